This is an optimization exercise on Yosys and OpenROAD, whose aim is small area, not a production implementation.
At most, simulation tests tie the RTL to the original design; equivalence was not proved.
The runs stand in the order in which they began. Some may have run side by side, so a run need not build on the results above it, and the first need not be the original design.
Not every run is shown, and edits may drop behaviour that the tests do not exercise.
The RTL of runs 16 and 17 was laid out without a check of its function.
No activity file was given, so power comes from the tool's default toggle rates.

==> design.v <==
module axis_rotate
#(
    parameter   DATA_WIDTH          = 128,
    parameter   USER_WIDTH          = 64
)
(
    input   logic                       aclk,
    input   logic                       aresetn,
    input   logic   [DATA_WIDTH-1:0]    s_axis_tdata,
    input   logic   [USER_WIDTH-1:0]    s_axis_tuser,
    input   logic                       s_axis_tvalid,
    output  logic                       s_axis_tready,
    input   logic                       s_axis_tlast,
    input   logic   [DATA_WIDTH/8-1:0]  s_axis_tkeep,
    output   logic  [DATA_WIDTH-1:0]    m_axis_tdata,
    output   logic  [USER_WIDTH-1:0]    m_axis_tuser,
    output   logic                      m_axis_tvalid,
    input    logic                      m_axis_tready,
    output   logic                      m_axis_tlast,
    output   logic  [DATA_WIDTH/8-1:0]  m_axis_tkeep
);
logic s_axis_tready_int;
logic m_axis_tvalid_int;
integer i;
always @(posedge aclk or negedge aresetn)
begin
    if(!aresetn) begin
        m_axis_tdata        <= {DATA_WIDTH{1'b0}};
        m_axis_tuser        <= {USER_WIDTH{1'b0}};
        m_axis_tvalid_int   <= 1'b0;
        m_axis_tlast        <= 1'b0;
        m_axis_tkeep        <= {DATA_WIDTH/8{1'b0}};
    end
    else begin
        if (s_axis_tready_int==1'b1) begin
            m_axis_tvalid_int   <= s_axis_tvalid;
            m_axis_tlast        <= s_axis_tlast;
            m_axis_tuser        <= s_axis_tuser;
            i = s_axis_tuser[$clog2(DATA_WIDTH/8)-1:0];
            if (s_axis_tuser[$clog2(DATA_WIDTH/8)-1:0]==0) begin
                m_axis_tdata <= s_axis_tdata;
                m_axis_tkeep <= s_axis_tkeep;
            end
            if (s_axis_tuser[$clog2(DATA_WIDTH/8)]==1'b0) begin
                m_axis_tdata <= (s_axis_tdata << i*8) | (s_axis_tdata >> DATA_WIDTH-i*8);
                m_axis_tkeep <= (s_axis_tkeep << i) | (s_axis_tkeep >> DATA_WIDTH/8-i);
            end
            if (s_axis_tuser[$clog2(DATA_WIDTH/8)]==1'b1) begin
                m_axis_tdata <= (s_axis_tdata >> i*8) | (s_axis_tdata << DATA_WIDTH-i*8);
                m_axis_tkeep <= (s_axis_tkeep >> i) | (s_axis_tkeep << DATA_WIDTH/8-i);
            end
        end
    end
end
assign s_axis_tready_int = m_axis_tready | ~m_axis_tvalid_int;
assign s_axis_tready = s_axis_tready_int;
assign m_axis_tvalid = m_axis_tvalid_int;
endmodule
==> run.sh <==
#!/bin/bash
# synth_recipe.tcl (not shown) runs the flow's synth.tcl, then flattens the netlist and writes it again
# the make line also repeats each setting of config.mk as NAME=value (left out here)
make -C /OpenROAD-flow-scripts/flow DESIGN_CONFIG=/design/flow/config.mk WORK_HOME=/design/flow/orfs CLKGATE_MAP_FILE= SYNTH_SCRIPT=/design/flow/synth_recipe.tcl finish
==> config.mk <==
export PLATFORM = sky130hd
export DESIGN_NAME = axis_rotate
export DESIGN_NICKNAME = axis_rotate
export VERILOG_FILES = /design/flow/design.v
export SDC_FILE = /design/flow/constraint.sdc
export NUM_CORES = 4
export LEC_CHECK = 0
export CAP_MARGIN = 20
export CORE_MARGIN = 2
export CORE_UTILIZATION = 40
export SLEW_MARGIN = 20
==> constraint.sdc <==
create_clock -name core_clock -period 5.0 [get_ports {aclk}]
set_input_delay 1.0000 -clock core_clock [delete_from_list [all_inputs] [get_ports {aclk}]]
set_output_delay 1.0000 -clock core_clock [all_outputs]
set_load 0.01 [all_outputs]
==> impl_results.md, run 1 <==
* Status: finished clean
* Worst path most repeated cell: clkdlybuf4s50_1
* Post-Syn Nets at 3772
* Clock skew at 15.7 ps
* PD cells at 256 nW/um^2
* Yosys cell types at 84
* Largest net degree at the start of global routing at 138
* Core area at 80500 sq um
* Longest Clk Path Bufs at 3
* Crit-path max FO at 65
* Fin util at 47.1%
* Critical path type: in2out
* Final nets at 3829
* Final period utilization at 75.7%
* CP Launch Point: m_axis_tready
* GPL Wtd Cong at 1.00
* Vias/cell at 7.53
* Hold Buf Count CTS at 0
* Port Buffers at 423
* Sequential-to-total area share from yosys stat at 16.2%
* DRC Markers at 0
* CTS Root Cell: clkbuf_16
* Die Area at 83600 sq um
* Post-CTS Setup Inserts at 0
* Worst path depth at 4
* YS warnings at 1
* Leak Pwr at 14.1 nW
* CTS resizes at 0
* # H-tree levels at 1
* RSZ-0062 raised after global routing: no
* HPWL after DPL at 113000 um
* R2R cell count at 6
* Chip Width at 289 um
* Post-route ant nets at 0
* Worst r2r dst: m_axis_tkeep[5]$_DFFE_PN0P_
* Total power at 9.72 mW
* Gr usage total at 39.9%
* Worst-path cell chain: clkdlybuf4s50_1, nor2b_4, inv_6, clkdlybuf4s50_1
* Async set-reset flop share out of synthesis at 100%
* Initial antenna violation count at 29
* DIE HEIGHT at 289 um
* Slew margin rel. at 21.7%
* Final Routed Wirelength at 172000 um
* Grt total ovfl at 0
* Final Hold Viols at 0
* Tmin final at 3790 ps
* Maxcap violations at 0
* Global-route wire length before repair at 246000 um
* 1st-pass router iterations at 8
* Worst slew pin tran at 1170 ps
* Slowest-stage cell, CP: clkdlybuf4s50_1
* Final Instance Area at 38000 sq um
* Max IR drop VDD at 0.000314 V
* Critical Path Source Type: input pin
* WP data required at 4000 ps
* Final setup violation count at 0
* Cell count after synthesis at 3558
* CTS tree: yes
* Synthesized flop and latch total at 210
* Synth top area share at 26.0%
* Synth area leader: mux4_2
* Top post-synthesis cells by area: mux4_2, dfrtp_1, mux2i_1
* Reg2Reg Setup Slack at 1830 ps
* Slew Viols, Final at 0
* Nature of the critical path endpoint: output pin
* Syn avg cell area at 9.14 sq um
* Crit path to: s_axis_tready
* Post-placement cell area at 36800 sq um
* CTS buffer count at 30
* Most common cell in the netlist: nor2_1
* EDFF count, synth at 0
* CP arrival at 2790 ps
* Area grow syn2layout at 16.7%
* Fin Setup TNS at 0 ps
* Worst min-delay path class: reg2reg
* Top post-synthesis cells by count: nor2_1, nand2_1, mux4_2
* Row cnt at 104
* Starting density of the core at 40.4%
* Ratio of cells with drive above 1 in the final layout at 21.1%
* Top_reg_cell synth: dfrtp_1
* Vias at 35.5k
* Clock transition at path regs at 60 ps
* Worst skew pair latency at 630 ps
* Worst stage delay on the critical path at 680 ps
* Post-Syn Area at 32500 sq um
* CP delay by family, top: buffers and inverters
* DRT iter0 DRCs at 6358
* Worst r2r src: m_axis_tvalid_int$_DFFE_PN0P_
* Max Fclk at 264 MHz
* Clock Sinks at 210
* HP Start: m_axis_tuser[31]$_DFFE_PN0P_
* Wire per inst at 36.6 um
* Vias in the first global route at 32.7k
* Top Ports at 424
* Bufs and invs on worst path at 3
-- layout make-up --
class                           count  area, sq um
Antenna cell                       17         42.5
Multi-Input combinational cell   2812        24600
Tap cell                         1060         1330
Clock inverter                     19          288
Inverter                            9         48.8
Clock buffer                       35          831
Sequential cell                   210         5260
Timing Repair Buffer              552         5520
Fill cell                        7668        42600
-- how the worst min path moves through the flow --
stage / to / slack [ps] / cells after the start
6_report: m_axis_tuser[31]$_DFFE_PN0P_ / 460 / 2
5_1_grt: m_axis_tuser[45]$_DFFE_PN0P_ / 480 / 2
4_1_cts: m_axis_tuser[34]$_DFFE_PN0P_ / 470 / 2
3_5_place_dp: m_axis_tuser[34]$_DFFE_PN0P_ / 450 / 2
3_3_place_gp: m_axis_tuser[11]$_DFFE_PN0P_ / 450 / 2
2_1_floorplan: m_axis_tlast$_DFFE_PN0P_ / 510 / 2
-- power breakdown --
group / switching (mW) / internal [mW] / total [mW]
logic: 2.72 / 2.07 / 4.79
registers: 0.430 / 1.97 / 2.40
clock network: 0.992 / 1.54 / 2.53
total: 4.14 / 5.59 / 9.72
-- logic make-up (layout without fill, tap and decap cells) --
logic type      after synthesis  in the layout  synth area share [%]
flops                       210            210                  16.2
compound gates              810            810                  18.2
other cells                   0             17                     0
xor+xnor                      2              2                 0.112
buf+inv                     536            615                  8.39
mux                         866            866                  42.2
simple gates               1133           1133                  14.9
fa+ha+maj                     1              1                0.0385
-- registers in the layout, indices dropped and copies added (netlist names) --
signal / cells
m_axis_tlast: 1
m_axis_tkeep: 16
m_axis_tdata: 128
m_axis_tvalid_int: 1
m_axis_tuser: 64
-- metal layers --
layer / vias to the layer above / share of wire [%] / track usage (%)
met5: - / 0.066 / 0
met4: 16 / 5.6 / 17.9
met3: 716 / 18 / 20.0
met2: 3551 / 39 / 53.3
met1: 17220 / 37 / 53.4
li1: 14003 / - / -
-- cells in the final DEF (no fill, tap or decap), types with 10 or more instances in the layout --
cell / instances
o31ai_1: 18
diode_2: 17
mux4_2: 376
nor4_1: 17
buf_4: 105
a221oi_1: 34
a311oi_1: 22
and2_1: 11
nor2b_1: 11
nor2_1: 426
a22oi_1: 31
o311ai_0: 14
o211ai_1: 29
a21oi_1: 122
nand2b_1: 37
buf_12: 24
nor3_1: 121
o21ai_0: 97
clkbuf_16: 31
a211oi_1: 100
o221ai_1: 44
a2bb2oi_1: 15
mux2_2: 154
a32oi_1: 13
mux2i_1: 326
a222oi_1: 11
dfrtp_1: 210
nand2_1: 408
a2111oi_0: 48
a221o_1: 13
o22ai_1: 41
or3_1: 10
nand3_1: 48
clkdlybuf4s50_1: 417
o32ai_1: 48
a31oi_1: 26
-- metrics by stage --
| step | instances | worst slack, ps | hold WS (ps) |
|---|---|---|---|
| 2_1_floorplan | 3558 | 813 | 507 |
| 3_3_place_gp | 4643 | 809 | 448 |
| 3_5_place_dp | 4643 | 728 | 454 |
| 4_1_cts | 4697 | 1220 | 468 |
| 5_1_grt | 4700 | 1170 | 481 |
| 6_report | 4714 | 1210 | 462 |
-- tightest hold or removal path, stage by stage, from the launching register on --
cell and delay, ps:
dfrtp_1 330, nand2_1 50, nand2_1 50
==> run 2: changes to the inputs <==
==> design.v (replaced) <==
module axr_oai22 (input logic a1, a2, b1, b2, output logic y);
    assign y = ~((a1 | a2) & (b1 | b2));
endmodule
module axr_aoi222 (input logic a1, a2, b1, b2, c1, c2, output logic y);
    assign y = ~((a1 & a2) | (b1 & b2) | (c1 & c2));
endmodule
module axr_inv (input logic a, output logic y);
    assign y = ~a;
endmodule
module axis_rotate
#(
    parameter   DATA_WIDTH          = 128,
    parameter   USER_WIDTH          = 64
)
(
    input   logic                       aclk,
    input   logic                       aresetn,
    input   logic   [DATA_WIDTH-1:0]    s_axis_tdata,
    input   logic   [USER_WIDTH-1:0]    s_axis_tuser,
    input   logic                       s_axis_tvalid,
    output  logic                       s_axis_tready,
    input   logic                       s_axis_tlast,
    input   logic   [DATA_WIDTH/8-1:0]  s_axis_tkeep,
    output   logic  [DATA_WIDTH-1:0]    m_axis_tdata,
    output   logic  [USER_WIDTH-1:0]    m_axis_tuser,
    output   logic                      m_axis_tvalid,
    input    logic                      m_axis_tready,
    output   logic                      m_axis_tlast,
    output   logic  [DATA_WIDTH/8-1:0]  m_axis_tkeep
);
localparam NB = DATA_WIDTH/8;        
localparam SW = $clog2(NB);          
localparam LW = 9*NB;                
logic m_valid;
wire  load = m_axis_tready | ~m_valid;
assign s_axis_tready = load;
assign m_axis_tvalid = m_valid;
always_ff @(posedge aclk or negedge aresetn) begin
    if (!aresetn)
        m_valid <= 1'b0;
    else if (load)
        m_valid <= s_axis_tvalid;
end
wire [SW-1:0] n   = s_axis_tuser[SW-1:0];
wire [SW-1:0] amt = s_axis_tuser[SW] ? (~n + 1'b1) : n;
wire [SW-1:0] amt_n = ~amt;
wire sel_keep = load & ~amt[SW-1];
wire sel_rot  = load &  amt[SW-1];
wire sel_hold = ~load;
logic [LW-1:0] lanes;
always_comb begin
    for (int k = 0; k < NB; k++)
        lanes[9*k +: 9] = {s_axis_tkeep[k], s_axis_tdata[8*k +: 8]};
end
wire [LW-1:0] st [0:SW-1];
assign st[0] = lanes;
genvar s, i;
generate
    for (s = 0; s < SW-1; s = s + 1) begin : g_stage
        for (i = 0; i < LW; i = i + 1) begin : g_bit
            axr_oai22 u_mux (
                .a1(amt[s]),   .a2(st[s][i]),
                .b1(amt_n[s]), .b2(st[s][(i + LW - 9*(1<<s)) % LW]),
                .y (st[s+1][i]));
        end
    end
endgenerate
logic [LW-1:0] r;         
wire  [LW-1:0] r_n;       
wire  [LW-1:0] r_d;
generate
    for (i = 0; i < LW; i = i + 1) begin : g_out
        axr_inv u_inv (.a(r[i]), .y(r_n[i]));
        axr_aoi222 u_last (
            .a1(sel_keep), .a2(st[SW-1][i]),
            .b1(sel_rot),  .b2(st[SW-1][(i + LW - 9*(NB/2)) % LW]),
            .c1(sel_hold), .c2(r_n[i]),
            .y (r_d[i]));
    end
endgenerate
always_ff @(posedge aclk)
    r <= r_d;
always_ff @(posedge aclk) begin
    if (load) begin
        m_axis_tuser <= s_axis_tuser;
        m_axis_tlast <= s_axis_tlast;
    end
end
always_comb begin
    for (int k = 0; k < NB; k++) begin
        m_axis_tdata[8*k +: 8] = r[9*k +: 8];
        m_axis_tkeep[k]        = r[9*k + 8];
    end
end
endmodule
--- a/config.mk
+++ b/config.mk
@@ -11 +11,3 @@
 export SLEW_MARGIN = 20
+export SYNTH_HIERARCHICAL = 1
+export SYNTH_MINIMUM_KEEP_SIZE = 0
==> run 2 against run 1 <==
Still clean on timing, DRC and antenna. Clock skew rose by 4.3 ps. Clock power fell by 35%. Count of clock-buffer cells in the layout fell by 2. Sequential share of layout area rose by 18 points. Via count fell by 69%. Design area fell by 60%. Worst hold slack improved by 6.8 ps. Sequential power fell by 4%. Largest cell class is now registers.
==> impl_results.md, run 2 <==
* Status: finished clean
* Crit-path max FO at 75
* Tmin final at 3420 ps
* Vias in the first global route at 10.1k
* Starting density of the core at 41.0%
* YS warnings at 7
* Max reg flops at 144
* Core area at 23500 sq um
* Largest registers: r x144, m_axis_tuser x64
* Critical Path Source Type: input pin
* CP Launch Point: s_axis_tuser[1]
* Die Area at 25400 sq um
* Grt total ovfl at 0
* HP Start: r[96]$_DFF_P_
* Most common cell after layout, fill and taps aside: o22ai_1
* CTS Root Cell: clkbuf_16
* Wire per inst at 22.3 um
* Leak Pwr at 5.92 nW
* Nature of the critical path endpoint: flop
* Clock Sinks at 210
* Top post-synthesis cells by count: o22ai_1, inv_1, a222oi_1, dfxtp_1, edfxtp_1
* HPWL after DPL at 28200 um
* Fin util at 64.8%
* DIE HEIGHT at 159 um
* Global-route wire length before repair at 57900 um
* CP arrival at 3760 ps
* Worst slew pin tran at 953 ps
* Maxcap violations at 0
* EDFF count, synth at 65
* Row cnt at 56
* WP data required at 5340 ps
* Async set-reset flop share out of synthesis at 0.476%
* Chip Width at 159 um
* RSZ-0062 raised after global routing: no
* Longest Clk Path Bufs at 3
* DRC Markers at 0
* Vias/cell at 6.34
* Initial antenna violation count at 7
* Final nets at 1626
* Worst r2r src: m_valid$_DFFE_PN0N_
* Final setup violation count at 0
* Worst min-delay path class: reg2reg
* Area grow syn2layout at 58.2%
* Final Instance Area at 15300 sq um
* CTS tree: yes
* Largest net degree at the start of global routing at 145
* Slew margin rel. at 36.5%
* GPL Wtd Cong at 0.903
* DRT iter0 DRCs at 1517
* Post-route ant nets at 0
* Final Routed Wirelength at 38900 um
* Synthesized flop and latch total at 210
* Post-placement cell area at 14500 sq um
* Final Hold Viols at 0
* Post-Syn Nets at 1160
* CTS buffer count at 23
* Top_reg_cell synth: dfxtp_1
* Ratio of cells with drive above 1 in the final layout at 4.55%
* Vias at 11.1k
* Yosys cell types at 16
* PD cells at 405 nW/um^2
* Sequential-to-total area share from yosys stat at 50.4%
* Gr usage total at 28.6%
* Final period utilization at 68.5%
* Top Ports at 424
* Worst skew pair latency at 520 ps
* 1st-pass router iterations at 13
* Max Fclk at 292 MHz
* Syn avg cell area at 10.2 sq um
* Post-Syn Area at 9640 sq um
* Synth top area share at 29.9%
* Port Buffers at 423
* Slew Viols, Final at 0
* # H-tree levels at 1
* Max IR drop VDD at 0.000240 V
* Top post-synthesis cells by area: dfxtp_1, o22ai_1, edfxtp_1
* CTS resizes at 0
* Synth area leader: dfxtp_1
* Clock skew at 20.0 ps
* Most frequent cells in the layout: o22ai_1, clkdlybuf4s50_1, inv_1, a222oi_1, dfxtp_1
* Top reg by flops: r
* Cell count after synthesis at 946
* Most common cell in the netlist: o22ai_1
* Clock transition at path regs at 60 ps
* Post-CTS Setup Inserts at 0
* Critical path type: in2reg
* Hold Buf Count CTS at 0
## run 2: cell count changes after synthesis, sizes merged, moves of 122 or more
cell    before  now
a21oi      122    0
a222oi      11  144
buf        248    0
clkbuf     279    0
dfrtp      210    1
dfxtp        0  144
inv          6  149
mux2       155    0
mux2i      326    0
mux4       385    0
nand2      410    1
nor2       432    1
nor3       123    0
o22ai       42  432
## run 2: report_power, final
part	total, mW	internal [mW]	leakage, nW	switching [mW]
Sequential	2.30	2.10	1.88	0.199
Combinational	2.24	1.13	3.68	1.11
Clock	1.64	0.960	0.361	0.676
## run 2: worst paths after layout
kind,end,slack [ps],cells after the start
max in group asynchronous,m_valid$_DFFE_PN0N_,4280,1
max,r[12]$_DFF_P_,1580,10
min reg2reg,r[96]$_DFF_P_,470,2
max reg2reg,r[12]$_DFF_P_,2460,6
min in group asynchronous,m_valid$_DFFE_PN0N_,620,1
min,r[96]$_DFF_P_,470,2
## run 2: area by class of cell
class                           count  area [sq um]
Fill cell                        2014          8290
Sequential cell                   210          4860
Timing Repair Buffer              441          4420
Multi-Input combinational cell    587          4280
Clock buffer                       33           657
Inverter                          149           568
Tap cell                          319           399
Clock inverter                      8          63.8
Antenna cell                        3          7.51
## run 2: kinds of logic (layout without fill, tap and decap cells)
logic type,after synthesis,in the layout,synth area share (%)
compound gates,578,578,43.2
simple gates,6,6,0.337
buf+inv,149,631,5.80
xor+xnor,2,2,0.182
flops,210,210,50.4
fa+ha+maj,1,1,0.130
other cells,0,3,0
## run 2: metal layers
layer	global-route usage (%)	vias up	wire length (um)
met4	10.7	6	1320
met5	0	-	46
li1	-	5202	-
met1	33.2	5170	14500
met3	9.12	81	4220
met2	49.5	641	18800
## run 2: critical path, stage by stage
cell             delay (ps)
clkdlybuf4s50_1         590
inv_1                   120
ha_1                    310
nand2_1                 110
o21ai_4                  90
inv_4                   550
buf_4                   410
o22ai_1                 150
o22ai_1                 260
a222oi_1                150
## run 2: metrics by stage
step	power (mW)	cells	TNS, ps	setup slack, ps	hold slack [ps]
after global routing	6.47	1750	0	1420	482
after floorplan	3.36	946	-458710	-3180	495
final	6.18	1750	0	1580	469
after CTS	6.19	1747	0	1640	471
after global placement	4.53	1706	0	1170	459
after detailed placement	4.55	1706	0	1100	462
## run 2: per-module statistics from Yosys, one instance, submodules excluded
module,area [sq um],copies in the design,flops+latches
axr_aoi222,10.0,144,0
axr_oai22,6.26,432,0
axr_inv,3.75,144,0
axis_rotate,4960,1,210
==> run 3: changes to the inputs <==
==> flow/run.sh (new file) <==
#!/bin/bash
# Standard layout, with the smallest buffer on the ports.
set -euo pipefail
export BUFFER_PORTS_ARGS="-buffer_cell sky130_fd_sc_hd__buf_1"
bash standard.sh finish > flow_make.log 2>&1
==> standard.sh (new file) <==
#!/bin/bash
# synth_recipe.tcl (not shown) runs the flow's synth.tcl, then flattens the netlist and writes it again
# the make line also repeats each setting of config.mk as NAME=value (left out here)
make -C /OpenROAD-flow-scripts/flow DESIGN_CONFIG=/design/flow/config.mk WORK_HOME=/design/flow/orfs CLKGATE_MAP_FILE= SYNTH_SCRIPT=/design/flow/synth_recipe.tcl "${@:-finish}"
--- a/config.mk
+++ b/config.mk
@@ -9,3 +9,4 @@
 export CORE_MARGIN = 2
-export CORE_UTILIZATION = 40
+export CORE_UTILIZATION = 60
+export CTS_BUF_LIST = sky130_fd_sc_hd__clkbuf_4 sky130_fd_sc_hd__clkbuf_8
 export SLEW_MARGIN = 20
removed: run.sh
==> run 3 against run 2 <==
Design area fell by 19%. First-iteration DRC count increased by 38%. Die area decreased by 33%. Sequential share of layout area grew 7.4 points. Clock skew up 3.1 ps. Clock power decreased by 13%. Setup slack better by 140 ps. Sequential cell count unchanged. Non-clock buffer count down 2. Synthesized area stayed put. Critical endpoint is now r[25]$_DFF_P_.
==> impl_results.md, run 3 <==
* Post-Syn Nets at 1160
* Final nets at 1635
* Largest net degree at the start of global routing at 101
* Final Routed Wirelength at 35900 um
* WP data required at 5330 ps
* Slew Viols, Final at 0
* Longest Clk Path Bufs at 3
* Final setup violation count at 0
* EDFF count, synth at 65
* Yosys cell types at 16
* Met2 Usage GRT at 64.6%
* Synth top area share at 29.9%
* Worst r2r src: m_valid$_DFFE_PN0N_
* Final Hold Viols at 0
* Ratio of cells with drive above 1 in the final layout at 5.82%
* Cell count after synthesis at 946
* CTS buffer count at 34
* Worst stage delay on the critical path at 820 ps
* R2R cell count at 4
* # H-tree levels at 2
* CTS resizes at 0
* Synthesized flop and latch total at 210
* Starting density of the core at 61.1%
* Worst path depth at 7
* GPL Wtd Cong at 0.937
* Post-Syn Area at 9640 sq um
* Reg2Reg Setup Slack at 2540 ps
* CP arrival at 3610 ps
* Worst r2r dst: r[25]$_DFF_P_
* Global-route wire length before repair at 52800 um
* HPWL after DPL at 24300 um
* Clock Sinks at 210
* Max reg flops at 144
* Hold Buf Count CTS at 0
* Most common cell after layout, fill and taps aside: o22ai_1
* PD cells at 440 nW/um^2
* DRC Markers at 0
* Maxcap violations at 0
* Crit path to: r[25]$_DFF_P_
* Most frequent cells in the layout: o22ai_1, buf_1, inv_1, a222oi_1, dfxtp_1
* Grt total ovfl at 0
* Post-Layout Cell Count at 1662
* Final period utilization at 65.6%
* Status: finished clean
* Fin Setup TNS at 0 ps
* CP delay by family, top: buffers and inverters
* Vias in the first global route at 10.2k
* Top post-synthesis cells by count: o22ai_1, inv_1, a222oi_1, dfxtp_1, edfxtp_1
* Vias at 11.8k
* Tmin final at 3280 ps
* Post-route ant nets at 0
* Clock skew at 23.1 ps
* CTS tree: yes
* Slew margin rel. at 29.0%
* Critical Path Source Type: input pin
* Top Ports at 424
* Leak Pwr at 4.71 nW
* Met3 Use GR at 10.5%
* Synth area leader: dfxtp_1
* CTS Root Cell: clkbuf_8
* Die Area at 17100 sq um
* Slowest-stage cell, CP: and2_4
* Max Fclk at 305 MHz
* WHS at 222 ps
* Gr usage total at 39.2%
* Top post-synthesis cells by area: dfxtp_1, o22ai_1, edfxtp_1
* Most common cell in the netlist: o22ai_1
* Nature of the critical path endpoint: flop
* YS warnings at 7
* Sequential-to-total area share from yosys stat at 50.4%
* Core area at 15800 sq um
* Post-CTS Setup Inserts at 0
* CP Launch Point: s_axis_tuser[0]
* Worst min-delay path class: in2async
* Critical path type: in2reg
* Row cnt at 46
* Initial antenna violation count at 2
* Bufs and invs on worst path at 3
* Area grow syn2layout at 28.2%
* Met1 Usage GRT at 46.7%
* Worst skew pair latency at 520 ps
* Top reg by flops: r
* Port Buffers at 423
* Crit-path max FO at 81
* Top_reg_cell synth: dfxtp_1
* GRT busiest layer: met2
* Async set-reset flop share out of synthesis at 0.476%
* Chip Width at 131 um
* Fillers at 1107
* Max IR drop VDD at 0.000260 V
* 1st-pass router iterations at 13
* Worst-path cell chain: clkbuf_4, buf_4, o31ai_2, xnor2_1, and2_4, buf_12, a222oi_1
* Syn avg cell area at 10.2 sq um
* Vias/cell at 7.08
* DIE HEIGHT at 131 um
* Placed cells at 1601
* Worst slew pin tran at 1070 ps
* Wire per inst at 21.6 um
* Largest registers: r x144, m_axis_tuser x64
* Clock transition at path regs at 60 ps
* RSZ-0062 raised after global routing: no
* DRT iter0 DRCs at 2100
run 3: cell counts after synthesis:
No cell type changed its count.
run 3: Yosys stat by module (local to each module, per instance):
module / cells inside / flops+latches / area, sq um / times used
axr_aoi222: 1 / 0 / 10.0 / 144
axr_oai22: 1 / 0 / 6.26 / 432
axr_inv: 1 / 0 / 3.75 / 144
axis_rotate: 226 / 210 / 4960 / 1
run 3: metal layers:
layer  vias up  part of all wire [%]
met5         -                     0
met3       180                    12
met2      1046                    48
li1       5208                     -
met4         0                   5.9
met1      5331                    34
run 3: through the flow:
stage | area, sq um | util, % | total power, mW | setup slack (ps)
final | 12400 | 78.4 | 5.44 | 1720
after global routing | 12400 | 78.4 | 5.68 | 1620
after CTS | 12400 | 78.4 | 5.39 | 1830
after detailed placement | 11700 | 74.4 | 3.98 | 1380
after global placement | 11700 | 74.4 | 3.94 | 1420
after floorplan | 9690 | - | 3.36 | -3180
run 3: kinds of logic after synthesis:
kind of cell | synth area share, %
buffers and inverters | 5.80
adders and majority gates | 0.130
and+or+nand+nor | 0.337
AOI/OAI and AO/OA | 43.2
DFF | 50.4
xor gates and xnor gates | 0.182
run 3: final cells by class:
cell class	instances	area (sq um)	area share (%)
Sequential cell	210	4860	39.3
Multi-Input combinational cell	587	4280	34.6
Timing Repair Buffer	439	1750	14.1
Clock buffer	47	578	4.67
Inverter	149	568	4.59
Tap cell	216	270	2.19
Clock inverter	11	53.8	0.435
Antenna cell	3	7.51	0.0607
run 3: where the power goes:
group,internal [mW],leakage (nW),total [mW],switching (mW)
sequential,2.10,1.88,2.29,0.181
combinational,0.617,2.49,1.73,1.12
clock,0.748,0.342,1.42,0.669
total,3.47,4.71,5.44,1.97
run 3: how the worst min path moves through the flow:
| stage | startpoint | endpoint | slack (ps) | depth (start not counted) |
|---|---|---|---|---|
| finish | aresetn | m_valid$_DFFE_PN0N_ | 220 | 1 |
| global placement | r[22]$_DFF_P_ | r[22]$_DFF_P_ | 460 | 2 |
| CTS | aresetn | m_valid$_DFFE_PN0N_ | 220 | 1 |
| global route | aresetn | m_valid$_DFFE_PN0N_ | 230 | 1 |
| detailed placement | r[17]$_DFF_P_ | r[17]$_DFF_P_ | 460 | 2 |
| floorplan | r[0]$_DFF_P_ | r[0]$_DFF_P_ | 500 | 2 |
==> run 4: changes to the inputs <==
--- a/design.v
+++ b/design.v
@@ -6,4 +6,4 @@
 endmodule
-module axr_inv (input logic a, output logic y);
-    assign y = ~a;
+module axr_ao22 (input logic a1, a2, b1, b2, output logic y);
+    assign y = (a1 & a2) | (b1 & b2);
 endmodule
@@ -35,2 +35,3 @@
 wire  load = m_axis_tready | ~m_valid;
+wire  hold = ~load;
 assign s_axis_tready = load;
@@ -43,8 +44,7 @@
 end
-wire [SW-1:0] n   = s_axis_tuser[SW-1:0];
-wire [SW-1:0] amt = s_axis_tuser[SW] ? (~n + 1'b1) : n;
+wire [SW-1:0] n     = s_axis_tuser[SW-1:0];
+wire [SW-1:0] amt   = {SW{load}} & (s_axis_tuser[SW] ? (~n + 1'b1) : n);
 wire [SW-1:0] amt_n = ~amt;
-wire sel_keep = load & ~amt[SW-1];
-wire sel_rot  = load &  amt[SW-1];
-wire sel_hold = ~load;
+wire sel_str = load & ~amt[0];
+wire sel_rot = load &  amt[0];
 logic [LW-1:0] lanes;
@@ -54,7 +54,14 @@
 end
-wire [LW-1:0] st [0:SW-1];
-assign st[0] = lanes;
+logic [LW-1:0] r;                    
+wire  [LW-1:0] st [0:SW];            
 genvar s, i;
 generate
-    for (s = 0; s < SW-1; s = s + 1) begin : g_stage
+    for (i = 0; i < LW; i = i + 1) begin : g_first
+        axr_aoi222 u_mux (
+            .a1(sel_str), .a2(lanes[i]),
+            .b1(sel_rot), .b2(lanes[(i + LW - 9) % LW]),
+            .c1(hold),    .c2(r[i]),
+            .y (st[1][i]));
+    end
+    for (s = 1; s < SW; s = s + 1) begin : g_stage
         for (i = 0; i < LW; i = i + 1) begin : g_bit
@@ -67,23 +74,4 @@
 endgenerate
-logic [LW-1:0] r;         
-wire  [LW-1:0] r_n;       
-wire  [LW-1:0] r_d;
-generate
-    for (i = 0; i < LW; i = i + 1) begin : g_out
-        axr_inv u_inv (.a(r[i]), .y(r_n[i]));
-        axr_aoi222 u_last (
-            .a1(sel_keep), .a2(st[SW-1][i]),
-            .b1(sel_rot),  .b2(st[SW-1][(i + LW - 9*(NB/2)) % LW]),
-            .c1(sel_hold), .c2(r_n[i]),
-            .y (r_d[i]));
-    end
-endgenerate
 always_ff @(posedge aclk)
-    r <= r_d;
-always_ff @(posedge aclk) begin
-    if (load) begin
-        m_axis_tuser <= s_axis_tuser;
-        m_axis_tlast <= s_axis_tlast;
-    end
-end
+    r <= st[SW];
 always_comb begin
@@ -94,2 +82,15 @@
 end
+logic [USER_WIDTH:0] u_q, u_d;
+generate
+    for (i = 0; i <= USER_WIDTH; i = i + 1) begin : g_user
+        axr_ao22 u_hold (
+            .a1(load), .a2(i < USER_WIDTH ? s_axis_tuser[i] : s_axis_tlast),
+            .b1(hold), .b2(u_q[i]),
+            .y (u_d[i]));
+    end
+endgenerate
+always_ff @(posedge aclk)
+    u_q <= u_d;
+assign m_axis_tuser = u_q[USER_WIDTH-1:0];
+assign m_axis_tlast = u_q[USER_WIDTH];
 endmodule
==> run 4 against run 3 <==
Setup slack lost 270 ps. Sequential cell count unchanged. Sequential share of layout area shrank 3.9 points. Die area down 6.0%. Non-clock buffer count up 4. Wire length increased by 4.2%. Clock skew down 0.59 ps. Worst hold slack improved by 41 ps. Critical endpoint is now r[47]$_DFF_P_. Largest power group unchanged. Highest routed layer unchanged.
==> impl_results.md, run 4 <==
* Initial antenna violation count at 0
* Yosys cell types at 17
* Final Hold Viols at 0
* Total power at 5.98 mW
* Vias/cell at 7.69
* Fillers at 1033
* Port Buffers at 423
* Tmin final at 3550 ps
* CTS buffer count at 35
* Top Ports at 424
* Area grow syn2layout at 31.5%
* Synthesized flop and latch total at 210
* Top_reg_cell synth: dfxtp_1
* Top post-synthesis cells by count: o22ai_1, dfxtp_1, a222oi_1
* Worst-path cell chain: buf_1, inv_1, ha_1, mux2i_1, or2_4, buf_4, buf_4, o22ai_1, o22ai_1, o22ai_1
* Gr usage total at 42.8%
* Die Area at 16100 sq um
* Post-route ant nets at 0
* Async set-reset flop share out of synthesis at 0.476%
* Most common cell after layout, fill and taps aside: o22ai_1
* # H-tree levels at 2
* Chip Width at 127 um
* CP arrival at 3900 ps
* Slew margin rel. at 29.3%
* Setup slack after layout at 1450 ps
* Sequential-to-total area share from yosys stat at 46.5%
* DIE HEIGHT at 127 um
* Fin util at 81.3%
* Worst path most repeated cell: o22ai_1
* DRT iter0 DRCs at 2928
* Critical Path Source Type: input pin
* EDFF count, synth at 0
* Post-CTS Setup Inserts at 0
* Synth top area share at 46.2%
* Longest Clk Path Bufs at 3
* Max IR drop VDD at 0.000313 V
* Final period utilization at 71.1%
* Worst skew pair latency at 530 ps
* HPWL after DPL at 25400 um
* Vias at 12.0k
* Max reg flops at 144
* Most common cell in the netlist: o22ai_1
* Slowest-stage cell, CP: buf_4
* Pre-CTS setup slack at 1090 ps
* PD cells at 502 nW/um^2
* Post-Syn Nets at 1085
* Final setup violation count at 0
* Maxcap violations at 0
* Final nets at 1564
* Vias in the first global route at 10.3k
* GPL Wtd Cong at 0.969
* Final Instance Area at 11900 sq um
* Clock transition at path regs at 60 ps
* Worst min-delay path class: in2async
* Crit-path max FO at 91
* Critical path type: in2reg
* Ratio of cells with drive above 1 in the final layout at 6.56%
* 1st-pass router iterations at 15
* Slew Viols, Final at 0
* Hold Buf Count CTS at 0
* Largest registers: r x144, u_q x65, m_valid x1
* WP data required at 5350 ps
* Top reg by flops: r
* Starting density of the core at 61.8%
* WHS at 263 ps
* Most frequent cells in the layout: o22ai_1, buf_1, dfxtp_1, a222oi_1, a22o_1
* Status: finished clean
* Global-route wire length before repair at 55700 um
* CTS tree: yes
* Syn avg cell area at 10.4 sq um
* Max Fclk at 281 MHz
* CTS Root Cell: clkbuf_8
* Row cnt at 44
* Cell count after synthesis at 871
* Clock Sinks at 210
* Worst slew pin tran at 1060 ps
* Post-Syn Area at 9050 sq um
* Synth area leader: dfxtp_1
* Clock skew at 22.5 ps
* Top post-synthesis cells by area: dfxtp_1, o22ai_1, a222oi_1
* DRC Markers at 0
* Final Routed Wirelength at 37400 um
* Grt total ovfl at 0
* Post-placement cell area at 11100 sq um
* Worst stage delay on the critical path at 680 ps
* Largest net degree at the start of global routing at 173
* Leak Pwr at 3.99 nW
* RSZ-0062 raised after global routing: no
* Wire per inst at 24.0 um
* Nature of the critical path endpoint: flop
* YS warnings at 7
* CTS resizes at 0
* Core area at 14600 sq um
## run 4: cell count changes after synthesis, moves of 3 or more
| cell | previous run | this run |
|---|---|---|
| inv_1 | 149 | 4 |
| a22o_1 | 0 | 65 |
| nor2_1 | 1 | 4 |
| dfxtp_1 | 144 | 209 |
| or2_1 | 0 | 3 |
| edfxtp_1 | 65 | 0 |
## run 4: modules after synthesis, one instance, submodules excluded
module | times used | flip-flops and latches | cells inside | area (sq um)
axis_rotate | 1 | 210 | 230 | 4340
axr_ao22 | 65 | 0 | 1 | 8.76
axr_aoi222 | 144 | 0 | 1 | 10.0
axr_oai22 | 432 | 0 | 1 | 6.26
## run 4: kinds of logic after synthesis
| kind of cell | count (synthesis) | synth area share [%] |
|---|---|---|
| and+or+nand+nor | 10 | 0.595 |
| AOI/OAI and AO/OA | 642 | 52.2 |
| xor gates and xnor gates | 2 | 0.194 |
| buffers and inverters | 5 | 0.221 |
| muxes | 1 | 0.111 |
| DFF | 210 | 46.5 |
| adders and majority gates | 1 | 0.138 |
## run 4: worst max-delay path: cells and delay by family
| family | cells | cell delay [ps] |
|---|---|---|
| buffers and inverters | 4 | 1630 |
| and+or+nand+nor | 1 | 160 |
| adders and majority gates | 1 | 310 |
| muxes | 1 | 150 |
| AOI/OAI and AO/OA | 3 | 620 |
## run 4: final timing paths
path | startpoint | endpoint | slack (ps) | depth (start not counted)
max | s_axis_tuser[0] | r[47]$_DFF_P_ | 1450 | 10
min | aresetn | m_valid$_DFFE_PN0N_ | 260 | 1
max reg2reg | m_valid$_DFFE_PN0N_ | r[108]$_DFF_P_ | 1970 | 8
min reg2reg | u_q[27]$_DFF_P_ | u_q[27]$_DFF_P_ | 470 | 1
max in group asynchronous | aresetn | m_valid$_DFFE_PN0N_ | 4610 | 1
min in group core_clock | u_q[27]$_DFF_P_ | u_q[27]$_DFF_P_ | 470 | 1
## run 4: power breakdown
part           total (mW)  leakage [nW]  internal [mW]  switching, mW
Sequential           2.34          1.77           2.06          0.286
Clock                1.65         0.399          0.952          0.693
Combinational        1.99          1.82          0.766           1.23
Total                5.98          3.99           3.78           2.20
## run 4: cell type report
cell class,count,area [sq um],share of cell area (%)
tap,184,230,1.93
clock buffer,51,664,5.58
antenna,2,5.00,0.0420
sequential,210,4210,35.4
multi-input combinational,656,4860,40.9
timing repair buffer,443,1830,15.3
clock inverter,7,85.1,0.715
inverter,4,18.8,0.158
## run 4: per-layer routing
metal | track usage, % | vias to the layer above | part of all wire [%]
li1 | - | 5209 | -
met1 | 52.2 | 5402 | 35
met2 | 67.9 | 1154 | 45
met3 | 13.7 | 204 | 14
met4 | 22.3 | 0 | 6.1
met5 | 0 | - | 0
## run 4: stage by stage
stage,setup TNS [ps],cells
after global routing,0,1555
final,0,1557
after CTS,0,1554
after floorplan,-60280,871
after detailed placement,0,1496
after global placement,0,1496
==> run 5: changes to the inputs <==
==> flow/run.sh (replaced) <==
#!/bin/bash
# Standard layout, with the smallest buffer on the ports and a leaner clock tree
# (larger sink clusters, no dummy loads).
set -euo pipefail
export BUFFER_PORTS_ARGS="-buffer_cell sky130_fd_sc_hd__buf_1"
export CTS_ARGS="-sink_clustering_enable -repair_clock_nets -sink_clustering_size 24 -sink_clustering_max_diameter 60 -buf_list {sky130_fd_sc_hd__clkbuf_8} -dont_use_dummy_load"
bash standard.sh finish > flow_make.log 2>&1
--- a/config.mk
+++ b/config.mk
@@ -9,4 +9,3 @@
 export CORE_MARGIN = 2
-export CORE_UTILIZATION = 60
-export CTS_BUF_LIST = sky130_fd_sc_hd__clkbuf_4 sky130_fd_sc_hd__clkbuf_8
+export CORE_UTILIZATION = 70
 export SLEW_MARGIN = 20
==> run 5 against run 4 <==
The run now fails in I/O pin placement. Synthesized cell count is the same. Synthesized area is the same.
==> impl_results.md, run 5 <==
* Syn avg cell area at 10.4 sq um
* Top post-synthesis cells by area: dfxtp_1, o22ai_1, a222oi_1
* Top_reg_cell synth: dfxtp_1
* Starting density of the core at 71.7%
* DIE HEIGHT at 118 um
* Post-Syn Area at 9050 sq um
* Status: stopped before the end
* Yosys cell types at 17
* First error: [ERROR PPL-0024] Number of IO pins (424) exceeds maximum number of available positions (418). Increase the die perimeter from 470.78um to 576.64um.
* Synth top area share at 46.2%
* Post-Syn Nets at 1085
* Cell count after synthesis at 871
* Stop stage: I/O pin placement
* Top post-synthesis cells by count: o22ai_1, dfxtp_1, a222oi_1
* Synthesized flop and latch total at 210
* Row cnt at 41
* YS warnings at 7
* EDFF count, synth at 0
* Sequential-to-total area share from yosys stat at 46.5%
* Synth area leader: dfxtp_1
* Async set-reset flop share out of synthesis at 0.476%
* Chip Width at 118 um
* Most common cell in the netlist: o22ai_1
[run 5: cell counts after synthesis]
Identical to the previous run, type by type.
[run 5: kinds of logic after synthesis]
| kind of cell | synth area share (%) |
|---|---|
| AOI/OAI and AO/OA | 52.2 |
| DFF | 46.5 |
| and+or+nand+nor | 0.595 |
| buffers and inverters | 0.221 |
| xor gates and xnor gates | 0.194 |
| muxes | 0.111 |
| adders and majority gates | 0.138 |
[run 5: Yosys stat by module, one instance, submodules excluded]
module / flip-flops and latches / cell area (sq um) / cells / times used
axr_oai22: 0 / 6.26 / 1 / 432
axis_rotate: 210 / 4340 / 230 / 1
axr_aoi222: 0 / 10.0 / 1 / 144
axr_ao22: 0 / 8.76 / 1 / 65
==> run 6: changes to the inputs <==
==> flow/run.sh (replaced) <==
#!/bin/bash
# Standard layout, with the smallest buffer on the ports and a leaner clock tree
# (larger sink clusters, no dummy loads).
set -euo pipefail
export BUFFER_PORTS_ARGS="-buffer_cell sky130_fd_sc_hd__buf_1"
export CTS_ARGS="-sink_clustering_enable -repair_clock_nets -sink_clustering_size 28 -sink_clustering_max_diameter 60 -buf_list {sky130_fd_sc_hd__clkbuf_16} -dont_use_dummy_load"
bash standard.sh finish > flow_make.log 2>&1
--- a/config.mk
+++ b/config.mk
@@ -7,6 +7,6 @@
 export LEC_CHECK = 0
-export CAP_MARGIN = 20
+export CAP_MARGIN = 0
 export CORE_MARGIN = 2
-export CORE_UTILIZATION = 70
-export SLEW_MARGIN = 20
+export CORE_UTILIZATION = 45
+export SLEW_MARGIN = 0
 export SYNTH_HIERARCHICAL = 1
==> run 6 against run 5 <==
The run now finishes clean. Synthesized cell count is the same. Synthesized area is the same.
==> impl_results.md, run 6 <==
* Most common cell after layout, fill and taps aside: o22ai_1
* Synth area leader: dfxtp_1
* Worst min-delay path class: in2async
* Crit-path max FO at 66
* Starting density of the core at 46.2%
* Critical path type: in2out
* Hold Buf Count CTS at 0
* Yosys cell types at 17
* Clock skew at 44.5 ps
* Final setup violation count at 0
* Top reg by flops: r
* Tmin final at 3390 ps
* Port Buffers at 423
* Grt total ovfl at 0
* EDFF count, synth at 0
* Worst skew pair latency at 510 ps
* Async set-reset flop share out of synthesis at 0.476%
* Status: finished clean
* WP data required at 4000 ps
* Max IR drop VDD at 0.000219 V
* Total power at 5.49 mW
* Core area at 19600 sq um
* Wire per inst at 22.8 um
* Synth top area share at 46.2%
* Post-Syn Area at 9050 sq um
* Cell count after synthesis at 871
* DIE HEIGHT at 146 um
* Worst-path cell chain: buf_1, nor2b_4, buf_4, inv_2, buf_4, buf_1
* Final Routed Wirelength at 36400 um
* CP delay by family, top: buffers and inverters
* Ratio of cells with drive above 1 in the final layout at 3.54%
* Vias in the first global route at 9723
* Final nets at 1544
* PD cells at 471 nW/um^2
* Chip Width at 146 um
* Most frequent cells in the layout: o22ai_1, buf_1, dfxtp_1, a222oi_1, a22o_1
* HPWL after DPL at 25500 um
* # H-tree levels at 1
* CTS Root Cell: clkbuf_16
* Bufs and invs on worst path at 5
* Final period utilization at 67.9%
* Fillers at 1864
* 1st-pass router iterations at 13
* Sequential-to-total area share from yosys stat at 46.5%
* Top post-synthesis cells by area: dfxtp_1, o22ai_1, a222oi_1
* Slowest-stage cell, CP: buf_4
* Maxcap violations at 0
* Worst stage delay on the critical path at 500 ps
* Clock Sinks at 210
* Max reg flops at 144
* Die Area at 21300 sq um
* CTS resizes at 0
* DRC Markers at 0
* Post-Layout Cell Count at 1600
* Placed cells at 1575
* Reg2Reg Setup Slack at 2090 ps
* Most common cell in the netlist: o22ai_1
* Worst slew pin tran at 1260 ps
* Largest registers: r x144, u_q x65, m_valid x1
* Top_reg_cell synth: dfxtp_1
* Slew margin rel. at 15.9%
* Post-route ant nets at 0
* Syn avg cell area at 10.4 sq um
* Row cnt at 51
* Global-route wire length before repair at 54200 um
* Max Fclk at 295 MHz
* Critical Path Source Type: input pin
* Synthesized flop and latch total at 210
* Gr usage total at 31.1%
* Top Ports at 424
* GPL Wtd Cong at 0.856
* Clock transition at path regs at 60 ps
* Leak Pwr at 3.79 nW
* YS warnings at 7
* Longest Clk Path Bufs at 3
* Initial antenna violation count at 6
* Area grow syn2layout at 28.8%
* CTS tree: yes
* Final Hold Viols at 0
* RSZ-0062 raised after global routing: no
* CP arrival at 2390 ps
* Slew Viols, Final at 0
* Nature of the critical path endpoint: output pin
* Post-CTS Setup Inserts at 0
* Largest net degree at the start of global routing at 145
* Top post-synthesis cells by count: o22ai_1, dfxtp_1, a222oi_1
* DRT iter0 DRCs at 1806
* Vias/cell at 7.04
* Vias at 11.3k
* Post-Syn Nets at 1085
* CTS buffer count at 18
## run 6: cell counts after synthesis
Identical to the previous run, type by type.
## run 6: modules after synthesis, one instance, submodules excluded
module,times used,flip-flops and latches,cells inside
axis_rotate,1,210,230
axr_aoi222,144,0,1
axr_oai22,432,0,1
axr_ao22,65,0,1
## run 6: per-layer routing
metal	vias to the layer above	part of all wire (%)	global-route usage, %
met5	-	0	0
met4	0	3.8	12.1
met3	83	10	7.18
met2	720	47	50.9
met1	5287	39	39.7
li1	5175	-	-
## run 6: logic make-up after synthesis
logic type | synth area share, %
XOR/XNOR | 0.194
AO/OA/AOI/OAI | 52.2
buffers and inverters | 0.221
flip-flops | 46.5
adder cells (fa/ha/maj) | 0.138
AND/OR/NAND/NOR | 0.595
multiplexers | 0.111
## run 6: final cells by class
type                    instances  area [sq um]  area share [%]
inverters                       4          18.8           0.161
multi-input cells             656          4860            41.7
repair buffers                440          1770            15.1
well taps                     265           332            2.84
clock buffers                  18           450            3.86
diodes                          7          17.5           0.150
flip-flops and latches        210          4210            36.1
## run 6: path summary, 6_finish.rpt
check	depth (start not counted)	to	startpoint
max in group asynchronous	1	m_valid$_DFFE_PN0N_	aresetn
min in group core_clock	1	u_q[41]$_DFF_P_	u_q[41]$_DFF_P_
hold / removal	1	m_valid$_DFFE_PN0N_	aresetn
hold reg to reg	1	u_q[41]$_DFF_P_	u_q[41]$_DFF_P_
setup reg to reg	7	r[3]$_DFF_P_	m_valid$_DFFE_PN0N_
setup / recovery	6	s_axis_tready	m_axis_tready
## run 6: where the power goes
group	internal (mW)	switching [mW]	leakage, nW	total (mW)
Clock	0.635	0.582	0.222	1.22
Combinational	0.757	1.20	1.79	1.96
Sequential	2.06	0.260	1.77	2.32
## run 6: per-stage QoR
stage	hold WS, ps	area (sq um)	worst slack, ps	util [%]	TNS (ps)
finish	267	11700	1610	59.5	0
global route	253	11700	1500	59.5	0
CTS	255	11600	1590	59.4	0
detailed placement	451	11200	1320	57.1	0
global placement	450	11200	1340	57.1	0
floorplan	511	9100	-419	-	-60280
==> run 7: changes to the inputs <==
==> flow/run.sh (replaced) <==
#!/bin/bash
# Standard layout, with the smallest buffer on the ports and a leaner clock tree
# (larger sink clusters, no dummy loads).
set -euo pipefail
export BUFFER_PORTS_ARGS="-buffer_cell sky130_fd_sc_hd__buf_1"
export CTS_ARGS="-sink_clustering_enable -repair_clock_nets -sink_clustering_size 16 -sink_clustering_max_diameter 50 -buf_list {sky130_fd_sc_hd__clkbuf_8} -dont_use_dummy_load"
bash standard.sh finish > flow_make.log 2>&1
==> run 7 against run 6 <==
Worst hold slack worse by 52 ps. Sequential power about the same. Maximum frequency down 0.40%. Total power decreased by 4.3%. Wire length decreased by 0.23%. Die area is the same. Global-route usage down 0.16 points. Synthesized area unchanged. Synthesized cell count is the same. Clock skew shrank 8.1 ps. Critical endpoint unchanged. Largest cell class unchanged.
==> impl_results.md, run 7 <==
* WHS at 215 ps
* Gr usage total at 30.9%
* Slew margin rel. at 15.3%
* Total power at 5.25 mW
* Grt total ovfl at 0
* Max Fclk at 293 MHz
* Leak Pwr at 3.74 nW
* YS warnings at 7
* Post-Syn Nets at 1085
* Post-placement cell area at 11200 sq um
* Critical path type: in2out
* Final Routed Wirelength at 36300 um
* Worst r2r src: m_valid$_DFFE_PN0N_
* WP data required at 4000 ps
* Final setup violation count at 0
* Final period utilization at 68.2%
* Clock transition at path regs at 80 ps
* EDFF count, synth at 0
* Chip Width at 146 um
* Synth area leader: dfxtp_1
* # H-tree levels at 1
* Die Area at 21300 sq um
* Most frequent cells in the layout: o22ai_1, buf_1, dfxtp_1, a222oi_1, a22o_1
* Syn avg cell area at 10.4 sq um
* Cell count after synthesis at 871
* Critical Path Source Type: input pin
* Crit-path max FO at 66
* Vias at 11.3k
* Tmin final at 3410 ps
* Synth top area share at 46.2%
* CTS tree: yes
* Post-route ant nets at 0
* CP arrival at 2410 ps
* DRC Markers at 0
* CTS resizes at 0
* Post-Layout Cell Count at 1605
* Final nets at 1550
* Wire per inst at 22.6 um
* Sequential-to-total area share from yosys stat at 46.5%
* Top reg by flops: r
* Hold Buf Count CTS at 0
* Largest net degree at the start of global routing at 145
* Longest Clk Path Bufs at 3
* Area taken by multi-input logic gates at 4860 sq um
* Top post-synthesis cells by area: dfxtp_1, o22ai_1, a222oi_1
* Fin util at 58.9%
* Max reg flops at 144
* CTS Root Cell: clkbuf_8
* PD cells at 456 nW/um^2
* Clock skew at 36.4 ps
* Clock Sinks at 210
* Ratio of cells with drive above 1 in the final layout at 3.97%
* Placed cells at 1575
* HPWL after DPL at 25500 um
* Top post-synthesis cells by count: o22ai_1, dfxtp_1, a222oi_1
* Async set-reset flop share out of synthesis at 0.476%
* Nature of the critical path endpoint: output pin
* Initial antenna violation count at 6
* Yosys cell types at 17
* Top Ports at 424
* Setup slack after layout at 1590 ps
* GPL Wtd Cong at 0.856
* Area grow syn2layout at 27.5%
* Vias in the first global route at 9863
* Top_reg_cell synth: dfxtp_1
* Core area at 19600 sq um
* Most common cell in the netlist: o22ai_1
* Largest registers: r x144, u_q x65, m_valid x1
* Post-CTS Setup Inserts at 0
* FF/Latch Area at 4210 sq um
* Worst skew pair latency at 530 ps
* 1st-pass router iterations at 10
* Fillers at 1871
* Status: finished clean
* Maxcap violations at 0
* DIE HEIGHT at 146 um
* Pre-CTS setup slack at 1320 ps
* Final Hold Viols at 0
* Post-Syn Area at 9050 sq um
* Global-route wire length before repair at 54000 um
* Worst min-delay path class: in2async
* Port Buffers at 423
* RSZ-0062 raised after global routing: no
* DRT iter0 DRCs at 1817
* Worst slew pin tran at 1270 ps
* Synthesized flop and latch total at 210
* Row cnt at 51
* Fin Setup TNS at 0 ps
* Starting density of the core at 46.2%
* Final Instance Area at 11500 sq um
* CP Launch Point: m_axis_tready
* Most common cell after layout, fill and taps aside: o22ai_1
* Max IR drop VDD at 0.000238 V
* Slew Viols, Final at 0
* CTS buffer count at 24
* Vias/cell at 7.02
-- run 7: path summary, 6_finish.rpt --
check	slack (ps)	end	cells past startpoint
worst min register to register	470	u_q[2]$_DFF_P_	1
worst max-delay path	1590	s_axis_tready	6
worst max register to register	2100	r[3]$_DFF_P_	7
worst min-delay path	220	m_valid$_DFFE_PN0N_	1
max in group asynchronous	4690	m_valid$_DFFE_PN0N_	1
min in group core_clock	470	u_q[2]$_DFF_P_	1
-- run 7: kinds of logic after synthesis --
kind of cell / after synthesis / share of synthesized area, %
flops: 210 / 46.5
fa+ha+maj: 1 / 0.138
simple gates: 10 / 0.595
mux: 1 / 0.111
buf+inv: 5 / 0.221
xor+xnor: 2 / 0.194
compound gates: 642 / 52.2
-- run 7: worst max-delay path, stage by stage --
cell and delay (ps):
buf_1 100, nor2b_4 190, buf_4 500, inv_2 40
buf_4 340, buf_1 210
-- run 7: cell type report --
class	count	area share (%)
antenna	6	0.130
clock buffer	24	2.86
inverter	4	0.163
multi-input combinational	656	42.2
sequential	210	36.5
tap	265	2.87
timing repair buffer	440	15.3
-- run 7: modules after synthesis, one instance, submodules excluded --
module       cells inside  flip-flops and latches
axis_rotate           230                     210
axr_ao22                1                       0
axr_aoi222              1                       0
axr_oai22               1                       0
-- run 7: per-layer routing --
metal / up-vias / part of all wire (%) / GRT usage [%]
met5: - / 0 / 0
met2: 745 / 47 / 50.6
met3: 88 / 11 / 7.08
met1: 5235 / 38 / 39.0
met4: 0 / 3.7 / 13.6
li1: 5192 / - / -
-- run 7: where the power goes --
part	internal (mW)	switching (mW)	total, mW
registers	2.06	0.257	2.31
clock network	0.425	0.557	0.982
logic	0.757	1.20	1.96
total	3.24	2.02	5.25
==> run 8: changes to the inputs <==
==> flow/run.sh (replaced) <==
#!/bin/bash
# Standard layout, with the smallest buffer on the ports and a leaner clock tree
# (larger sink clusters, no dummy loads).
set -euo pipefail
export BUFFER_PORTS_ARGS="-buffer_cell sky130_fd_sc_hd__buf_1"
export CTS_ARGS="-sink_clustering_enable -repair_clock_nets -sink_clustering_size 18 -sink_clustering_max_diameter 100 -buf_list {sky130_fd_sc_hd__clkbuf_8} -dont_use_dummy_load"
bash standard.sh finish > flow_make.log 2>&1
==> run 8 against run 7 <==
Maximum frequency up 0.61%. Total power down 3.7%. Count of clock-buffer cells in the layout fell by 9.
==> impl_results.md, run 8 <==
* Worst skew pair latency at 510 ps
* Total length of routed met3 wires at 3880 um
* Slew margin rel. at 16.4%
* Clock power frac at 15.8%
* Wire per inst at 22.5 um
* Post-placement cell area at 11200 sq um
* DRC Markers at 0
* Max IR drop VDD at 0.000216 V
* Chip Width at 146 um
* Core area at 19600 sq um
* R2R cell count at 7
* HPWL after DPL at 25500 um
* CTS resizes at 0
* Clock skew at 39.6 ps
* Largest registers: r x144, u_q x65, m_valid x1
* Synth top area share at 46.2%
* Starting density of the core at 46.2%
* Vias in the first global route at 9716
* DRT iter0 DRCs at 1791
* Final setup violation count at 0
* PD cells at 443 nW/um^2
* Tmin final at 3390 ps
* Final nets at 1541
* CTS Root Cell: clkbuf_8
* Synthesized flop and latch total at 210
* Post-Syn Nets at 1085
* Top post-synthesis cells by area: dfxtp_1, o22ai_1, a222oi_1
* Worst r2r src: m_valid$_DFFE_PN0N_
* Maxcap violations at 0
* Sequential-to-total area share from yosys stat at 46.5%
* Switch Pwr at 1.98 mW
* Critical path type: in2out
* 1st-pass router iterations at 12
* WP data required at 4000 ps
* Clock Sinks at 210
* Post-Syn Area at 9050 sq um
* Most common cell in the netlist: o22ai_1
* P_int at 3.08 mW
* Gr usage total at 30.9%
* Port Buffers at 423
* Area grow syn2layout at 26.1%
* EDFF count, synth at 0
* Synth area leader: dfxtp_1
* Setup slack after layout at 1610 ps
* CP arrival at 2390 ps
* Vias at 11.2k
* Seq pwr share at 45.6%
* Critical Path Source Type: input pin
* Top Ports at 424
* Grt total ovfl at 0
* Die Area at 21300 sq um
* Final Hold Viols at 0
* Sw frac at 39.1%
* Vias/cell at 7.02
* Syn avg cell area at 10.4 sq um
* Crit-path max FO at 66
* Ratio of cells with drive above 1 in the final layout at 3.32%
* Max reg flops at 144
* CTS buffer count at 15
* GPL Wtd Cong at 0.856
* Metal-1 WL at 13700 um
* Async set-reset flop share out of synthesis at 0.476%
* Largest net degree at the start of global routing at 145
* DIE HEIGHT at 146 um
* # H-tree levels at 1
* Fillers at 1897
* Yosys cell types at 17
* Cell count after synthesis at 871
* Slew Viols, Final at 0
* CTS tree: yes
* Row cnt at 51
* Top post-synthesis cells by count: o22ai_1, dfxtp_1, a222oi_1
* Status: finished clean
* Worst r2r dst: r[49]$_DFF_P_
* Met2 routed WL at 17100 um
* Clock transition at path regs at 120 ps
* Fin Setup TNS at 0 ps
* Initial antenna violation count at 5
* Top_reg_cell synth: dfxtp_1
* Most common cell after layout, fill and taps aside: o22ai_1
* YS warnings at 7
* RSZ-0062 raised after global routing: no
* Final period utilization at 67.8%
* Most frequent cells in the layout: o22ai_1, buf_1, dfxtp_1, a222oi_1, a22o_1
* Max Fclk at 295 MHz
* Nature of the critical path endpoint: output pin
* Worst min-delay path class: in2async
* Gate power share at 38.6%
* Post-CTS Setup Inserts at 0
* Crit path to: s_axis_tready
* Worst slew pin tran at 1250 ps
* Pre-CTS setup slack at 1320 ps
* Longest Clk Path Bufs at 3
* Post-Layout Cell Count at 1596
* Final Instance Area at 11400 sq um
* Placed cells at 1575
* CP Launch Point: m_axis_tready
* Final Routed Wirelength at 36000 um
* Top reg by flops: r
* Leak Pwr at 3.67 nW
* Global-route wire length before repair at 53800 um
* Post-route ant nets at 0
* Reg2Reg Setup Slack at 2120 ps
* Highest Signal Layer: met4
* Hold Buf Count CTS at 0
-- run 8: worst min path at each step --
stage / slack [ps] / cells after the start / start / endpoint
global placement: 450 / 1 / u_q[48]$_DFF_P_ / u_q[48]$_DFF_P_
CTS: 200 / 1 / aresetn / m_valid$_DFFE_PN0N_
finish: 220 / 1 / aresetn / m_valid$_DFFE_PN0N_
floorplan: 510 / 1 / u_q[0]$_DFF_P_ / u_q[0]$_DFF_P_
detailed placement: 450 / 1 / u_q[10]$_DFF_P_ / u_q[10]$_DFF_P_
global route: 200 / 1 / aresetn / m_valid$_DFFE_PN0N_
-- run 8: kinds of logic after synthesis --
kind of cell    count (synthesis)  share of synthesized area, %
fa+ha+maj                       1                         0.138
flops                         210                          46.5
xor+xnor                        2                         0.194
mux                             1                         0.111
simple gates                   10                         0.595
buf+inv                         5                         0.221
compound gates                642                          52.2
-- run 8: critical path, stage by stage --
cell and delay (ps):
buf_1 100, nor2b_4 190, buf_4 490, inv_2 40
buf_4 340, buf_1 210
-- run 8: metal layers --
metal  global-route usage [%]  vias up
met5                        0        -
met4                     11.5        0
met3                     7.34       79
met2                     51.1      766
met1                     39.2     5202
li1                         -     5161
-- run 8: through the flow --
stage / hold WS, ps / power [mW] / utilization [%]
CTS: 204 / 5.05 / 58.2
global route: 199 / 5.33 / 58.2
floorplan: 511 / 3.54 / -
detailed placement: 451 / 4.26 / 57.1
finish: 220 / 5.06 / 58.2
global placement: 450 / 4.26 / 57.1
-- run 8: power groups by stage --
stage | Clock [mW] | Sequential, mW | Combinational [mW]
floorplan | 0 | 2.45 | 1.10
global placement | 0 | 2.34 | 1.92
detailed placement | 0 | 2.34 | 1.92
CTS | 0.823 | 2.30 | 1.93
global route | 0.877 | 2.34 | 2.11
finish | 0.797 | 2.31 | 1.95
-- run 8: per-module statistics from Yosys, one instance, submodules excluded --
module / flip-flops and latches / copies in the design / cell area [sq um]
axr_aoi222: 0 / 144 / 10.0
axr_ao22: 0 / 65 / 8.76
axr_oai22: 0 / 432 / 6.26
axis_rotate: 210 / 1 / 4340
-- run 8: cell type report --
cell class                      instances  area [sq um]  area share [%]
Timing Repair Buffer                  440          1770            15.5
Sequential cell                       210          4210            36.9
Clock buffer                           15           206            1.81
Tap cell                              265           332            2.91
Multi-Input combinational cell        656          4860            42.6
Antenna cell                            6          15.0           0.132
Inverter                                4          18.8           0.164
==> run 9: changes to the inputs <==
==> flow/run.sh (replaced) <==
#!/bin/bash
# Standard layout, with the smallest buffer on the ports and a leaner clock tree
# (larger sink clusters, no dummy loads).
set -euo pipefail
export BUFFER_PORTS_ARGS="-buffer_cell sky130_fd_sc_hd__buf_1"
export CTS_ARGS="-sink_clustering_enable -repair_clock_nets -sink_clustering_size 16 -sink_clustering_max_diameter 100 -buf_list {sky130_fd_sc_hd__clkbuf_8} -dont_use_dummy_load"
bash standard.sh finish > flow_make.log 2>&1
==> run 9 against run 8 <==
Worst hold slack worse by 11 ps. Register-to-register slack about the same. Total power up 1.1%. Final cell count is 0.19% higher. Clock power is 6.9% higher. Count of clock-buffer cells in the layout is 2 higher. Still clean on timing, DRC and antenna. First-iteration DRC count shrank 3.2%. Critical path type unchanged. Largest power group unchanged. Combinational power about the same. Sequential share of layout area fell by 0.097 points.
==> impl_results.md, run 9 <==
* Status: finished clean
* Clock skew at 82.7 ps
* Met2 Usage GRT at 50.9%
* Hold Buf Count CTS at 0
* Total power at 5.12 mW
* Post-route ant nets at 0
* Vias at 11.2k
* DRT iter0 DRCs at 1733
* Row cnt at 51
* Met3 Use GR at 6.99%
* Slew Viols, Final at 0
* Async set-reset flop share out of synthesis at 0.476%
* Top Ports at 424
* Starting density of the core at 46.2%
* Crit-path max FO at 66
* Top post-synthesis cells by count: o22ai_1, dfxtp_1, a222oi_1
* Gr usage total at 31.0%
* Synth area leader: dfxtp_1
* 1st-pass router iterations at 12
* Most common cell after layout, fill and taps aside: o22ai_1
* Final setup violation count at 0
* RSZ-0062 raised after global routing: no
* YS warnings at 7
* CTS tree: yes
* Grt total ovfl at 0
* Worst skew pair latency at 520 ps
* Max Fclk at 295 MHz
* Global-route wire length before repair at 54000 um
* Final nets at 1543
* Top post-synthesis cells by area: dfxtp_1, o22ai_1, a222oi_1
* Cell count after synthesis at 871
* Wire per inst at 22.6 um
* GRT busiest layer: met2
* DRC Markers at 0
* Longest Clk Path Bufs at 3
* Max IR drop VDD at 0.000229 V
* Core area at 19600 sq um
* Largest registers: r x144, u_q x65, m_valid x1
* Vias in the first global route at 9713
* Clock Sinks at 210
* # H-tree levels at 1
* Post-Syn Area at 9050 sq um
* Post-Syn Nets at 1085
* Most frequent cells in the layout: o22ai_1, buf_1, dfxtp_1, a222oi_1, a22o_1
* Slew margin rel. at 15.0%
* EDFF count, synth at 0
* Most common cell in the netlist: o22ai_1
* CTS buffer count at 17
* Reg2Reg Setup Slack at 2120 ps
* GPL Wtd Cong at 0.856
* Largest net degree at the start of global routing at 145
* Post-CTS Setup Inserts at 0
* WP data required at 4000 ps
* Sequential-to-total area share from yosys stat at 46.5%
* Final Routed Wirelength at 36200 um
* Worst slew pin tran at 1280 ps
* Area grow syn2layout at 26.4%
* Top_reg_cell synth: dfxtp_1
* Initial antenna violation count at 6
* HPWL after DPL at 25500 um
* Met1 Usage GRT at 39.6%
* CTS resizes at 0
* Port Buffers at 423
* Critical Path Source Type: input pin
* Critical path type: in2out
* Clock transition at path regs at 110 ps
* Worst min-delay path class: in2async
* Leak Pwr at 3.69 nW
* CP arrival at 2390 ps
* DIE HEIGHT at 146 um
* Die Area at 21300 sq um
* Chip Width at 146 um
* Max reg flops at 144
* Fin util at 58.4%
* Ratio of cells with drive above 1 in the final layout at 3.47%
* Synthesized flop and latch total at 210
* Final period utilization at 67.9%
* Synth top area share at 46.2%
* Vias/cell at 7.01
* Yosys cell types at 17
* Maxcap violations at 0
* Final Hold Viols at 0
* Nature of the critical path endpoint: output pin
* Syn avg cell area at 10.4 sq um
* PD cells at 447 nW/um^2
* Top reg by flops: r
* Tmin final at 3390 ps
* CTS Root Cell: clkbuf_8
-- run 9: cell counts after synthesis --
Identical to the previous run, type by type.
-- run 9: worst max-delay path, stage by stage --
cell,delay [ps]
buf_1,100
nor2b_4,190
buf_4,490
inv_2,40
buf_4,340
buf_1,210
-- run 9: power breakdown --
| group | total (mW) | internal (mW) | switching [mW] | leakage (nW) |
|---|---|---|---|---|
| Combinational | 1.96 | 0.757 | 1.20 | 1.79 |
| Sequential | 2.31 | 2.05 | 0.257 | 1.77 |
| Clock | 0.852 | 0.307 | 0.545 | 0.122 |
| Total | 5.12 | 3.12 | 2.00 | 3.69 |
-- run 9: per-layer routing --
layer  up-vias  wire [um]
li1       5181          -
met2       739      17000
met5         -          0
met1      5209      14000
met3        78       3800
met4         0       1290
-- run 9: final timing paths --
check | from | cells after the start | to
max in group asynchronous | aresetn | 1 | m_valid$_DFFE_PN0N_
min in group core_clock | u_q[41]$_DFF_P_ | 1 | u_q[41]$_DFF_P_
hold / removal | aresetn | 1 | m_valid$_DFFE_PN0N_
setup / recovery | m_axis_tready | 6 | s_axis_tready
hold reg to reg | u_q[41]$_DFF_P_ | 1 | u_q[41]$_DFF_P_
setup reg to reg | m_valid$_DFFE_PN0N_ | 5 | r[121]$_DFF_P_
-- run 9: kinds of logic after synthesis --
family                     share of synthesized area [%]
buffers and inverters                              0.221
muxes                                              0.111
xor gates and xnor gates                           0.194
and+or+nand+nor                                    0.595
DFF                                                 46.5
adders and majority gates                          0.138
AOI/OAI and AO/OA                                   52.2
-- run 9: per-module statistics from Yosys, one instance, submodules excluded --
module	cell area, sq um	cells inside	flip-flops and latches	copies in the design
axis_rotate	4340	230	210	1
axr_ao22	8.76	1	0	65
axr_aoi222	10.0	1	0	144
axr_oai22	6.26	1	0	432
-- run 9: per-stage QoR --
step	cell area (sq um)	setup slack (ps)	std cells	hold slack, ps	TNS [ps]
after detailed placement	11200	1320	1575	451	0
after floorplan	9100	-419	871	511	-60280
after CTS	11400	1600	1592	194	0
final	11400	1610	1599	210	0
after global placement	11200	1340	1575	450	0
after global routing	11400	1500	1597	191	0
-- run 9: cell type report --
| type | count | area (sq um) |
|---|---|---|
| Fill cell | 1900 | 8150 |
| Multi-Input combinational cell | 656 | 4860 |
| Sequential cell | 210 | 4210 |
| Timing Repair Buffer | 440 | 1770 |
| Tap cell | 265 | 332 |
| Clock buffer | 17 | 234 |
| Inverter | 4 | 18.8 |
| Antenna cell | 7 | 17.5 |
==> run 10: changes to the inputs <==
==> flow/run.sh (replaced) <==
#!/bin/bash
# Standard layout, with the smallest buffer on the ports and a leaner clock tree
# (larger sink clusters, no dummy loads).
set -euo pipefail
export BUFFER_PORTS_ARGS="-buffer_cell sky130_fd_sc_hd__buf_1"
export CTS_ARGS="-sink_clustering_enable -repair_clock_nets -sink_clustering_size 17 -sink_clustering_max_diameter 80 -buf_list {sky130_fd_sc_hd__clkbuf_8} -dont_use_dummy_load"
bash standard.sh finish > flow_make.log 2>&1
==> run 10 against run 9 <==
Design area down 0.12%. Maximum frequency hardly changed. Sequential power about the same. Critical endpoint unchanged. Largest power group unchanged.
==> impl_results.md, run 10 <==
* Most common cell in the netlist: o22ai_1
* Status: finished clean
* DRT iter0 DRCs at 1810
* Top reg by flops: r
* Worst min-delay path class: in2async
* Async set-reset flop share out of synthesis at 0.476%
* Largest registers: r x144, u_q x65, m_valid x1
* Port Buffers at 423
* CTS tree: yes
* Starting density of the core at 46.2%
* YS warnings at 7
* Most common cell after layout, fill and taps aside: o22ai_1
* Gr usage total at 30.9%
* Largest family of logic cells by synthesized area: compound AO/OA/AOI/OAI gates
* Clock transition at path regs at 110 ps
* Row cnt at 51
* Post-Layout Cell Count at 1598
* Yosys cell types at 17
* Final setup violation count at 0
* Most frequent cells in the layout: o22ai_1, buf_1, dfxtp_1, a222oi_1, a22o_1
* CTS buffer count at 16
* WHS at 235 ps
* Critical Path Source Type: input pin
* Vias in the first global route at 9740
* R2R cell count at 7
* Wire per inst at 22.6 um
* Grt total ovfl at 0
* Core area at 19600 sq um
* Synthesized flop and latch total at 210
* CTS resizes at 0
* Post-Syn Nets at 1085
* Initial antenna violation count at 6
* Nature of the critical path endpoint: output pin
* Global-route wire length before repair at 53900 um
* Top_reg_cell synth: dfxtp_1
* Worst-path cell chain: buf_1, nor2b_4, buf_4, inv_2, buf_4, buf_1
* Clock skew at 22.5 ps
* Final nets at 1542
* Max reg flops at 144
* Synth Area in Simple Gates at 0.595%
* WP data required at 4000 ps
* Critical path type: in2out
* Post-route ant nets at 0
* Synth area leader: dfxtp_1
* Worst stage delay on the critical path at 500 ps
* Final period utilization at 67.9%
* Max IR drop VDD at 0.000198 V
* Crit-path max FO at 66
* Adder-Cell Fraction of Synth Area at 0.138%
* Final Routed Wirelength at 36200 um
* Top post-synthesis cells by area: dfxtp_1, o22ai_1, a222oi_1
* HPWL after DPL at 25500 um
* Die Area at 21300 sq um
* Synth Area in XOR/XNOR at 0.194%
* Mux share of post-synthesis cell area at 0.111%
* Area grow syn2layout at 26.3%
* GPL Wtd Cong at 0.856
* Reg2Reg Setup Slack at 2080 ps
* 1st-pass router iterations at 10
* Syn avg cell area at 10.4 sq um
* Hold Buf Count CTS at 0
* Worst skew pair latency at 500 ps
* Slowest-stage cell, CP: buf_4
* Clock Sinks at 210
* Synth Area in Compound Gates at 52.2%
* Vias/cell at 6.97
* Sequential-to-total area share from yosys stat at 46.5%
* DIE HEIGHT at 146 um
* Maxcap violations at 0
* Final Hold Viols at 0
* Top post-synthesis cells by count: o22ai_1, dfxtp_1, a222oi_1
* EDFF count, synth at 0
* Post-Syn Area at 9050 sq um
* Worst slew pin tran at 1270 ps
* Top Ports at 424
* Synth top area share at 46.2%
* Leak Pwr at 3.68 nW
* Vias at 11.1k
* Placed cells at 1575
* Ratio of cells with drive above 1 in the final layout at 3.39%
* RSZ-0062 raised after global routing: no
* Tmin final at 3400 ps
* Slew Viols, Final at 0
* Chip Width at 146 um
* DRC Markers at 0
* # H-tree levels at 1
* Slew margin rel. at 15.6%
* Largest net degree at the start of global routing at 145
* Max Fclk at 295 MHz
* CP arrival at 2400 ps
* Worst r2r dst: r[3]$_DFF_P_
* Post-CTS Setup Inserts at 0
* PD cells at 445 nW/um^2
* Longest Clk Path Bufs at 3
* Cell count after synthesis at 871
* CTS Root Cell: clkbuf_8
* Worst r2r src: m_valid$_DFFE_PN0N_
-- run 10: cell counts after synthesis --
Identical to the previous run, type by type.
-- run 10: layer usage --
layer | vias to the layer above | GRT usage [%] | share of wire [%]
li1 | 5171 | - | -
met1 | 5156 | 39.4 | 39
met2 | 720 | 50.8 | 47
met3 | 85 | 6.80 | 11
met4 | 0 | 12.4 | 3.7
met5 | - | 0 | 0
-- run 10: area by class of cell --
| class | instances | area [sq um] |
|---|---|---|
| Inverter | 4 | 18.8 |
| Multi-Input combinational cell | 656 | 4860 |
| Timing Repair Buffer | 440 | 1770 |
| Clock buffer | 16 | 220 |
| Fill cell | 1886 | 8160 |
| Antenna cell | 7 | 17.5 |
| Tap cell | 265 | 332 |
| Sequential cell | 210 | 4210 |
-- run 10: worst max path at each step --
stage,startpoint,endpoint,cells past startpoint
3_5_place_dp,s_axis_tuser[0],r[49]$_DFF_P_,10
4_1_cts,m_axis_tready,s_axis_tready,6
6_report,m_axis_tready,s_axis_tready,6
5_1_grt,m_axis_tready,s_axis_tready,6
2_1_floorplan,m_axis_tready,r[0]$_DFF_P_,7
3_3_place_gp,s_axis_tuser[0],r[49]$_DFF_P_,10
-- run 10: critical path, delay by kind of cell --
kind / cells / cell delay [ps]
buf+inv: 5 / 1190
simple gates: 1 / 190
-- run 10: logic make-up after synthesis --
logic type	count (synthesis)
flops	210
simple gates	10
compound gates	642
xor+xnor	2
buf+inv	5
mux	1
fa+ha+maj	1
-- run 10: per-module statistics from Yosys (local to each module, per instance) --
| module | flip-flops and latches | copies in the design | cells | cell area, sq um |
|---|---|---|---|---|
| axr_aoi222 | 0 | 144 | 1 | 10.0 |
| axr_ao22 | 0 | 65 | 1 | 8.76 |
| axr_oai22 | 0 | 432 | 1 | 6.26 |
| axis_rotate | 210 | 1 | 230 | 4340 |
-- run 10: report_power, final --
group,total [mW],internal [mW],switching (mW)
combinational,1.96,0.757,1.20
sequential,2.31,2.05,0.258
clock,0.820,0.291,0.529
total,5.09,3.10,1.99
-- run 10: through the flow --
stage	power (mW)	util [%]	setup WS [ps]	TNS, ps	instance area [sq um]
6_report	5.09	58.3	1600	0	11400
5_1_grt	5.35	58.3	1500	0	11400
4_1_cts	5.07	58.2	1600	0	11400
3_5_place_dp	4.26	57.1	1320	0	11200
3_3_place_gp	4.26	57.1	1340	0	11200
2_1_floorplan	3.54	-	-419	-60280	9100
==> run 11: changes to the inputs <==
--- a/config.mk
+++ b/config.mk
@@ -10,2 +10,3 @@
 export CORE_UTILIZATION = 45
+export PLACE_DENSITY = 0.8
 export SLEW_MARGIN = 0
==> run 11 against run 10 <==
Count of clock-buffer cells in the layout stayed put. Final cell count hardly changed. Critical endpoint unchanged. Utilization is 0.077 points higher. Critical path type unchanged. Sequential power hardly changed. Synthesized cell count stayed put. Sequential cell count stayed put. Clock power hardly changed.
==> impl_results.md, run 11 <==
* Top reg by flops: r
* Top post-synthesis cells by count: o22ai_1, dfxtp_1, a222oi_1
* Vias/cell at 7.27
* Bufs and invs on worst path at 4
* Final period utilization at 65.6%
* Switch Pwr at 1.99 mW
* Post-Syn Area at 9050 sq um
* Largest registers: r x144, u_q x65, m_valid x1
* Worst stage delay on the critical path at 520 ps
* Final setup violation count at 0
* Crit path to: s_axis_tready
* EDFF count, synth at 0
* Gr usage total at 30.5%
* Max IR drop VDD at 0.000231 V
* Yosys cell types at 17
* Most common cell after layout, fill and taps aside: o22ai_1
* Leak Pwr at 3.69 nW
* Crit-path max FO at 33
* Area grow syn2layout at 26.5%
* Worst min-delay path class: in2async
* Top post-synthesis cells by area: dfxtp_1, o22ai_1, a222oi_1
* PD cells at 445 nW/um^2
* Initial antenna violation count at 3
* Clock transition at path regs at 100 ps
* Wire per inst at 22.5 um
* Post-route ant nets at 0
* Largest net degree at the start of global routing at 145
* Global-route wire length before repair at 53700 um
* HPWL after DPL at 25400 um
* Worst skew pair latency at 510 ps
* Grt total ovfl at 0
* WHS at 265 ps
* Max reg flops at 144
* Slew Viols, Final at 0
* Critical path type: in2out
* Fillers at 1814
* Core area at 19600 sq um
* Top_reg_cell synth: dfxtp_1
* Status: finished clean
* Async set-reset flop share out of synthesis at 0.476%
* Row cnt at 51
* Critical Path Source Type: input pin
* CTS tree: yes
* Max Fclk at 305 MHz
* CTS buffer count at 16
* Clock skew at 40.1 ps
* Worst slew pin tran at 997 ps
* Seq pwr share at 45.5%
* CP Launch Point: m_axis_tready
* GPL Wtd Cong at 0.959
* Synth area leader: dfxtp_1
* CP arrival at 2280 ps
* Most frequent cells in the layout: o22ai_1, buf_1, dfxtp_1, a222oi_1, a22o_1
* Slew margin rel. at 33.4%
* Final Hold Viols at 0
* DRC Markers at 0
* Chip Width at 146 um
* Gate power share at 38.4%
* Clock Sinks at 210
* Clock power frac at 16.1%
* Vias at 11.6k
* Longest Clk Path Bufs at 3
* Worst r2r dst: r[34]$_DFF_P_
* 1st-pass router iterations at 13
* Tmin final at 3280 ps
* Worst path depth at 5
* CTS Root Cell: clkbuf_8
* YS warnings at 7
* Worst-path cell chain: buf_1, nor2b_4, buf_4, inv_2, buf_1
* Reg2Reg Setup Slack at 2130 ps
* Top Ports at 424
* Hold Buf Count CTS at 0
* Most common cell in the netlist: o22ai_1
* R2R cell count at 7
* Sw frac at 39.1%
* Die Area at 21300 sq um
* Worst r2r src: m_valid$_DFFE_PN0N_
* Final Routed Wirelength at 35900 um
* P_int at 3.10 mW
* # H-tree levels at 1
* CTS resizes at 0
* Ratio of cells with drive above 1 in the final layout at 3.47%
* Cell count after synthesis at 871
* Worst path most repeated cell: buf_1
* CP delay by family, top: buffers and inverters
* Starting density of the core at 46.2%
* DRT iter0 DRCs at 2213
* Vias in the first global route at 9991
* RSZ-0062 raised after global routing: no
* WP data required at 4000 ps
* Total power at 5.10 mW
* Maxcap violations at 0
* Synthesized flop and latch total at 210
* Synth top area share at 46.2%
* Syn avg cell area at 10.4 sq um
* Post-CTS Setup Inserts at 0
* Slowest-stage cell, CP: nor2b_4
* DIE HEIGHT at 146 um
* Sequential-to-total area share from yosys stat at 46.5%
* Final nets at 1543
* Nature of the critical path endpoint: output pin
* Post-Syn Nets at 1085
* Port Buffers at 423
==> run 11: cell counts after synthesis <==
Identical to the previous run, type by type.
==> run 11: worst reg2reg max path, stage by stage, from the launching register on <==
cell,delay (ps)
dfrtp_1,380
nor2b_4,560
nor2_4,180
buf_4,360
a222oi_1,590
o22ai_1,220
o22ai_1,280
o22ai_1,130
==> run 11: cells by family after synthesis <==
family / count (synthesis) / share of synthesized area, %
xor+xnor: 2 / 0.194
fa+ha+maj: 1 / 0.138
simple gates: 10 / 0.595
mux: 1 / 0.111
flops: 210 / 46.5
buf+inv: 5 / 0.221
compound gates: 642 / 52.2
==> run 11: through the flow <==
stage	utilization [%]	std cells	instance area (sq um)	TNS (ps)	setup slack (ps)
CTS	58.3	1592	11400	0	1740
global placement	57.2	1576	11200	0	1530
global route	58.4	1595	11400	0	1650
floorplan	-	871	9100	-60280	-419
finish	58.4	1597	11400	0	1720
detailed placement	57.2	1576	11200	0	1520
==> run 11: layout make-up <==
class | count | area [sq um] | share of cell area [%]
multi-input combinational | 656 | 4860 | 42.5
sequential | 210 | 4210 | 36.8
timing repair buffer | 441 | 1790 | 15.6
tap | 265 | 332 | 2.90
clock buffer | 16 | 220 | 1.92
inverter | 4 | 18.8 | 0.164
antenna | 5 | 12.5 | 0.109
==> run 11: Yosys stat by module, one instance, submodules excluded <==
| module | flip-flops and latches | cells inside | times used |
|---|---|---|---|
| axis_rotate | 210 | 230 | 1 |
| axr_ao22 | 0 | 1 | 65 |
| axr_aoi222 | 0 | 1 | 144 |
| axr_oai22 | 0 | 1 | 432 |
==> run 11: how the worst min path moves through the flow <==
stage	startpoint	to	slack [ps]	depth (start not counted)
after global routing	aresetn	m_valid$_DFFE_PN0N_	220	1
after detailed placement	u_q[41]$_DFF_P_	u_q[41]$_DFF_P_	450	1
final	aresetn	m_valid$_DFFE_PN0N_	260	1
after floorplan	u_q[0]$_DFF_P_	u_q[0]$_DFF_P_	510	1
after CTS	aresetn	m_valid$_DFFE_PN0N_	230	1
after global placement	u_q[13]$_DFF_P_	u_q[13]$_DFF_P_	450	1
==> run 11: metal layers <==
metal	vias up	part of all wire, %	GRT usage [%]
met5	-	0	0
met4	0	3.9	13.5
met3	109	12	5.86
met2	957	48	50.2
met1	5375	36	38.9
li1	5162	-	-
==> run 11: power groups by stage <==
stage	sequential [mW]	combinational (mW)	clock (mW)
floorplan	2.45	1.10	0
global placement	2.34	1.88	0
detailed placement	2.33	1.91	0
CTS	2.30	1.92	0.835
global route	2.34	2.11	0.902
finish	2.32	1.96	0.819
==> run 12: changes to the inputs <==
==> flow/run.sh (replaced) <==
#!/bin/bash
# Standard layout, with the smallest buffer on the ports and a leaner clock tree
# (larger sink clusters, no dummy loads).
set -euo pipefail
export BUFFER_PORTS_ARGS="-buffer_cell sky130_fd_sc_hd__buf_1"
export CTS_ARGS="-sink_clustering_enable -repair_clock_nets -sink_clustering_size 17 -sink_clustering_max_diameter 80 -buf_list {sky130_fd_sc_hd__clkbuf_4 sky130_fd_sc_hd__clkbuf_8} -dont_use_dummy_load"
bash standard.sh finish > flow_make.log 2>&1
--- a/config.mk
+++ b/config.mk
@@ -10,3 +10,2 @@
 export CORE_UTILIZATION = 45
-export PLACE_DENSITY = 0.8
 export SLEW_MARGIN = 0
==> run 12 against run 11 <==
Final cell count is essentially flat. Die area unchanged. Global-route usage up 0.42 points. Maximum frequency decreased by 3.3%. Still clean. Worst hold slack worse by 30 ps. Critical path depth rose by 1. Clock power hardly changed. First-iteration DRC count fell by 18%. Register-to-register slack worse by 50 ps. Synthesized area did not move.
==> impl_results.md, run 12 <==
* Starting density of the core at 46.2%
* Final period utilization at 67.9%
* Synthesized flop and latch total at 210
* YS warnings at 7
* Top reg by flops: r
* Synth area leader: dfxtp_1
* Status: finished clean
* Initial antenna violation count at 6
* Crit-path max FO at 66
* EDFF count, synth at 0
* CTS tree: yes
* Leak Pwr at 3.68 nW
* Most common cell in the netlist: o22ai_1
* GPL Wtd Cong at 0.856
* Largest net degree at the start of global routing at 145
* PD cells at 445 nW/um^2
* Critical path type: in2out
* Vias in the first global route at 9740
* Chip Width at 146 um
* Final Instance Area at 11400 sq um
* Area taken by multi-input logic gates at 4860 sq um
* Ratio of cells with drive above 1 in the final layout at 3.39%
* Final Hold Viols at 0
* Max IR drop VDD at 0.000198 V
* CTS buffer count at 16
* GRT busiest layer: met2
* Post-Syn Nets at 1085
* Top Ports at 424
* Clock Sinks at 210
* Worst skew pair latency at 500 ps
* Final nets at 1542
* Gr usage total at 30.9%
* Row cnt at 51
* DRC Markers at 0
* # H-tree levels at 1
* Most common cell after layout, fill and taps aside: o22ai_1
* Max Fclk at 295 MHz
* Clock skew at 22.5 ps
* 1st-pass router iterations at 10
* RSZ-0062 raised after global routing: no
* Critical Path Source Type: input pin
* CTS resizes at 0
* Worst slew pin tran at 1270 ps
* Cell count after synthesis at 871
* DRT iter0 DRCs at 1810
* Vias/cell at 6.97
* Met3 Use GR at 6.80%
* Met1 Usage GRT at 39.4%
* Post-route ant nets at 0
* CP arrival at 2400 ps
* Slew margin rel. at 15.6%
* Tmin final at 3400 ps
* HPWL after DPL at 25500 um
* Most frequent cells in the layout: o22ai_1, buf_1, dfxtp_1, a222oi_1, a22o_1
* Fin util at 58.3%
* Post-placement cell area at 11200 sq um
* Hold Buf Count CTS at 0
* Async set-reset flop share out of synthesis at 0.476%
* Clock transition at path regs at 110 ps
* Sequential-to-total area share from yosys stat at 46.5%
* Area grow syn2layout at 26.3%
* Largest registers: r x144, u_q x65, m_valid x1
* Core area at 19600 sq um
* Met2 Usage GRT at 50.8%
* Yosys cell types at 17
* Vias at 11.1k
* Top_reg_cell synth: dfxtp_1
* Maxcap violations at 0
* Port Buffers at 423
* Top post-synthesis cells by area: dfxtp_1, o22ai_1, a222oi_1
* WP data required at 4000 ps
* Fillers at 1886
* Post-Syn Area at 9050 sq um
* Post-CTS Setup Inserts at 0
* Longest Clk Path Bufs at 3
* Nature of the critical path endpoint: output pin
* Worst min-delay path class: in2async
* Syn avg cell area at 10.4 sq um
* DIE HEIGHT at 146 um
* CTS Root Cell: clkbuf_8
* Final setup violation count at 0
* Final Routed Wirelength at 36200 um
* Synth top area share at 46.2%
* FF/Latch Area at 4210 sq um
* Top post-synthesis cells by count: o22ai_1, dfxtp_1, a222oi_1
* Wire per inst at 22.6 um
* Die Area at 21300 sq um
* Slew Viols, Final at 0
* Max reg flops at 144
* Global-route wire length before repair at 53900 um
* R2R cell count at 7
* Grt total ovfl at 0
[run 12: cell count changes in the layout (fill, tap and decap cells not counted)]
cell / previous run / this run
diode_2: 5 / 7
buf_12: 5 / 4
[run 12: Yosys stat by module (local to each module, per instance)]
module / flip-flops and latches / area [sq um]
axr_aoi222: 0 / 10.0
axr_ao22: 0 / 8.76
axis_rotate: 210 / 4340
axr_oai22: 0 / 6.26
[run 12: layer usage]
layer  wire length (um)  share of wire, %
met3               3870                11
met4               1330               3.7
met5                  0                 0
met2              17000                47
met1              14000                39
[run 12: logic make-up (layout without fill, tap and decap cells)]
kind of cell | after synthesis | after routing | share of synthesized area [%]
AOI/OAI and AO/OA | 642 | 642 | 52.2
DFF | 210 | 210 | 46.5
and+or+nand+nor | 10 | 10 | 0.595
buffers and inverters | 5 | 460 | 0.221
xor gates and xnor gates | 2 | 2 | 0.194
adders and majority gates | 1 | 1 | 0.138
muxes | 1 | 1 | 0.111
other | 0 | 7 | 0
[run 12: final cells by class]
cell class	instances	area share, %
inverters	4	0.164
clock buffers	16	1.93
flip-flops and latches	210	36.8
multi-input cells	656	42.6
well taps	265	2.90
repair buffers	440	15.4
diodes	7	0.153
[run 12: final timing paths]
check / start / slack, ps / to
max in group asynchronous: aresetn / 4670 / m_valid$_DFFE_PN0N_
min in group core_clock: u_q[41]$_DFF_P_ / 480 / u_q[41]$_DFF_P_
min reg2reg: u_q[41]$_DFF_P_ / 480 / u_q[41]$_DFF_P_
max: m_axis_tready / 1600 / s_axis_tready
min: aresetn / 240 / m_valid$_DFFE_PN0N_
max reg2reg: m_valid$_DFFE_PN0N_ / 2080 / r[3]$_DFF_P_
[run 12: report_power, final]
group / switching (mW) / internal (mW) / total (mW) / leakage, nW
combinational: 1.20 / 0.757 / 1.96 / 1.79
clock: 0.529 / 0.291 / 0.820 / 0.115
sequential: 0.258 / 2.05 / 2.31 / 1.77
[run 12: worst max-delay path, stage by stage]
cell and delay (ps):
buf_1 100, nor2b_4 190, buf_4 500, inv_2 40, buf_4 340, buf_1 210
[run 12: stage by stage]
stage          cells  hold slack [ps]  setup slack, ps  setup TNS, ps  total power, mW
6_report        1598              235             1600              0             5.09
2_1_floorplan    871              511             -419         -60280             3.54
5_1_grt         1596              214             1500              0             5.35
3_5_place_dp    1575              451             1320              0             4.26
4_1_cts         1591              217             1600              0             5.07
3_3_place_gp    1575              450             1340              0             4.26
==> run 13: changes to the inputs <==
==> flow/run.sh (replaced) <==
#!/bin/bash
# Standard layout, with the smallest buffer on the ports and a leaner clock tree
# (larger sink clusters, no dummy loads).
set -euo pipefail
export BUFFER_PORTS_ARGS="-buffer_cell sky130_fd_sc_hd__buf_1"
export CTS_ARGS="-sink_clustering_enable -repair_clock_nets -sink_clustering_size 30 -sink_clustering_max_diameter 80 -buf_list {sky130_fd_sc_hd__clkbuf_16} -dont_use_dummy_load"
bash standard.sh finish > flow_make.log 2>&1
==> run 13 against run 12 <==
Non-clock buffer count did not move. Critical path depth did not move. Global-route usage shrank 0.12 points. Worst hold slack improved by 30 ps. Count of clock-buffer cells in the layout decreased by 5. Maximum frequency increased by 0.11%. Die area stayed put. Design area rose by 0.48%. Clock skew about the same. Final cell count down 0.31%. Synthesized area stayed put. Combinational power is essentially flat. Critical endpoint unchanged.
==> impl_results.md, run 13 <==
* Vias/cell at 6.99
* Fillers at 1890
* PD cells at 452 nW/um^2
* Post-route ant nets at 0
* CTS Root Cell: clkbuf_16
* Wire per inst at 22.6 um
* Status: finished clean
* WHS at 265 ps
* Yosys cell types at 17
* Max IR drop VDD at 0.000208 V
* Final Hold Viols at 0
* Leak Pwr at 3.70 nW
* Nature of the critical path endpoint: output pin
* Hold Buf Count CTS at 0
* Crit path to: s_axis_tready
* Final period utilization at 67.8%
* 1st-pass router iterations at 9
* Grt total ovfl at 0
* Top post-synthesis cells by count: o22ai_1, dfxtp_1, a222oi_1
* Largest registers: r x144, u_q x65, m_valid x1
* YS warnings at 7
* Most frequent cells in the layout: o22ai_1, buf_1, dfxtp_1, a222oi_1, a22o_1
* Synthesized flop and latch total at 210
* Most common cell after layout, fill and taps aside: o22ai_1
* EDFF count, synth at 0
* CP Launch Point: m_axis_tready
* Synth Area in XOR/XNOR at 0.194%
* Max Fclk at 295 MHz
* Max reg flops at 144
* GPL Wtd Cong at 0.856
* Starting density of the core at 46.2%
* HPWL after DPL at 25500 um
* Final Instance Area at 11500 sq um
* DRC Markers at 0
* Vias at 11.1k
* Vias in the first global route at 9664
* Mux share of post-synthesis cell area at 0.111%
* WP data required at 4000 ps
* R2R cell count at 7
* Top_reg_cell synth: dfxtp_1
* Top post-synthesis cells by area: dfxtp_1, o22ai_1, a222oi_1
* Worst skew pair latency at 470 ps
* Reg2Reg Setup Slack at 2110 ps
* Port Buffers at 423
* Post-Syn Nets at 1085
* Slew margin rel. at 15.2%
* Critical Path Source Type: input pin
* Post-CTS Setup Inserts at 0
* Clock transition at path regs at 110 ps
* Total power at 5.19 mW
* CTS tree: yes
* DRT iter0 DRCs at 1928
* Synth area leader: dfxtp_1
* Most common cell in the netlist: o22ai_1
* Initial antenna violation count at 6
* Worst slew pin tran at 1270 ps
* DIE HEIGHT at 146 um
* Final nets at 1537
* Chip Width at 146 um
* CTS buffer count at 11
* Row cnt at 51
* Final setup violation count at 0
* Largest family of logic cells by synthesized area: compound AO/OA/AOI/OAI gates
* Largest net degree at the start of global routing at 145
* Tmin final at 3390 ps
* CP arrival at 2390 ps
* Clock Sinks at 210
* Slew Viols, Final at 0
* # H-tree levels at 1
* Post-placement cell area at 11200 sq um
* Global-route wire length before repair at 53700 um
* Longest Clk Path Bufs at 3
* Critical path type: in2out
* Worst r2r dst: r[3]$_DFF_P_
* Clock skew at 22.6 ps
* Crit-path max FO at 66
* Top Ports at 424
* Die Area at 21300 sq um
* Adder-Cell Fraction of Synth Area at 0.138%
* Synth top area share at 46.2%
* Fin util at 58.6%
* Worst r2r src: m_valid$_DFFE_PN0N_
* Gr usage total at 30.8%
* Core area at 19600 sq um
* Sequential-to-total area share from yosys stat at 46.5%
* Cell count after synthesis at 871
* Synth Area in Compound Gates at 52.2%
* Synth Area in Simple Gates at 0.595%
* Area grow syn2layout at 26.9%
* CTS resizes at 0
* Ratio of cells with drive above 1 in the final layout at 3.03%
* Maxcap violations at 0
* Async set-reset flop share out of synthesis at 0.476%
* Top reg by flops: r
* Final Routed Wirelength at 35900 um
* Worst min-delay path class: in2async
* RSZ-0062 raised after global routing: no
* Post-Syn Area at 9050 sq um
* Syn avg cell area at 10.4 sq um
==> run 13: cell count changes in the layout (fill, tap and decap cells not counted) <==
cell	before	now
clkbuf_16	0	11
clkbuf_8	16	0
==> run 13: through the flow <==
stage	TNS, ps	worst slack [ps]	std cells
4_1_cts	0	1600	1586
3_5_place_dp	0	1320	1575
2_1_floorplan	-60280	-419	871
5_1_grt	0	1500	1591
3_3_place_gp	0	1340	1575
6_report	0	1610	1593
==> run 13: modules after synthesis, one instance, submodules excluded <==
module,flip-flops and latches,area [sq um],cells
axis_rotate,210,4340,230
axr_oai22,0,6.26,1
axr_aoi222,0,10.0,1
axr_ao22,0,8.76,1
==> run 13: worst min-delay path by stage <==
stage / from / to / slack (ps) / cells after the start
CTS: aresetn / m_valid$_DFFE_PN0N_ / 260 / 1
detailed placement: u_q[10]$_DFF_P_ / u_q[10]$_DFF_P_ / 450 / 1
global route: aresetn / m_valid$_DFFE_PN0N_ / 240 / 1
global placement: u_q[48]$_DFF_P_ / u_q[48]$_DFF_P_ / 450 / 1
floorplan: u_q[0]$_DFF_P_ / u_q[0]$_DFF_P_ / 510 / 1
finish: aresetn / m_valid$_DFFE_PN0N_ / 270 / 1
==> run 13: metal layers <==
| metal | vias up | track usage [%] | wire length, um | part of all wire (%) |
|---|---|---|---|---|
| li1 | 5159 | - | - | - |
| met1 | 5201 | 39.5 | 14000 | 39 |
| met2 | 696 | 50.2 | 16900 | 47 |
| met3 | 77 | 6.96 | 3720 | 10 |
| met4 | 0 | 12.5 | 1310 | 3.6 |
| met5 | - | 0 | 0 | 0 |
==> run 13: final cells by class <==
| type | instances | area (sq um) | area share, % |
|---|---|---|---|
| clock buffers | 11 | 275 | 2.40 |
| multi-input cells | 656 | 4860 | 42.4 |
| flip-flops and latches | 210 | 4210 | 36.7 |
| inverters | 4 | 18.8 | 0.163 |
| well taps | 265 | 332 | 2.89 |
| diodes | 7 | 17.5 | 0.153 |
| repair buffers | 440 | 1770 | 15.4 |
==> run 13: logic make-up after synthesis <==
group                      after synthesis
buffers and inverters                    5
muxes                                    1
AOI/OAI and AO/OA                      642
DFF                                    210
xor gates and xnor gates                 2
adders and majority gates                1
and+or+nand+nor                         10
==> run 13: where the power goes <==
| part | switching (mW) | internal, mW | total, mW | leakage, nW |
|---|---|---|---|---|
| Clock | 0.527 | 0.399 | 0.926 | 0.136 |
| Sequential | 0.257 | 2.05 | 2.31 | 1.77 |
| Combinational | 1.20 | 0.757 | 1.95 | 1.79 |
==> run 13: critical path, cell delays in order <==
cell and delay, ps:
buf_1 100, nor2b_4 190, buf_4 500, inv_2 40, buf_4 340, buf_1 210
==> run 14: changes to the inputs <==
==> flow/run.sh (replaced) <==
#!/bin/bash
# Standard layout, with the smallest buffer on the ports and a leaner clock tree
# (larger sink clusters, no dummy loads).
set -euo pipefail
export BUFFER_PORTS_ARGS="-buffer_cell sky130_fd_sc_hd__buf_1"
export CTS_ARGS="-sink_clustering_enable -repair_clock_nets -sink_clustering_size 17 -sink_clustering_max_diameter 80 -buf_list {sky130_fd_sc_hd__clkbuf_8} -dont_use_dummy_load"
bash standard.sh finish > flow_make.log 2>&1
--- a/config.mk
+++ b/config.mk
@@ -10,2 +10,3 @@
 export CORE_UTILIZATION = 45
+export GPL_TIMING_DRIVEN = 0
 export SLEW_MARGIN = 0
==> run 14 against run 13 <==
Sequential share of layout area shrank 0.60 points. Register-to-register slack lost 1300 ps. Synthesized cell count is the same. Global-route usage grew 0.56 points. Sequential cell count is the same. Critical path depth grew 4. Utilization grew 0.98 points. Worst hold slack lost 33 ps. Maximum frequency shrank 22%. Combinational power grew 3%. Count of clock-buffer cells in the layout grew 5. First-iteration DRC count shrank 0.52%.
==> impl_results.md, run 14 <==
* Status: finished clean
* Worst min-delay path class: in2async
* YS warnings at 7
* # H-tree levels at 1
* Area taken by multi-input logic gates at 4860 sq um
* Area grow syn2layout at 29.0%
* RSZ-0062 raised after global routing: no
* Maxcap violations at 0
* DRC Markers at 0
* FF/Latch Area at 4210 sq um
* Post-Syn Area at 9050 sq um
* Max reg flops at 144
* Post-route ant nets at 0
* Final Hold Viols at 0
* PD cells at 440 nW/um^2
* Port Buffers at 423
* HPWL after DPL at 26300 um
* Post-Layout Cell Count at 1599
* EDFF count, synth at 0
* Setup slack after layout at 640 ps
* Synth Area in XOR/XNOR at 0.194%
* CP delay by family, top: buffers and inverters
* Initial antenna violation count at 3
* 1st-pass router iterations at 10
* Critical Path Source Type: input pin
* Row cnt at 51
* Longest Clk Path Bufs at 3
* Worst slew pin tran at 865 ps
* Final Routed Wirelength at 36600 um
* Synthesized flop and latch total at 210
* Synth Area in Simple Gates at 0.595%
* Slew margin rel. at 42.3%
* Top_reg_cell synth: dfxtp_1
* DIE HEIGHT at 146 um
* Final period utilization at 87.2%
* Final setup violation count at 0
* Most common cell after layout, fill and taps aside: o22ai_1
* Slew Viols, Final at 0
* Tmin final at 4360 ps
* Synth top area share at 46.2%
* Worst-path cell chain: buf_1, nor2b_1, bufbuf_16, or2_4, buf_16, clkinvlp_4, buf_12, o22ai_1, o22ai_1, o22ai_1
* Vias/cell at 7.01
* Clock Sinks at 210
* CP arrival at 4800 ps
* Async set-reset flop share out of synthesis at 0.476%
* Most common cell in the netlist: o22ai_1
* Most frequent cells in the layout: o22ai_1, buf_1, dfxtp_1, a222oi_1, a22o_1
* Fin util at 59.6%
* Nature of the critical path endpoint: flop
* Worst path most repeated cell: o22ai_1
* Largest net degree at the start of global routing at 219
* Die Area at 21300 sq um
* Grt total ovfl at 0
* Adder-Cell Fraction of Synth Area at 0.138%
* Gr usage total at 31.3%
* CTS Root Cell: clkbuf_8
* Clock transition at path regs at 100 ps
* Max Fclk at 229 MHz
* Yosys cell types at 17
* Syn avg cell area at 10.4 sq um
* Core area at 19600 sq um
* Top Ports at 424
* Mux share of post-synthesis cell area at 0.111%
* Starting density of the core at 46.2%
* Bufs and invs on worst path at 5
* Synth Area in Compound Gates at 52.2%
* Fillers at 1898
* Worst r2r src: m_valid$_DFFE_PN0N_
* Top post-synthesis cells by count: o22ai_1, dfxtp_1, a222oi_1
* Fin Setup TNS at 0 ps
* Slowest-stage cell, CP: bufbuf_16
* Final Instance Area at 11700 sq um
* Sequential-to-total area share from yosys stat at 46.5%
* DRT iter0 DRCs at 1918
* Largest registers: r x144, u_q x65, m_valid x1
* Synth area leader: dfxtp_1
* Total power at 5.14 mW
* Pre-CTS setup slack at -821 ps
* Vias in the first global route at 9683
* Leak Pwr at 3.77 nW
* Critical path type: in2reg
* Max IR drop VDD at 0.000303 V
* Ratio of cells with drive above 1 in the final layout at 3.61%
* Final nets at 1546
* Vias at 11.2k
* Post-Syn Nets at 1085
* Worst skew pair latency at 510 ps
* WHS at 232 ps
* Worst stage delay on the critical path at 750 ps
* Hold Buf Count CTS at 0
* Cell count after synthesis at 871
* CTS tree: yes
* Top post-synthesis cells by area: dfxtp_1, o22ai_1, a222oi_1
* Clock skew at 27.1 ps
* Largest family of logic cells by synthesized area: compound AO/OA/AOI/OAI gates
* Global-route wire length before repair at 54400 um
* Top reg by flops: r
* Crit-path max FO at 218
* Wire per inst at 22.9 um
* Placed cells at 1576
* CTS buffer count at 16
* Post-placement cell area at 11400 sq um
* WP data required at 5440 ps
* Chip Width at 146 um
* GPL Wtd Cong at 0.887
* CP Launch Point: m_axis_tready
==> run 14: cell counts after synthesis <==
Identical to the previous run, type by type.
==> run 14: Yosys stat by module, one instance, submodules excluded <==
module / copies in the design / area, sq um / cells inside / flip-flops and latches
axis_rotate: 1 / 4340 / 230 / 210
axr_aoi222: 144 / 10.0 / 1 / 0
axr_ao22: 65 / 8.76 / 1 / 0
axr_oai22: 432 / 6.26 / 1 / 0
==> run 14: layer usage <==
layer / GRT usage [%] / share of wire (%)
met1: 39.1 / 38
met2: 53.0 / 48
met3: 7.99 / 11
met4: 10.0 / 3.2
met5: 0 / 0
==> run 14: repair_timing <==
item                       in CTS  in global routing
setup buffers                   0                  0
resized for setup               0                  0
setup endpoints to repair     144                  0
==> run 14: report_power, final <==
| group | switching (mW) | internal (mW) | total [mW] |
|---|---|---|---|
| Clock | 0.527 | 0.291 | 0.818 |
| Sequential | 0.253 | 2.05 | 2.31 |
| Combinational | 1.21 | 0.797 | 2.01 |
==> run 14: path summary, 6_finish.rpt <==
kind	endpoint	depth (start not counted)	slack, ps
setup / recovery	r[74]$_DFF_P_	10	640
hold / removal	m_valid$_DFFE_PN0N_	1	230
setup reg to reg	r[74]$_DFF_P_	9	830
hold reg to reg	u_q[10]$_DFF_P_	1	480
max in group asynchronous	m_valid$_DFFE_PN0N_	1	4670
min in group core_clock	u_q[10]$_DFF_P_	1	480
==> run 14: cell families (layout without fill, tap and decap cells) <==
family,Yosys count,count (layout)
simple gates,10,10
compound gates,642,642
buf+inv,5,464
mux,1,1
xor+xnor,2,2
flops,210,210
other cells,0,4
fa+ha+maj,1,1
==> run 14: layout make-up <==
type / count / share of cell area (%)
plain buffers: 1 / 0.279
flip-flops and latches: 210 / 36.1
clock buffers: 16 / 1.89
repair inverters: 2 / 0.0857
repair buffers: 441 / 17.0
inverters: 4 / 0.161
diodes: 4 / 0.0857
multi-input cells: 656 / 41.6
well taps: 265 / 2.84
==> run 15: changes to the inputs <==
--- a/config.mk
+++ b/config.mk
@@ -9,4 +9,3 @@
 export CORE_MARGIN = 2
-export CORE_UTILIZATION = 45
-export GPL_TIMING_DRIVEN = 0
+export CORE_UTILIZATION = 52
 export SLEW_MARGIN = 0
==> run 15 against run 14 <==
Die area shrank 13%. Maximum frequency is 28% higher. Sequential share of layout area rose by 0.88 points. Register-to-register slack improved by 1200 ps. Sequential power about the same. Combinational power fell by 3%. Setup slack better by 960 ps. Clock skew increased by 16 ps. Critical path depth is 5 lower. Synthesized area unchanged. Total power is 1.1% lower. Non-clock buffer count down 1.
==> impl_results.md, run 15 <==
* Largest family of logic cells by synthesized area: compound AO/OA/AOI/OAI gates
* Synth area leader: dfxtp_1
* Top Ports at 424
* RSZ-0062 raised after global routing: no
* WHS at 262 ps
* Maxcap violations at 0
* Mux share of post-synthesis cell area at 0.111%
* Async set-reset flop share out of synthesis at 0.476%
* CP delay by family, top: buffers and inverters
* EDFF count, synth at 0
* Top post-synthesis cells by area: dfxtp_1, o22ai_1, a222oi_1
* Wire per inst at 22.6 um
* Top post-synthesis cells by count: o22ai_1, dfxtp_1, a222oi_1
* Global-route wire length before repair at 51600 um
* DRT iter0 DRCs at 2263
* Longest Clk Path Bufs at 3
* Top reg by flops: r
* Most frequent cells in the layout: o22ai_1, buf_1, dfxtp_1, a222oi_1, a22o_1
* Nature of the critical path endpoint: output pin
* Yosys cell types at 17
* Sequential-to-total area share from yosys stat at 46.5%
* Bufs and invs on worst path at 4
* Grt total ovfl at 0
* Fillers at 1545
* Cell count after synthesis at 871
* CTS resizes at 0
* Row cnt at 48
* Vias/cell at 7.33
* Gate power share at 38.4%
* CTS Root Cell: clkbuf_8
* Leak Pwr at 3.69 nW
* Sw frac at 38.9%
* Worst min-delay path class: in2async
* Pre-CTS setup slack at 1390 ps
* DRC Markers at 0
* Clock skew at 42.9 ps
* CTS buffer count at 16
* Post-route ant nets at 0
* Synth Area in Simple Gates at 0.595%
* Largest registers: r x144, u_q x65, m_valid x1
* Status: finished clean
* Critical path type: in2out
* P_int at 3.10 mW
* 1st-pass router iterations at 12
* Ratio of cells with drive above 1 in the final layout at 3.47%
* Post-Syn Area at 9050 sq um
* Gr usage total at 34.8%
* Synth Area in XOR/XNOR at 0.194%
* Final period utilization at 67.9%
* Worst stage delay on the critical path at 640 ps
* DIE HEIGHT at 136 um
* Post-CTS Setup Inserts at 0
* Worst-path cell chain: buf_1, nor2b_4, buf_4, inv_2, buf_1
* Worst skew pair latency at 510 ps
* Fin Setup TNS at 0 ps
* Vias in the first global route at 9545
* Top_reg_cell synth: dfxtp_1
* PD cells at 446 nW/um^2
* Setup slack after layout at 1600 ps
* Initial antenna violation count at 6
* Vias at 11.4k
* Final Routed Wirelength at 35200 um
* Post-Syn Nets at 1085
* Max reg flops at 144
* Clock transition at path regs at 100 ps
* WP data required at 4000 ps
* HPWL after DPL at 24800 um
* Slowest-stage cell, CP: buf_4
* Syn avg cell area at 10.4 sq um
* Area grow syn2layout at 26.0%
* Worst slew pin tran at 1110 ps
* CP Launch Point: m_axis_tready
* Clock power frac at 16.0%
* Die Area at 18500 sq um
* Crit-path max FO at 72
* CP arrival at 2400 ps
* Starting density of the core at 52.7%
* # H-tree levels at 1
* Max IR drop VDD at 0.000249 V
* Clock Sinks at 210
* Largest net degree at the start of global routing at 105
* Synthesized flop and latch total at 210
* Hold Buf Count CTS at 0
* Final nets at 1543
* Critical Path Source Type: input pin
* GPL Wtd Cong at 0.918
* Worst r2r src: m_valid$_DFFE_PN0N_
* YS warnings at 7
* Synth top area share at 46.2%
* Most common cell in the netlist: o22ai_1
* Seq pwr share at 45.7%
* Most common cell after layout, fill and taps aside: o22ai_1
* Final Hold Viols at 0
* Chip Width at 136 um
* Switch Pwr at 1.98 mW
* Slew margin rel. at 25.7%
* Synth Area in Compound Gates at 52.2%
* Max Fclk at 294 MHz
* Slew Viols, Final at 0
* Final setup violation count at 0
* Fin util at 66.4%
* Worst path most repeated cell: buf_1
* Core area at 17200 sq um
* Adder-Cell Fraction of Synth Area at 0.138%
* Tmin final at 3400 ps
* Port Buffers at 423
* CTS tree: yes
-- run 15: area by class of cell --
type                       count  area [sq um]  area share, %
clock buffer                  16           220           1.93
tap                          225           282           2.47
sequential                   210          4210           36.9
multi-input combinational    656          4860           42.7
timing repair buffer         441          1790           15.7
inverter                       4          18.8          0.165
antenna                        7          17.5          0.154
-- run 15: routing by layer --
metal | up-vias | part of all wire, % | track usage (%)
li1 | 5165 | - | -
met1 | 5270 | 37 | 43.0
met2 | 879 | 47 | 56.1
met3 | 116 | 12 | 9.28
met4 | 0 | 4.4 | 17.3
met5 | - | 0 | 0
-- run 15: worst register-to-register path, stage by stage, from the launching register on --
cell      delay, ps
dfrtp_1         400
nor2b_4         190
nor2_4          850
buf_12          460
a222oi_1        200
o22ai_1         350
o22ai_1         170
o22ai_1         220
-- run 15: modules after synthesis (local to each module, per instance) --
module / cells / flip-flops and latches / copies in the design / area [sq um]
axr_ao22: 1 / 0 / 65 / 8.76
axr_oai22: 1 / 0 / 432 / 6.26
axis_rotate: 230 / 210 / 1 / 4340
axr_aoi222: 1 / 0 / 144 / 10.0
-- run 15: power groups by stage --
| stage | combinational, mW | clock [mW] | sequential, mW |
|---|---|---|---|
| 6_report | 1.95 | 0.812 | 2.32 |
| 5_1_grt | 2.10 | 0.886 | 2.34 |
| 4_1_cts | 1.91 | 0.823 | 2.31 |
| 3_5_place_dp | 1.90 | 0 | 2.34 |
| 3_3_place_gp | 1.89 | 0 | 2.35 |
| 2_1_floorplan | 1.10 | 0 | 2.45 |
-- run 15: logic make-up after synthesis --
family	count (synthesis)
adder cells (fa/ha/maj)	1
multiplexers	1
XOR/XNOR	2
buffers and inverters	5
AND/OR/NAND/NOR	10
flip-flops	210
AO/OA/AOI/OAI	642
-- run 15: metrics by stage --
step	total power [mW]	cell area, sq um	instances
6_report	5.08	11400	1559
5_1_grt	5.33	11400	1558
4_1_cts	5.04	11400	1552
3_5_place_dp	4.24	11200	1536
3_3_place_gp	4.24	11200	1536
2_1_floorplan	3.54	9100	871
-- run 15: path summary, 6_finish.rpt --
check | end | cells past startpoint | slack (ps)
min | m_valid$_DFFE_PN0N_ | 1 | 260
min in group core_clock | u_q[48]$_DFF_P_ | 1 | 480
max | s_axis_tready | 5 | 1600
max in group asynchronous | m_valid$_DFFE_PN0N_ | 1 | 4640
min reg2reg | u_q[48]$_DFF_P_ | 1 | 480
max reg2reg | r[32]$_DFF_P_ | 7 | 2070
==> run 16: changes to the inputs <==
--- a/design.v
+++ b/design.v
@@ -8,2 +8,17 @@
     assign y = (a1 & a2) | (b1 & b2);
+endmodule
+module axr_and2 (input logic a, b, output logic y);
+    assign y = a & b;
+endmodule
+module axr_nand2 (input logic a, b, output logic y);
+    assign y = ~(a & b);
+endmodule
+module axr_andn (input logic a, b, output logic y);    
+    assign y = a & ~b;
+endmodule
+module axr_nor2 (input logic a, b, output logic y);
+    assign y = ~(a | b);
+endmodule
+module axr_ornot (input logic a, b, output logic y);   
+    assign y = a | ~b;
 endmodule
@@ -35,3 +50,2 @@
 wire  load = m_axis_tready | ~m_valid;
-wire  hold = ~load;
 assign s_axis_tready = load;
@@ -44,7 +58,21 @@
 end
-wire [SW-1:0] n     = s_axis_tuser[SW-1:0];
-wire [SW-1:0] amt   = {SW{load}} & (s_axis_tuser[SW] ? (~n + 1'b1) : n);
-wire [SW-1:0] amt_n = ~amt;
-wire sel_str = load & ~amt[0];
-wire sel_rot = load &  amt[0];
+wire [SW-1:0] n   = s_axis_tuser[SW-1:0];
+wire [SW-1:0] rot = s_axis_tuser[SW] ? (~n + 1'b1) : n;
+localparam NC = 2;
+wire [NC-1:0] sel_str, sel_rot, sel_hold, sel_load;
+wire [NC-1:0] amt   [1:SW-1];
+wire [NC-1:0] amt_n [1:SW-1];
+genvar c, s, i;
+generate
+    for (c = 0; c < NC; c = c + 1) begin : g_sel
+        axr_andn  u_str  (.a(load), .b(rot[0]), .y(sel_str[c]));
+        axr_and2  u_rot  (.a(load), .b(rot[0]), .y(sel_rot[c]));
+        axr_nor2  u_hold (.a(m_axis_tready), .b(~m_valid), .y(sel_hold[c]));
+        axr_ornot u_load (.a(m_axis_tready), .b(m_valid), .y(sel_load[c]));
+        for (s = 1; s < SW; s = s + 1) begin : g_amt
+            axr_and2  u_a  (.a(load), .b(rot[s]), .y(amt[s][c]));
+            axr_nand2 u_an (.a(load), .b(rot[s]), .y(amt_n[s][c]));
+        end
+    end
+endgenerate
 logic [LW-1:0] lanes;
@@ -56,3 +84,2 @@
 wire  [LW-1:0] st [0:SW];            
-genvar s, i;
 generate
@@ -60,5 +87,5 @@
         axr_aoi222 u_mux (
-            .a1(sel_str), .a2(lanes[i]),
-            .b1(sel_rot), .b2(lanes[(i + LW - 9) % LW]),
-            .c1(hold),    .c2(r[i]),
+            .a1(sel_str[i*NC/LW]),  .a2(lanes[i]),
+            .b1(sel_rot[i*NC/LW]),  .b2(lanes[(i + LW - 9) % LW]),
+            .c1(sel_hold[i*NC/LW]), .c2(r[i]),
             .y (st[1][i]));
@@ -68,4 +95,4 @@
             axr_oai22 u_mux (
-                .a1(amt[s]),   .a2(st[s][i]),
-                .b1(amt_n[s]), .b2(st[s][(i + LW - 9*(1<<s)) % LW]),
+                .a1(amt[s][i*NC/LW]),   .a2(st[s][i]),
+                .b1(amt_n[s][i*NC/LW]), .b2(st[s][(i + LW - 9*(1<<s)) % LW]),
                 .y (st[s+1][i]));
@@ -86,4 +113,4 @@
         axr_ao22 u_hold (
-            .a1(load), .a2(i < USER_WIDTH ? s_axis_tuser[i] : s_axis_tlast),
-            .b1(hold), .b2(u_q[i]),
+            .a1(sel_load[i*NC/(USER_WIDTH+1)]), .a2(i < USER_WIDTH ? s_axis_tuser[i] : s_axis_tlast),
+            .b1(sel_hold[i*NC/(USER_WIDTH+1)]), .b2(u_q[i]),
             .y (u_d[i]));
--- a/config.mk
+++ b/config.mk
@@ -9,3 +9,3 @@
 export CORE_MARGIN = 2
-export CORE_UTILIZATION = 52
+export CORE_UTILIZATION = 45
 export SLEW_MARGIN = 0
==> run 16 against run 15 <==
Sequential cell count is the same. Setup slack better by 26 ps. Die area is 16% higher. Sequential power hardly changed. Clock skew increased by 16 ps. Synthesized cell count rose by 1.4%. First-iteration DRC count is 21% higher. Worst hold slack worse by 62 ps. Critical path type is now in2reg.
==> impl_results.md, run 16 <==
* Post-Layout Cell Count at 1618
* Cell count after synthesis at 883
* Clock skew at 59.3 ps
* Largest net degree at the start of global routing at 73
* Post-Syn Area at 9120 sq um
* Top reg by flops: r
* Worst skew pair latency at 540 ps
* Slew Viols, Final at 0
* Final period utilization at 67.4%
* Initial antenna violation count at 2
* Hold Buf Count CTS at 0
* Maxcap violations at 0
* Synthesized flop and latch total at 210
* Worst stage delay on the critical path at 910 ps
* Synth area leader: dfxtp_1
* Top Ports at 424
* Worst path most repeated cell: o22ai_1
* EDFF count, synth at 0
* 1st-pass router iterations at 12
* Chip Width at 146 um
* Most common cell in the netlist: o22ai_1
* CTS buffer count at 16
* Top_reg_cell synth: dfxtp_1
* CP delay by family, top: simple AND/OR/NAND/NOR gates
* Total power at 5.19 mW
* Gr usage total at 35.4%
* Leak Pwr at 3.76 nW
* YS warnings at 7
* Critical path type: in2reg
* Core area at 20000 sq um
* Vias at 12.0k
* Max Fclk at 297 MHz
* CTS resizes at 0
* Syn avg cell area at 10.3 sq um
* Nature of the critical path endpoint: flop
* CP arrival at 3770 ps
* Most frequent cells in the layout: o22ai_1, buf_1, dfxtp_1, a222oi_1, a22o_1
* Global-route wire length before repair at 61300 um
* Max reg flops at 144
* Largest registers: r x144, u_q x65, m_valid x1
* Port Buffers at 423
* Slew margin rel. at 19.4%
* # H-tree levels at 1
* Area grow syn2layout at 26.8%
* PD cells at 448 nW/um^2
* Max IR drop VDD at 0.000202 V
* Clock transition at path regs at 120 ps
* Final nets at 1562
* Starting density of the core at 45.5%
* Sequential-to-total area share from yosys stat at 46.1%
* RSZ-0062 raised after global routing: no
* Ratio of cells with drive above 1 in the final layout at 4.38%
* Most common cell after layout, fill and taps aside: o22ai_1
* DRT iter0 DRCs at 2727
* Worst slew pin tran at 1210 ps
* Final Hold Viols at 0
* Wire per inst at 25.6 um
* Fin Setup TNS at 0 ps
* Status: finished clean
* Synth top area share at 45.9%
* Async set-reset flop share out of synthesis at 0.476%
* Crit-path max FO at 49
* FF/Latch Area at 4210 sq um
* Row cnt at 52
* Post-route ant nets at 0
* Grt total ovfl at 0
* DRC Markers at 0
* Vias/cell at 7.39
* Worst-path cell chain: buf_1, nand2b_1, and2_2, buf_4, a222oi_1, o22ai_1, o22ai_1, o22ai_1
* Post-CTS Setup Inserts at 0
* Slowest-stage cell, CP: and2_2
* Longest Clk Path Bufs at 3
* DIE HEIGHT at 146 um
* Clock Sinks at 210
* Area taken by multi-input logic gates at 4940 sq um
* Tmin final at 3370 ps
* Fillers at 1927
* Final setup violation count at 0
* HPWL after DPL at 27500 um
* Placed cells at 1600
* Final Routed Wirelength at 41400 um
* GPL Wtd Cong at 0.921
* CTS tree: yes
* Top post-synthesis cells by count: o22ai_1, dfxtp_1, a222oi_1
* Worst min-delay path class: in2async
* Vias in the first global route at 10.5k
* Top post-synthesis cells by area: dfxtp_1, o22ai_1, a222oi_1
* Critical Path Source Type: input pin
* Die Area at 21400 sq um
* Post-Syn Nets at 1097
* Bufs and invs on worst path at 2
* WP data required at 5400 ps
* Yosys cell types at 15
* CTS Root Cell: clkbuf_8
==> run 16: cell count changes after synthesis, sizes merged, moves of 2 or more <==
cell	delta
and2	+8
nand2	+7
nand2b	+5
nor2	-2
or2	-4
==> run 16: through the flow <==
step	utilization [%]	hold slack (ps)	cell area, sq um	setup slack [ps]
3_3_place_gp	56.6	450	11300	1220
2_1_floorplan	-	511	9130	922
5_1_grt	57.7	191	11600	1510
4_1_cts	57.7	195	11600	1740
3_5_place_dp	56.6	451	11300	1180
6_report	57.7	200	11600	1630
==> run 16: final cells by class <==
cell class                      count  area share [%]
Sequential cell                   210            36.4
Clock buffer                       16            1.90
Inverter                            3          0.0973
Tap cell                          270            2.92
Multi-Input combinational cell    670            42.7
Timing Repair Buffer              447            15.9
Antenna cell                        2          0.0433
==> run 16: worst register-to-register path: stages (launching register included) <==
cell      delay, ps
dfrtp_1         440
nand2b_1        220
and2_2          910
buf_4           450
a222oi_1        150
o22ai_1         310
o22ai_1         180
o22ai_1         210
==> run 16: path summary, 6_finish.rpt <==
kind	endpoint	cells past startpoint	slack (ps)	from
min in group core_clock	u_q[31]$_DFF_P_	1	480	u_q[31]$_DFF_P_
max in group asynchronous	m_valid$_DFFE_PN0P_	1	4700	aresetn
worst min register to register	u_q[31]$_DFF_P_	1	480	u_q[31]$_DFF_P_
worst max-delay path	r[84]$_DFF_P_	8	1630	m_axis_tready
worst min-delay path	m_valid$_DFFE_PN0P_	1	200	aresetn
worst max register to register	r[84]$_DFF_P_	7	1980	m_valid$_DFFE_PN0P_
==> run 16: power by group <==
part	leakage (nW)	switching, mW	internal [mW]
clock	0.115	0.555	0.291
combinational	1.88	1.25	0.766
sequential	1.77	0.271	2.05
total	3.76	2.08	3.11
==> run 16: cells by family after synthesis <==
kind of cell / Yosys count / synth area share [%]
AO/OA/AOI/OAI: 643 / 51.9
flip-flops: 210 / 46.1
AND/OR/NAND/NOR: 24 / 1.56
buffers and inverters: 3 / 0.123
XOR/XNOR: 2 / 0.192
adder cells (fa/ha/maj): 1 / 0.137
==> run 16: per-layer routing <==
| layer | vias to the layer above | global-route usage [%] | wire (um) |
|---|---|---|---|
| met2 | 1048 | 57.8 | 18900 |
| met1 | 5561 | 46.9 | 15800 |
| met3 | 149 | 7.50 | 5010 |
| met4 | 0 | 12.0 | 1750 |
| li1 | 5204 | - | - |
| met5 | - | 0 | 0 |
==> run 16: Yosys stat by module, one instance, submodules excluded, excerpt <==
module      area (sq um)  cells  times used
axr_nand2           3.75      1           6
axr_nor2            3.75      1           2
axr_ornot           6.26      1           2
axr_aoi222          10.0      1         144
axr_and2            6.26      1           8
axr_andn            13.8      1           2
==> run 17: changes to the inputs <==
--- a/design.v
+++ b/design.v
@@ -60,3 +60,3 @@
 wire [SW-1:0] rot = s_axis_tuser[SW] ? (~n + 1'b1) : n;
-localparam NC = 2;
+localparam NC = 4;
 wire [NC-1:0] sel_str, sel_rot, sel_hold, sel_load;
==> run 17 against run 16 <==
Still clean. Combinational power up 6%. Final cell count up 2.6%. Register-to-register slack worse by 190 ps. Setup slack worse by 390 ps. Sequential share of layout area down 0.64 points. Total power up 3.0%. Critical path type unchanged. Critical endpoint is now r[104]$_DFF_P_. Largest cell class unchanged.
==> impl_results.md, run 17 <==
* Status: finished clean
* Most common cell in the netlist: o22ai_1
* Top Ports at 424
* Setup slack after layout at 1240 ps
* Ratio of cells with drive above 1 in the final layout at 5.27%
* Leak Pwr at 3.90 nW
* DRC Markers at 0
* Port Buffers at 423
* CTS tree: yes
* Starting density of the core at 45.8%
* Wire per inst at 29.9 um
* Worst-path cell chain: buf_1, nand2b_1, nor2b_4, a222oi_1, o22ai_1, o22ai_1, o22ai_1
* Crit-path max FO at 36
* Post-route ant nets at 0
* GPL Wtd Cong at 0.992
* Chip Width at 147 um
* Nature of the critical path endpoint: flop
* Post-Syn Nets at 1117
* CTS buffer count at 16
* Reg2Reg Setup Slack at 1790 ps
* 1st-pass router iterations at 29
* Row cnt at 52
* Tmin final at 3760 ps
* WP data required at 5410 ps
* Met2 Usage GRT at 68.8%
* Vias/cell at 7.81
* Final nets at 1602
* Synth area leader: dfxtp_1
* Pre-CTS setup slack at 850 ps
* Synthesized flop and latch total at 210
* Most common cell after layout, fill and taps aside: o22ai_1
* Hold Buf Count CTS at 0
* Met3 Use GR at 12.4%
* CTS resizes at 0
* # H-tree levels at 1
* Final period utilization at 75.2%
* Bufs and invs on worst path at 1
* DRT iter0 DRCs at 2988
* HPWL after DPL at 33700 um
* Area grow syn2layout at 27.4%
* Grt total ovfl at 0
* Vias at 13.0k
* Worst min-delay path class: in2async
* Post-Syn Area at 9240 sq um
* Clock transition at path regs at 110 ps
* Most frequent cells in the layout: o22ai_1, buf_1, dfxtp_1, a222oi_1, a22o_1
* Yosys cell types at 15
* RSZ-0062 raised after global routing: no
* Post-CTS Setup Inserts at 0
* Worst r2r dst: r[104]$_DFF_P_
* Slowest-stage cell, CP: nor2b_4
* R2R cell count at 6
* Worst path most repeated cell: o22ai_1
* Syn avg cell area at 10.2 sq um
* YS warnings at 7
* Maxcap violations at 0
* Worst slew pin tran at 1210 ps
* Gr usage total at 42.3%
* Clock Sinks at 210
* Die Area at 21700 sq um
* PD cells at 453 nW/um^2
* Worst skew pair latency at 540 ps
* CTS Root Cell: clkbuf_8
* Slew margin rel. at 18.9%
* Max Fclk at 266 MHz
* Post-Layout Cell Count at 1660
* CP arrival at 4170 ps
* Critical path type: in2reg
* Core area at 20200 sq um
* EDFF count, synth at 0
* Sequential-to-total area share from yosys stat at 45.5%
* Top reg by flops: r
* Fin Setup TNS at 0 ps
* Largest registers: r x144, u_q x65, m_valid x1
* Async set-reset flop share out of synthesis at 0.476%
* DIE HEIGHT at 147 um
* Final Hold Viols at 0
* Global-route wire length before repair at 71300 um
* Cell count after synthesis at 903
* Max reg flops at 144
* Worst r2r src: m_valid$_DFFE_PN0P_
* Largest net degree at the start of global routing at 38
* Vias in the first global route at 12.3k
* Top post-synthesis cells by count: o22ai_1, dfxtp_1, a222oi_1
* Met1 Usage GRT at 50.7%
* Max IR drop VDD at 0.000238 V
* Longest Clk Path Bufs at 3
* GRT busiest layer: met2
* Critical Path Source Type: input pin
* Placed cells at 1640
* Top_reg_cell synth: dfxtp_1
* Initial antenna violation count at 3
* Clock skew at 29.3 ps
* Final setup violation count at 0
* Top post-synthesis cells by area: dfxtp_1, o22ai_1, a222oi_1
* CP delay by family, top: simple AND/OR/NAND/NOR gates
* Slew Viols, Final at 0
* Final Routed Wirelength at 49700 um
* Worst stage delay on the critical path at 960 ps
* Synth top area share at 45.3%
-- run 17: cell count changes after synthesis --
cell,before,now
nor2_1,2,4
and2_1,8,16
nor2b_4,2,4
nand2b_1,5,7
nand2_1,7,13
-- run 17: layout make-up --
type                            count  area, sq um
Multi-Input combinational cell    690         5060
Antenna cell                        4         10.0
Timing Repair Buffer              467         1930
Sequential cell                   210         4210
Fill cell                        1917         8390
Tap cell                          270          338
Inverter                            3         11.3
Clock buffer                       16          220
-- run 17: through the flow --
stage	instance area, sq um	util (%)	hold WS (ps)	power, mW
floorplan	9240	-	511	3.51
global placement	11500	57.3	450	4.41
detailed placement	11500	57.3	451	4.40
CTS	11800	58.3	190	5.24
global route	11800	58.4	205	5.52
finish	11800	58.4	200	5.34
-- run 17: worst max path at each step --
stage / startpoint / to / cells after the start
final: m_axis_tready / r[104]$_DFF_P_ / 7
after global routing: m_axis_tready / r[25]$_DFF_P_ / 7
after CTS: m_axis_tready / r[41]$_DFF_P_ / 7
after detailed placement: m_axis_tready / r[32]$_DFF_P_ / 7
after global placement: m_axis_tready / r[86]$_DFF_P_ / 7
after floorplan: m_axis_tready / r[0]$_DFF_P_ / 5
-- run 17: Yosys stat by module (local to each module, per instance), excerpt --
| module | flops+latches | cells inside | cell area, sq um | copies in the design |
|---|---|---|---|---|
| axr_and2 | 0 | 1 | 6.26 | 16 |
| axr_andn | 0 | 1 | 13.8 | 4 |
| axr_ao22 | 0 | 1 | 8.76 | 65 |
| axr_aoi222 | 0 | 1 | 10.0 | 144 |
| axr_nor2 | 0 | 1 | 3.75 | 4 |
| axr_oai22 | 0 | 1 | 6.26 | 432 |
| axr_ornot | 0 | 1 | 6.26 | 4 |
-- run 17: kinds of logic after synthesis --
kind of cell	Yosys count	synth area share, %
buf+inv	3	0.122
xor+xnor	2	0.190
simple gates	44	2.84
compound gates	643	51.2
flops	210	45.5
fa+ha+maj	1	0.135
-- run 17: per-layer routing --
| metal | part of all wire, % | vias up |
|---|---|---|
| met3 | 15 | 324 |
| met5 | 0 | - |
| met4 | 5.9 | 0 |
| met2 | 45 | 1393 |
| li1 | - | 5317 |
| met1 | 34 | 5929 |
-- run 17: report_power, final --
part | internal [mW] | total (mW) | switching, mW | leakage, nW
clock | 0.291 | 0.856 | 0.565 | 0.115
sequential | 2.05 | 2.33 | 0.284 | 1.77
combinational | 0.780 | 2.15 | 1.37 | 2.02
total | 3.12 | 5.34 | 2.22 | 3.90

-- re-timing with driven ports --
The results above use ideal ports. As a check the final layouts listed here were re-extracted and re-timed, cells and wires unchanged.
Step 1: set_driving_cell puts a clkbuf_16 on aclk and a buf_2 on each other input, an assumption about the parent block.
Step 2 also shifts input and output timing later by t, the mid clock arrival at the registers, as if the neighbouring blocks saw the same clock.
Slacks: ideal ports / drivers / drivers and shift; pairs: ideal ports / drivers.
| run | t (ns) | setup WS [ns] | worst setup path at the end | slew at the worst register clock pin (ns) | cell pins on the clock port's net |
|---|---|---|---|---|---|
| run 1 | 0.677 | 1.214 / 1.188 / 0.616 | input to register | 0.07 / 0.07 | 1 |
| run 2 | 0.557 | 1.576 / 1.593 / 1.036 | input to register | 0.06 / 0.06 | 1 |
| run 3 | 0.559 | 1.718 / 1.655 / 1.096 | input to register | 0.07 / 0.07 | 1 |
| run 4 | 0.556 | 1.447 / 1.455 / 0.898 | input to register | 0.07 / 0.07 | 1 |
| run 6 | 0.521 | 1.605 / 1.581 / 1.253 | input to register | 0.09 / 0.09 | 1 |
| run 7 | 0.555 | 1.592 / 1.569 / 1.235 | input to register | 0.10 / 0.10 | 1 |
| run 8 | 0.534 | 1.612 / 1.589 / 1.256 | input to register | 0.12 / 0.12 | 1 |
| run 9 | 0.522 | 1.607 / 1.584 / 1.234 | input to register | 0.11 / 0.11 | 1 |
| run 10 | 0.534 | 1.605 / 1.582 / 1.245 | input to register | 0.11 / 0.11 | 1 |
| run 11 | 0.524 | 1.718 / 1.691 / 1.362 | input to register | 0.11 / 0.11 | 1 |
| run 12 | 0.534 | 1.605 / 1.582 / 1.245 | input to register | 0.11 / 0.11 | 1 |
| run 13 | 0.506 | 1.608 / 1.585 / 1.256 | input to register | 0.11 / 0.11 | 1 |
| run 14 | 0.538 | 0.640 / 0.663 / 0.125 | input to register | 0.11 / 0.11 | 1 |
| run 15 | 0.532 | 1.604 / 1.582 / 1.203 | input to register | 0.11 / 0.11 | 1 |
| run 16 | 0.550 | 1.630 / 1.638 / 1.087 | input to register | 0.12 / 0.12 | 1 |
| run 17 | 0.568 | 1.242 / 1.252 / 0.684 | input to register | 0.12 / 0.12 | 1 |
After both steps every run listed still meets setup and hold. For run 3, which loses most, drivers alone change the setup slack by -0.063 ns; drivers and shift together by -0.622 ns.
